Context: an optimization exercise on an open-source flow, tuned for a short achievable clock period and few clock cycles. The choices shown serve that exercise and are no tape-out recipe. Where RTL was checked, it was by simulation tests only, not by an equivalence proof against the original. Order is by start time. A run may have started before the one above it ended, and the first run may already hold edits. The series may have gaps, and a smaller design here may also do less where the tests do not look. For runs 2 to 4, only the layout was checked, not whether the RTL still works.

$ cat flow/run.sh
#!/bin/bash
# synth_recipe.tcl (not shown) runs the flow's synth.tcl, then flattens the netlist and writes it again
# the make line also repeats each setting of config.mk as NAME=value (left out here)
make -C /OpenROAD-flow-scripts/flow DESIGN_CONFIG=/design/flow/config.mk WORK_HOME=/design/flow/orfs CLKGATE_MAP_FILE= SYNTH_SCRIPT=/design/flow/synth_recipe.tcl finish
$ cat flow/config.mk
export PLATFORM = sky130hd
export DESIGN_NAME = risc
export DESIGN_NICKNAME = risc
export VERILOG_FILES = /design/flow/design.v
export SDC_FILE = /design/flow/constraint.sdc
export NUM_CORES = 4
export LEC_CHECK = 0
export CAP_MARGIN = 20
export CORE_MARGIN = 2
export CORE_UTILIZATION = 40
export SLEW_MARGIN = 20
$ cat flow/constraint.sdc
create_clock -name core_clock -period 10.0 [get_ports {clk}]
set_input_delay 2.0000 -clock core_clock [delete_from_list [all_inputs] [get_ports {clk}]]
set_output_delay 2.0000 -clock core_clock [all_outputs]
set_load 0.01 [all_outputs]
$ cat flow/design.v
module risc(clk, reset, mem_addr, mem_wdata, mem_rdata, mem_read, mem_write,
            rg0, rg1, rg2, rg3, rg4, rg5, rg6, rg7);
input clk, reset;
output [15:0] mem_addr, mem_wdata;
input  [15:0] mem_rdata;
output mem_read, mem_write;
output [15:0] rg0, rg1, rg2, rg3, rg4, rg5, rg6, rg7;
localparam CB = 4;               
localparam CN = 1 << CB;         
localparam TW = 16 - CB;         
localparam M_NONE = 2'd0, M_LOAD = 2'd1, M_LM = 2'd2, M_SM = 2'd3;
reg [15:0] r0, r1, r2, r3, r4, r5, r6, pc1;    
reg fz, fc;                                    
reg [15:0] ir, ir_pc, ir_npc;
reg ir_v, ir_pred, fill_v;
reg [15:0] fa;                                 
reg [15:0] maddr, mwdata;
reg mwrite, pfetch;                            
reg [1:0] mode;
reg [2:0] ld_dst;
reg [6:0] mmask;                               
reg [CN-1:0] c_v, c_j;
wire [CN*16-1:0] c_d;
wire [CN*TW-1:0] c_t;
wire [CN*16-1:0] c_g;
assign mem_addr = maddr;
assign mem_wdata = mwdata;
assign mem_write = mwrite;
assign mem_read = 1'b1;
assign rg0 = r0; assign rg1 = r1; assign rg2 = r2; assign rg3 = r3;
assign rg4 = r4; assign rg5 = r5; assign rg6 = r6; assign rg7 = pc1;
wire [127:0] rflat = {ir_npc, r6, r5, r4, r3, r2, r1, r0};
wire [3:0] op = ir[15:12];
wire [2:0] fra = ir[11:9], frb = ir[8:6], frc = ir[5:3];
wire [1:0] cz = ir[1:0];
wire [15:0] imm6 = {{10{ir[5]}}, ir[5:0]};
wire [15:0] imm9 = {{7{ir[8]}}, ir[8:0]};
wire [6:0] imask = ir[6:0];
wire [15:0] va = rflat[fra*16 +: 16];
wire [15:0] vb = rflat[frb*16 +: 16];
wire x_stall = (mode == M_LOAD) || (mode == M_LM) || (mode == M_SM && mmask != 7'd0);
wire xv = ir_v && !x_stall;
wire is_add = op == 4'b0000, is_nd = op == 4'b0010, is_adi = op == 4'b0001,
     is_lhi = op == 4'b0011, is_lw = op == 4'b0100, is_sw = op == 4'b0101,
     is_lm = op == 4'b0110, is_sm = op == 4'b0111, is_beq = op == 4'b1100,
     is_jal = op == 4'b1000, is_jlr = op == 4'b1001;
wire cond = (cz == 2'b00) || (cz == 2'b01 && fz) || (cz == 2'b10 && fc);
wire [15:0] s_ab = va + vb;
wire [15:0] s_bi = vb + imm6;
wire [15:0] nd_ab = ~(va & vb);
wire [15:0] d_ba = vb - va;
wire eq_ab = va == vb;
wire [15:0] btgt = ir_npc + imm6;
reg x_we; reg [2:0] x_wd; reg [15:0] x_wv;
reg x_fe; reg x_z, x_c;
reg x_rd; reg [15:0] x_tgt;
always @(*) begin
  x_we = 1'b0; x_wd = fra; x_wv = s_bi;
  x_fe = 1'b0; x_z = 1'b0; x_c = 1'b0;
  x_rd = 1'b0; x_tgt = btgt;
  if (is_add && cond) begin
    x_we = 1'b1; x_wd = frc; x_wv = s_ab;
    x_fe = 1'b1; x_z = vb[14:0] == 15'd0; x_c = vb[15];
  end
  if (is_nd && cond) begin
    x_we = 1'b1; x_wd = frc; x_wv = nd_ab;
  end
  if (is_adi) begin
    x_we = 1'b1; x_wv = s_bi;
    x_fe = 1'b1; x_z = s_bi == 16'd0; x_c = (vb[15] == imm6[15]) ? vb[15] : ~s_bi[15];
  end
  if (is_lhi) begin
    x_we = 1'b1; x_wv = imm9;
  end
  if (is_lw) begin
    x_fe = 1'b1; x_z = vb == 16'd0; x_c = 1'b0;
  end
  if (is_beq) begin
    x_fe = 1'b1; x_z = eq_ab; x_c = (vb[15] == va[15]) ? vb[15] : ~d_ba[15];
    x_rd = eq_ab;
  end
  if (is_jal) begin
    x_we = 1'b1; x_wv = ir_npc;
    x_rd = !ir_pred;
  end
  if (is_jlr) begin
    x_we = 1'b1; x_wv = ir_npc;
    x_rd = 1'b1; x_tgt = (fra == frb) ? ir_npc : vb;
  end
end
wire redirect = xv && x_rd;
wire [CB-1:0] cidx = fa[CB-1:0];
wire hit = c_v[cidx] && (c_t[cidx*TW +: TW] == fa[15:CB]);
wire cjmp = c_j[cidx];
wire [15:0] fa1 = fa + 16'd1;
wire ir_free = !ir_v || xv;
wire deliver = ir_free && (hit || pfetch) && !redirect;
wire [15:0] fa_next = redirect ? x_tgt :
                      deliver ? ((hit && cjmp) ? c_g[cidx*16 +: 16] : fa1) : fa;
wire jal_mark = xv && is_jal && !ir_pred;
wire cwe = fill_v || jal_mark;
wire [CB-1:0] widx = ir_pc[CB-1:0];
wire [2:0] mlow = mmask[0] ? 3'd0 : mmask[1] ? 3'd1 : mmask[2] ? 3'd2 : mmask[3] ? 3'd3 :
                  mmask[4] ? 3'd4 : mmask[5] ? 3'd5 : 3'd6;
wire [2:0] ilow = imask[0] ? 3'd0 : imask[1] ? 3'd1 : imask[2] ? 3'd2 : imask[3] ? 3'd3 :
                  imask[4] ? 3'd4 : imask[5] ? 3'd5 : 3'd6;
wire [6:0] mrest = mmask & (mmask - 7'd1);
wire [6:0] irest = imask & (imask - 7'd1);
wire [15:0] mlow_v = rflat[mlow*16 +: 16];
wire [15:0] ilow_v = rflat[ilow*16 +: 16];
always @(posedge clk) begin
  if (!reset) begin
    r0 <= 16'd0; r1 <= 16'd0; r2 <= 16'd0; r3 <= 16'd0;
    r4 <= 16'd0; r5 <= 16'd0; r6 <= 16'd0; pc1 <= 16'd0;
    fz <= 1'b0; fc <= 1'b0;
    ir_v <= 1'b0; ir_pred <= 1'b0; fill_v <= 1'b0;
    fa <= 16'd0; maddr <= 16'd0; mwdata <= 16'd0; mwrite <= 1'b0; pfetch <= 1'b1;
    mode <= M_NONE; ld_dst <= 3'd0; mmask <= 7'd0;
    c_v <= {CN{1'b0}}; c_j <= {CN{1'b0}};
  end else begin
    if (mode == M_LOAD || mode == M_LM) begin
      case (mode == M_LM ? mlow : ld_dst)
        3'd0: r0 <= mem_rdata; 3'd1: r1 <= mem_rdata; 3'd2: r2 <= mem_rdata;
        3'd3: r3 <= mem_rdata; 3'd4: r4 <= mem_rdata; 3'd5: r5 <= mem_rdata;
        3'd6: r6 <= mem_rdata; default: ;
      endcase
    end else if (xv && x_we) begin
      case (x_wd)
        3'd0: r0 <= x_wv; 3'd1: r1 <= x_wv; 3'd2: r2 <= x_wv; 3'd3: r3 <= x_wv;
        3'd4: r4 <= x_wv; 3'd5: r5 <= x_wv; 3'd6: r6 <= x_wv; default: ;
      endcase
    end
    if (xv) pc1 <= ir_npc;
    if (xv && x_fe) begin fz <= x_z; fc <= x_c; end
    if (deliver) begin
      ir <= hit ? c_d[cidx*16 +: 16] : mem_rdata;
      ir_pc <= fa; ir_npc <= fa1;
      ir_pred <= hit && cjmp;
      ir_v <= 1'b1;
    end else if (xv) begin
      ir_v <= 1'b0;
    end
    fill_v <= deliver && !hit;
    fa <= fa_next;
    if (cwe) begin
      c_v[widx] <= 1'b1;
      c_j[widx] <= jal_mark;
    end
    if (mode == M_LM && mrest != 7'd0) begin
      maddr <= maddr + 16'd1; mwrite <= 1'b0; pfetch <= 1'b0;
      mmask <= mrest;
    end else if (mode == M_SM && mmask != 7'd0) begin
      maddr <= maddr + 16'd1; mwrite <= 1'b1; pfetch <= 1'b0;
      mwdata <= mlow_v; mmask <= mrest;
    end else if (xv && is_lw) begin
      maddr <= s_bi; mwrite <= 1'b0; pfetch <= 1'b0;
      mode <= M_LOAD; ld_dst <= fra;
    end else if (xv && is_sw) begin
      maddr <= s_bi; mwrite <= 1'b1; pfetch <= 1'b0; mwdata <= va;
      mode <= M_SM; mmask <= 7'd0;
    end else if (xv && is_lm && imask != 7'd0) begin
      maddr <= va; mwrite <= 1'b0; pfetch <= 1'b0;
      mode <= M_LM; mmask <= imask;
    end else if (xv && is_sm && imask != 7'd0) begin
      maddr <= va; mwrite <= 1'b1; pfetch <= 1'b0; mwdata <= ilow_v;
      mode <= M_SM; mmask <= irest;
    end else begin
      maddr <= fa_next; mwrite <= 1'b0; pfetch <= 1'b1;
      mode <= M_NONE;
    end
  end
end
genvar gi;
generate
  for (gi = 0; gi < CN; gi = gi + 1) begin : ce
    reg [15:0] d, g;
    reg [TW-1:0] t;
    always @(posedge clk) begin
      if (cwe && widx == gi) begin
        d <= ir;
        t <= ir_pc[15:CB];
        if (jal_mark) g <= x_tgt;
      end
    end
    assign c_d[gi*16 +: 16] = d;
    assign c_t[gi*TW +: TW] = t;
    assign c_g[gi*16 +: 16] = g;
  end
endgenerate
endmodule
==> results of run 1 <==
## cell families (layout without fill, tap and decap cells)
group           Yosys count  in the layout  share of synthesized area
xor+xnor                 80             80                     0.0151
compound gates          622            622                     0.0853
other cells               1              3                  0.0000809
fa+ha+maj                76             76                     0.0211
buf+inv                 296            544                     0.0261
simple gates            804            804                     0.0778
mux                     475            475                      0.189
flops                   979            979                      0.585
## cell usage in the layout (no fill, tap or decap), types with 20 or more instances in the layout
cell	instances
inv_1	76
clkbuf_16	99
a22oi_1	31
buf_4	100
a21oi_1	187
ha_1	70
o211ai_1	30
o21ai_0	131
nor2b_1	30
clkdlybuf4s50_1	177
mux2_2	26
a211oi_1	36
nand2b_1	20
xor2_1	25
xnor2_1	55
mux2i_1	131
mux4_2	318
nor2_1	201
nand2_1	333
a311oi_1	22
and2_1	29
a31oi_1	31
dfxtp_1	224
edfxtp_1	752
nand3_1	53
nor3_1	35
## stage by stage
| stage | setup slack (ns) | utilization | hold slack [ns] | instance area, µm² |
|---|---|---|---|---|
| finish | 3.90 | 0.468 | 0.453 | 53600 |
| global route | 3.54 | 0.468 | 0.470 | 53600 |
| CTS | 3.96 | 0.467 | 0.458 | 53600 |
| detailed placement | 4.04 | 0.437 | 0.450 | 50100 |
| global placement | 4.09 | 0.437 | 0.445 | 50100 |
| floorplan | 3.49 | - | 0.406 | 46300 |
## worst register-to-register path: stages, from the launching register on
cell and delay (ns):
edfxtp_1 0.48, buf_4 0.63, mux4_2 0.65, mux2i_1 0.57, inv_1 0.24, ha_1 0.45, inv_1 0.10, nor3_1 0.28
nand2_1 0.10, or4_1 0.55, a21oi_2 0.19, buf_4 0.33, a221o_1 0.57, nor2_1 0.12, a221oi_1 0.32, a21oi_1 0.13
o221a_1 0.24
## routing by layer
| metal | wire (µm) | GRT usage | vias to the layer above |
|---|---|---|---|
| met3 | 12100 | 0.0429 | 246 |
| met1 | 58900 | 0.330 | 15700 |
| li1 | - | - | 13300 |
| met2 | 67100 | 0.386 | 1458 |
| met4 | 4770 | 0.0786 | 2 |
| met5 | 13 | 0 | - |
## final cells by class
class | instances | area [µm²]
antenna | 2 | 5.00
clock buffer | 121 | 2590
clock inverter | 64 | 898
fill | 9939 | 61000
inverter | 79 | 302
multi-input combinational | 2058 | 18200
sequential | 979 | 27100
tap | 1512 | 1890
timing repair buffer | 280 | 2550
## final timing paths
check | end | cells past startpoint
max | maddr[6] | 16
min | pc1[14] | 2
max reg2reg | maddr[6] | 16
min reg2reg | pc1[14] | 2
==> metrics.yaml, run 1 <==
h-tree-depth: 3
dp_cells: 4907
cts_tree: "yes"
cts_buffers: 98
cp-end-kind: "flop"
syn_nets: 3425
clock-sinks: 979
critPathArrivalTime_ns: 6.66
slew_violations: 0
period_share: 0.610
synth-seq-area-share: 0.585
startpoint: "ir[6]"
r2r_start: "ir[6]"
hold_violations: 0
routed_via_density: 6.02
synth_warnings: 1
run_status: "complete, no violations"
top_regs: "ce.d: 256 flops, ce.g: 256 flops, ce.t: 192 flops"
die_h_um: 344
cpPeakStageDelay_ns: 0.63
drive_above_1_share: 0.186
ioPinCount: 180
netlist_instances: 3333
synth_area_leaders: "edfxtp_1 49%, mux4_2 15%, dfxtp_1 9.8%, mux2i_1 2.8%, nand2_1 2.7%"
synth_cell_types: 80
cts_resized: 0
detail-route-antenna-nets: 0
nets: 3588
async_flop_share: 0
overflow: 0
crit_fanout: 44
fin_cells: 5095
cts_root_buf: "clkbuf_16"
dp_hpwl_um: 93700
synth-main-ff-cell: "edfxtp_1"
start_kind: "flop"
drc_errors: 0
synth_edf_count: 752
syn2layout_area_growth_pct: 15.7
die_area_mm2: 0.119
syn_area_per_cell_um2: 13.9
holdCritPathClass: "flop to flop"
grt_pass1_vias: 29700
fin_skew_ns: 0.0453
grt_max_degree: 92
max_slew_margin: 0.233
cp_cell_sequence: "buf_4 -> mux4_2 -> mux2i_1 -> inv_1 -> ha_1 -> inv_1 -> nor3_1 -> nand2_1 -> or4_1 -> a21oi_2 -> buf_4 -> a221o_1 -> nor2_1 -> a221oi_1 -> a21oi_1 -> o221a_1"
slowest_stage: "buf_4"
vias: 30700
synth_seq_cells: 979
post_cts_buffers: 0
routed_wl_um: 143000
drt_iter0_drc: 2999
rsz0062_at_grt: "no"
antenna_found_initial: 5
io_buffer_count: 178
die_w_um: 344
finalSetupViolCount: 0
fin_crit_ns: 6.10
grtUsageTotal: 0.240
ctsLongestPathBuffers: 3
cp_top_family: "compound AO/OA/AOI/OAI gates"
cts_hold_buf: 0
synth_largest_area_cell: "edfxtp_1"
synthMostInstantiatedCell: "edfxtp_1"
hold_start: "pc1[14]"
reg2reg_slack_ns: 3.90
cp_data_required_time_ns: 10.56
wl_per_cell_um: 28.0
maxCapViolCount: 0
clk_pin_slew_worst_paths_ns: 0.06
num_rows: 124
path_class: "flop to flop"
tns_ns: 0
coreArea_mm2: 0.115
netlist.area_leader.share: 0.487
grt_pass1_wl_um: 209000
syn-cell-area_mm2: 0.0463
synth_top_cells_by_count: "752 x edfxtp_1, 333 x nand2_1, 318 x mux4_2"
worst_pin_slew_ns: 1.15
clk_latency_ns: 0.70
crit_buf_inv: 4
gp_congestion: 0.961
fmax_ghz: 0.164
initial_utilization: 0.404
firstDrtPassIters: 5
Testbench counts, summed over its fixed seeds: cycles 35,801.
Power of run 1 is not shown: the default activity estimate is doubtful for this run.
==> inputs of run 2 (changes only) <==
--- a/flow/design.v
+++ b/flow/design.v
@@ -38,12 +38,26 @@
 wire [6:0] imask = ir[6:0];
 wire [15:0] va = rflat[fra*16 +: 16];
 wire [15:0] vb = rflat[frb*16 +: 16];
-wire x_stall = (mode == M_LOAD) || (mode == M_LM) || (mode == M_SM && mmask != 7'd0);
-wire xv = ir_v && !x_stall;
 wire is_add = op == 4'b0000, is_nd = op == 4'b0010, is_adi = op == 4'b0001,
      is_lhi = op == 4'b0011, is_lw = op == 4'b0100, is_sw = op == 4'b0101,
      is_lm = op == 4'b0110, is_sm = op == 4'b0111, is_beq = op == 4'b1100,
      is_jal = op == 4'b1000, is_jlr = op == 4'b1001;
+wire [7:0] oh_a8 = 8'd1 << fra, oh_b8 = 8'd1 << frb, oh_c8 = 8'd1 << frc, oh_l8 = 8'd1 << ld_dst;
+wire [6:0] oh_a = oh_a8[6:0], oh_b = oh_b8[6:0], oh_c = oh_c8[6:0];
+wire [6:0] rset = ((is_add | is_nd | is_sw | is_lm | is_sm | is_beq) ? oh_a : 7'd0) |
+                  ((is_add | is_nd | is_adi | is_lw | is_sw | is_beq | is_jlr) ? oh_b : 7'd0) |
+                  (is_sm ? imask : 7'd0);
+wire [6:0] wset = ((is_add | is_nd) ? oh_c : 7'd0) |
+                  ((is_adi | is_lhi | is_lw | is_jal | is_jlr) ? oh_a : 7'd0) |
+                  (is_lm ? imask : 7'd0);
+wire is_mem = is_lw | is_sw | ((is_lm | is_sm) && imask != 7'd0);
+wire [6:0] mrest = mmask & (mmask - 7'd1);
+wire [6:0] pend_w = (mode == M_LOAD) ? oh_l8[6:0] : (mode == M_LM) ? mmask : 7'd0;
+wire [6:0] pend_r = (mode == M_SM) ? mrest : 7'd0;
+wire port_busy = (mode == M_LM && mrest != 7'd0) || (mode == M_SM && mmask != 7'd0);
+wire x_stall = (((rset | wset) & pend_w) != 7'd0) || ((wset & pend_r) != 7'd0) ||
+               (is_mem && port_busy);
+wire xv = ir_v && !x_stall;
 wire cond = (cz == 2'b00) || (cz == 2'b01 && fz) || (cz == 2'b10 && fc);
 wire [15:0] s_ab = va + vb;
 wire [15:0] s_bi = vb + imm6;
@@ -104,7 +118,6 @@
                   mmask[4] ? 3'd4 : mmask[5] ? 3'd5 : 3'd6;
 wire [2:0] ilow = imask[0] ? 3'd0 : imask[1] ? 3'd1 : imask[2] ? 3'd2 : imask[3] ? 3'd3 :
                   imask[4] ? 3'd4 : imask[5] ? 3'd5 : 3'd6;
-wire [6:0] mrest = mmask & (mmask - 7'd1);
 wire [6:0] irest = imask & (imask - 7'd1);
 wire [15:0] mlow_v = rflat[mlow*16 +: 16];
 wire [15:0] ilow_v = rflat[ilow*16 +: 16];
@@ -118,16 +131,17 @@
     mode <= M_NONE; ld_dst <= 3'd0; mmask <= 7'd0;
     c_v <= {CN{1'b0}}; c_j <= {CN{1'b0}};
   end else begin
+    if (xv && x_we) begin
+      case (x_wd)
+        3'd0: r0 <= x_wv; 3'd1: r1 <= x_wv; 3'd2: r2 <= x_wv; 3'd3: r3 <= x_wv;
+        3'd4: r4 <= x_wv; 3'd5: r5 <= x_wv; 3'd6: r6 <= x_wv; default: ;
+      endcase
+    end
     if (mode == M_LOAD || mode == M_LM) begin
       case (mode == M_LM ? mlow : ld_dst)
         3'd0: r0 <= mem_rdata; 3'd1: r1 <= mem_rdata; 3'd2: r2 <= mem_rdata;
         3'd3: r3 <= mem_rdata; 3'd4: r4 <= mem_rdata; 3'd5: r5 <= mem_rdata;
         3'd6: r6 <= mem_rdata; default: ;
-      endcase
-    end else if (xv && x_we) begin
-      case (x_wd)
-        3'd0: r0 <= x_wv; 3'd1: r1 <= x_wv; 3'd2: r2 <= x_wv; 3'd3: r3 <= x_wv;
-        3'd4: r4 <= x_wv; 3'd5: r5 <= x_wv; 3'd6: r6 <= x_wv; default: ;
       endcase
     end
     if (xv) pc1 <= ir_npc;
--- a/flow/config.mk
+++ b/flow/config.mk
@@ -5,7 +5,9 @@
 export SDC_FILE = /design/flow/constraint.sdc
 export NUM_CORES = 4
 export LEC_CHECK = 0
+export ABC_CLOCK_PERIOD_IN_PS = 3000
 export CAP_MARGIN = 20
 export CORE_MARGIN = 2
 export CORE_UTILIZATION = 40
+export SETUP_SLACK_MARGIN = 5
 export SLEW_MARGIN = 20
==> run 2 against run 1 <==
- worst setup slack gained 1.3 ns
- still clean
- routed wire length grew 9.9%
- utilization is essentially flat
- clock skew grew 0.0023 ns
- critical path type unchanged
- register-to-register slack gained 1.3 ns
- clock-buffer cell count grew 20
==> metrics.yaml, run 2 <==
grtUsageTotal: 0.252  # +0.0126
final_cell_mix: "752 x edfxtp_1, 336 x mux4_2, 315 x nand2_1"
grt_pass1_wl_um: 228000  # +9.4%
coreArea_mm2: 0.120  # +4.5%
fin_skew_ns: 0.0476  # +0.00228 ns
final_common_cell: "edfxtp_1"
start_kind: "flop"
io_buffer_count: 178  # unchanged
grt_max_degree: 67  # -27%
dpl_cell_area_mm2: 0.0520  # +3.8%
dp_hpwl_um: 99700  # +6.4%
num_rows: 127  # +2.4%
antenna_found_initial: 3  # -2
syn_area_per_cell_um2: 13.6  # -2.0%
maxCapViolCount: 0  # unchanged
vias: 33700  # +9.7%
syn2layout_area_growth_pct: 16.2
synth_cell_types: 97  # +21%
rsz0062_at_grt: "no"
finalSetupViolCount: 0  # unchanged
cp_data_required_time_ns: 10.53  # -0.03 ns
cts_hold_buf: 0  # unchanged
synth_edf_count: 752  # unchanged
hold_start: "mwdata[7]"
slew_violations: 0  # unchanged
path_class: "flop to flop"
ioPinCount: 180  # unchanged
crit_fanout: 20  # -55%
fin_crit_ns: 4.81  # -1.28 ns
overflow: 0  # unchanged
holdCritPathClass: "flop to flop"
synth_top_cells_by_count: "752 x edfxtp_1, 336 x mux4_2, 318 x nand2_1"
min_to: "mwdata[7]"
reg2reg_slack_ns: 5.19  # +1.28 ns
grt_pass1_vias: 32200  # +8.2%
cts_root_buf: "clkbuf_16"
die_area_mm2: 0.123  # +4.1%
cts_tree: "yes"
synth_area_leaders: "edfxtp_1 47%, mux4_2 16%, dfxtp_1 9.4%, mux2i_1 2.6%, nand2_1 2.5%"
synth_largest_area_cell: "edfxtp_1"
clk_latency_ns: 0.71  # about the same
clock-sinks: 979  # unchanged
cts_buffers: 102  # +4.1%
netlist_instances: 3543  # +6.3%
hold_depth: 2  # unchanged
period_share: 0.481  # -0.128
syn_nets: 3636  # +6.2%
worst_hold_slack_ns: 0.456  # +0.00236 ns
nets: 3795  # +5.8%
critPathArrivalTime_ns: 5.34  # -1.32 ns
h-tree-depth: 3  # unchanged
r2r-end: "r5[15]"
initial_utilization: 0.403  # -0.00145
top_regs: "ce.d: 256 flops, ce.g: 256 flops, ce.t: 192 flops"
wl_per_cell_um: 29.1  # +3.7%
clk_pin_slew_worst_paths_ns: 0.06  # about the same
die_w_um: 351  # +2.0%
cp-end-kind: "flop"
synth_seq_cells: 979  # unchanged
max_slew_margin: 0.171  # -0.0619
routed_via_density: 6.24  # +3.5%
synth-seq-area-share: 0.562  # -0.0232
drive_above_1_share: 0.202  # +0.0166
r2r_cells: 13  # -3
worst_pin_slew_ns: 1.24  # +0.0870 ns
tns_ns: 0  # unchanged
r2r_start: "ir[9]"
netlist.area_leader.share: 0.468  # -0.0193
synth_warnings: 1  # unchanged
firstDrtPassIters: 5  # unchanged
hold_violations: 0  # unchanged
die_h_um: 351  # +2.0%
fmax_ghz: 0.208  # +27%
run_status: "complete, no violations"
async_flop_share: 0  # unchanged
gp_congestion: 0.987  # +2.7%
fin_area_mm2: 0.0561  # +4.6%
detail-route-antenna-nets: 0  # unchanged
routed_wl_um: 157000  # +9.9%
ctsLongestPathBuffers: 3  # unchanged
drc_errors: 0  # unchanged
drt_iter0_drc: 4446  # +48%
synth-main-ff-cell: "edfxtp_1"
syn-cell-area_mm2: 0.0483  # +4.1%
synthMostInstantiatedCell: "edfxtp_1"
==> run 2: what timing repair did <==
item | CTS | global route
endpoints found under the setup margin | 604 | 565
pin swaps | 9 | 6
resized for setup | 39 | 37
setup buffers | 16 | 18
cloned | 2 | 1
==> run 2: metal layers <==
metal / GRT usage / vias up / share of wire
met5: 0 / - / 0.000083
met4: 0.0878 / 2 / 0.037
met3: 0.0476 / 299 / 0.091
met2: 0.378 / 1865 / 0.45
met1: 0.367 / 17300 / 0.43
li1: - / 14200 / -
==> run 2: layout make-up <==
cell class / instances / area [µm²]
Inverter: 83 / 314
Tap cell: 1612 / 2020
Antenna cell: 1 / 2.50
Clock inverter: 48 / 462
Clock buffer: 141 / 2840
Timing Repair Buffer: 308 / 2990
Fill cell: 10600 / 63800
Sequential cell: 979 / 27100
Multi-Input combinational cell: 2228 / 20300
==> run 2: critical path: stages, from the launching register on <==
cell and delay, ns:
edfxtp_1 0.43, buf_8 0.23, buf_16 0.22, mux4_2 0.51, mux2i_1 0.75, inv_1 0.26, ha_1 0.31, a22o_1 0.26
or3_1 0.40, a311o_1 0.35, and3_1 0.19, o32a_1 0.43, mux2i_1 0.20, a21oi_1 0.08
==> run 2: cell families after synthesis <==
family	synth area share
flip-flops	0.562
other	0.0000777
multiplexers	0.189
AO/OA/AOI/OAI	0.102
buffers and inverters	0.0278
XOR/XNOR	0.0147
adder cells (fa/ha/maj)	0.0203
AND/OR/NAND/NOR	0.0832
==> run 2: metrics by stage <==
| step | std cells | util | worst slack (ns) |
|---|---|---|---|
| 4_1_cts | 5380 | 0.465 | 5.01 |
| 2_1_floorplan | 3543 | - | 5.04 |
| 3_3_place_gp | 5173 | 0.434 | 4.21 |
| 5_1_grt | 5399 | 0.468 | 4.97 |
| 6_report | 5400 | 0.468 | 5.19 |
| 3_5_place_dp | 5173 | 0.434 | 4.06 |
==> run 2: worst max path at each step <==
stage / to / start / cells past startpoint
CTS: r4[8] / ir[7] / 17
detailed placement: r0[10] / ir[7] / 17
finish: r5[15] / ir[9] / 13
floorplan: ir[0] / ir[7] / 14
global placement: r2[10] / ir[7] / 17
global route: r2[12] / ir[7] / 17
Power of run 2 is not shown: the default activity estimate is doubtful for this run.
==> inputs of run 3 (changes only) <==
==> flow/design.v (replaced) <==
module risc(clk, reset, mem_addr, mem_wdata, mem_rdata, mem_read, mem_write,
            rg0, rg1, rg2, rg3, rg4, rg5, rg6, rg7);
input clk, reset;
output [15:0] mem_addr, mem_wdata;
input  [15:0] mem_rdata;
output mem_read, mem_write;
output [15:0] rg0, rg1, rg2, rg3, rg4, rg5, rg6, rg7;
localparam CB = 5;               
localparam CN = 1 << CB;         
localparam TW = 16 - CB;         
localparam M_NONE = 2'd0, M_LOAD = 2'd1, M_LM = 2'd2, M_SM = 2'd3;
reg [15:0] r0, r1, r2, r3, r4, r5, r6, pc1;    
reg fz, fc;                                    
reg [15:0] ir, ir_pc, ir_npc;
reg ir_v, ir_pred;
reg [7:0] sa, sb, sc;                          
reg [10:0] cls;                                
reg [6:0] ir_rset, ir_wset;                    
reg ir_mem;                                    
reg [15:0] fa;                                 
reg [15:0] pfa;                                
reg [15:0] maddr, mwdata;
reg mwrite;
reg pdem;                                      
reg pfill;                                     
reg [1:0] mode;
reg [6:0] ld_oh;                               
reg [6:0] mmask;                               
reg fb_v;
reg [15:0] fb_w, fb_a;
reg [CN-1:0] c_v;
wire [CN-1:0] c_j;
wire [CN*16-1:0] c_d;
wire [CN*TW-1:0] c_t;
wire [CN*16-1:0] c_g;
assign mem_addr = maddr;
assign mem_wdata = mwdata;
assign mem_write = mwrite;
assign mem_read = 1'b1;
assign rg0 = r0; assign rg1 = r1; assign rg2 = r2; assign rg3 = r3;
assign rg4 = r4; assign rg5 = r5; assign rg6 = r6; assign rg7 = pc1;
wire c_add = cls[0], c_nd = cls[1], c_adi = cls[2], c_lhi = cls[3], c_lw = cls[4],
     c_sw = cls[5], c_lm = cls[6], c_sm = cls[7], c_beq = cls[8], c_jal = cls[9],
     c_jlr = cls[10];
wire [1:0] cz = ir[1:0];
wire [15:0] imm6 = {{10{ir[5]}}, ir[5:0]};
wire [15:0] imm9 = {{7{ir[8]}}, ir[8:0]};
wire [6:0] imask = ir[6:0];
wire [15:0] va = ({16{sa[0]}} & r0) | ({16{sa[1]}} & r1) | ({16{sa[2]}} & r2) |
                 ({16{sa[3]}} & r3) | ({16{sa[4]}} & r4) | ({16{sa[5]}} & r5) |
                 ({16{sa[6]}} & r6) | ({16{sa[7]}} & ir_npc);
wire [15:0] vb = ({16{sb[0]}} & r0) | ({16{sb[1]}} & r1) | ({16{sb[2]}} & r2) |
                 ({16{sb[3]}} & r3) | ({16{sb[4]}} & r4) | ({16{sb[5]}} & r5) |
                 ({16{sb[6]}} & r6) | ({16{sb[7]}} & ir_npc);
wire [6:0] mrest = mmask & (mmask - 7'd1);
wire [6:0] pend_w = (mode == M_LOAD) ? ld_oh : (mode == M_LM) ? mmask : 7'd0;
wire [6:0] pend_r = (mode == M_SM) ? mrest : 7'd0;
wire cont_lm = (mode == M_LM) && (mrest != 7'd0);
wire cont_sm = (mode == M_SM) && (mmask != 7'd0);
wire x_stall = (((ir_rset | ir_wset) & pend_w) != 7'd0) || ((ir_wset & pend_r) != 7'd0) ||
               (ir_mem && (cont_lm || cont_sm));
wire xv = ir_v && !x_stall;
wire cond = (cz == 2'b00) || (cz == 2'b01 && fz) || (cz == 2'b10 && fc);
wire [15:0] s_ab = va + vb;
wire [15:0] s_bi = vb + imm6;
wire [15:0] nd_ab = ~(va & vb);
wire [15:0] d_ba = vb - va;
wire eq_ab = va == vb;
wire [15:0] btgt = ir_npc + imm6;
wire [2:0] ilow = imask[0] ? 3'd0 : imask[1] ? 3'd1 : imask[2] ? 3'd2 : imask[3] ? 3'd3 :
                  imask[4] ? 3'd4 : imask[5] ? 3'd5 : 3'd6;
wire [6:0] irest = imask & (imask - 7'd1);
wire [2:0] mlow = mmask[0] ? 3'd0 : mmask[1] ? 3'd1 : mmask[2] ? 3'd2 : mmask[3] ? 3'd3 :
                  mmask[4] ? 3'd4 : mmask[5] ? 3'd5 : 3'd6;
wire [127:0] rflat = {ir_npc, r6, r5, r4, r3, r2, r1, r0};
wire [15:0] ilow_v = rflat[ilow*16 +: 16];
wire [15:0] mlow_v = rflat[mlow*16 +: 16];
reg x_we; reg [6:0] x_wd; reg [15:0] x_wv;
reg x_fe; reg x_z, x_c;
reg x_rd; reg [15:0] x_tgt;
always @(*) begin
  x_we = 1'b0; x_wd = sa[6:0]; x_wv = s_bi;
  x_fe = 1'b0; x_z = 1'b0; x_c = 1'b0;
  x_rd = 1'b0; x_tgt = btgt;
  if (c_add && cond) begin
    x_we = 1'b1; x_wd = sc[6:0]; x_wv = s_ab;
    x_fe = 1'b1; x_z = vb[14:0] == 15'd0; x_c = vb[15];
  end
  if (c_nd && cond) begin
    x_we = 1'b1; x_wd = sc[6:0]; x_wv = nd_ab;
  end
  if (c_adi) begin
    x_we = 1'b1; x_wv = s_bi;
    x_fe = 1'b1; x_z = s_bi == 16'd0; x_c = (vb[15] == imm6[15]) ? vb[15] : ~s_bi[15];
  end
  if (c_lhi) begin
    x_we = 1'b1; x_wv = imm9;
  end
  if (c_lw) begin
    x_fe = 1'b1; x_z = vb == 16'd0; x_c = 1'b0;
  end
  if (c_beq) begin
    x_fe = 1'b1; x_z = eq_ab; x_c = (vb[15] == va[15]) ? vb[15] : ~d_ba[15];
    x_rd = eq_ab;
  end
  if (c_jal) begin
    x_we = 1'b1; x_wv = ir_npc;
    x_rd = !ir_pred;
  end
  if (c_jlr) begin
    x_we = 1'b1; x_wv = ir_npc;
    x_rd = 1'b1; x_tgt = (sa == sb) ? ir_npc : vb;
  end
end
wire redirect = xv && x_rd;
wire [CB-1:0] cidx = fa[CB-1:0];
wire hit = c_v[cidx] && (c_t[cidx*TW +: TW] == fa[15:CB]);
wire pj = hit && c_j[cidx];                    
wire [15:0] cword = c_d[cidx*16 +: 16];
wire [15:0] fa1 = fa + 16'd1;
wire [CB-1:0] cidx1 = fa1[CB-1:0];
wire hit1 = c_v[cidx1] && (c_t[cidx1*TW +: TW] == fa1[15:CB]);
wire ir_free = !ir_v || xv;
wire deliver = ir_free && (hit || pdem) && !redirect;
wire [15:0] fa_next = redirect ? x_tgt :
                      deliver ? (pj ? c_g[cidx*16 +: 16] : fa1) : fa;
wire need_dem = redirect || (deliver ? (pj || !hit1) : !hit);
wire [15:0] prel = pfa - fa;
wire pf_keep = (prel != 16'd0) && (prel[15:5] == 11'd0);
wire pf_ok = (prel != 16'd0) && (prel[15:4] == 12'd0);
wire [7:0] dsa_c, dsb_c, dsc_c, dsa_m, dsb_m, dsc_m;
wire [10:0] dcls_c, dcls_m;
wire [6:0] drs_c, dws_c, drs_m, dws_m;
wire dmem_c, dmem_m;
predec pd_c(.w(cword), .sa(dsa_c), .sb(dsb_c), .sc(dsc_c), .cls(dcls_c),
            .rset(drs_c), .wset(dws_c), .mem(dmem_c));
predec pd_m(.w(mem_rdata), .sa(dsa_m), .sb(dsb_m), .sc(dsc_m), .cls(dcls_m),
            .rset(drs_m), .wset(dws_m), .mem(dmem_m));
wire [CB-1:0] widx = fb_a[CB-1:0];
wire fb_jal = fb_w[15:12] == 4'b1000;
wire [15:0] fb_tgt = fb_a + 16'd1 + {{10{fb_w[5]}}, fb_w[5:0]};
always @(posedge clk) begin
  if (!reset) begin
    r0 <= 16'd0; r1 <= 16'd0; r2 <= 16'd0; r3 <= 16'd0;
    r4 <= 16'd0; r5 <= 16'd0; r6 <= 16'd0; pc1 <= 16'd0;
    fz <= 1'b0; fc <= 1'b0;
    ir_v <= 1'b0;
    fa <= 16'd0; pfa <= 16'd1;
    maddr <= 16'd0; mwdata <= 16'd0; mwrite <= 1'b0; pdem <= 1'b1; pfill <= 1'b1;
    mode <= M_NONE; ld_oh <= 7'd0; mmask <= 7'd0;
    fb_v <= 1'b0;
    c_v <= {CN{1'b0}};
  end else begin
    if (xv && x_we) begin
      if (x_wd[0]) r0 <= x_wv;
      if (x_wd[1]) r1 <= x_wv;
      if (x_wd[2]) r2 <= x_wv;
      if (x_wd[3]) r3 <= x_wv;
      if (x_wd[4]) r4 <= x_wv;
      if (x_wd[5]) r5 <= x_wv;
      if (x_wd[6]) r6 <= x_wv;
    end
    if (mode == M_LOAD || mode == M_LM) begin
      case (mode == M_LM ? mlow : (ld_oh[0] ? 3'd0 : ld_oh[1] ? 3'd1 : ld_oh[2] ? 3'd2 :
                                   ld_oh[3] ? 3'd3 : ld_oh[4] ? 3'd4 : ld_oh[5] ? 3'd5 : 3'd6))
        3'd0: r0 <= mem_rdata; 3'd1: r1 <= mem_rdata; 3'd2: r2 <= mem_rdata;
        3'd3: r3 <= mem_rdata; 3'd4: r4 <= mem_rdata; 3'd5: r5 <= mem_rdata;
        3'd6: r6 <= mem_rdata; default: ;
      endcase
    end
    if (xv) pc1 <= ir_npc;
    if (xv && x_fe) begin fz <= x_z; fc <= x_c; end
    if (deliver) begin
      ir <= hit ? cword : mem_rdata;
      sa <= hit ? dsa_c : dsa_m;
      sb <= hit ? dsb_c : dsb_m;
      sc <= hit ? dsc_c : dsc_m;
      cls <= hit ? dcls_c : dcls_m;
      ir_rset <= hit ? drs_c : drs_m;
      ir_wset <= hit ? dws_c : dws_m;
      ir_mem <= hit ? dmem_c : dmem_m;
      ir_pc <= fa; ir_npc <= fa1;
      ir_pred <= pj;
      ir_v <= 1'b1;
    end else if (xv) begin
      ir_v <= 1'b0;
    end
    fa <= fa_next;
    fb_v <= pfill;
    fb_a <= maddr;
    fb_w <= mem_rdata;
    if (fb_v) c_v[widx] <= 1'b1;
    if (cont_lm) begin
      maddr <= maddr + 16'd1; mwrite <= 1'b0; pdem <= 1'b0; pfill <= 1'b0;
      mmask <= mrest;
    end else if (cont_sm) begin
      maddr <= maddr + 16'd1; mwrite <= 1'b1; pdem <= 1'b0; pfill <= 1'b0;
      mwdata <= mlow_v; mmask <= mrest;
    end else if (xv && c_lw) begin
      maddr <= s_bi; mwrite <= 1'b0; pdem <= 1'b0; pfill <= 1'b0;
      mode <= M_LOAD; ld_oh <= sa[6:0];
    end else if (xv && c_sw) begin
      maddr <= s_bi; mwrite <= 1'b1; pdem <= 1'b0; pfill <= 1'b0; mwdata <= va;
      mode <= M_SM; mmask <= 7'd0;
    end else if (xv && c_lm && imask != 7'd0) begin
      maddr <= va; mwrite <= 1'b0; pdem <= 1'b0; pfill <= 1'b0;
      mode <= M_LM; mmask <= imask;
    end else if (xv && c_sm && imask != 7'd0) begin
      maddr <= va; mwrite <= 1'b1; pdem <= 1'b0; pfill <= 1'b0; mwdata <= ilow_v;
      mode <= M_SM; mmask <= irest;
    end else if (need_dem || !pf_ok) begin
      maddr <= fa_next; mwrite <= 1'b0; pdem <= 1'b1; pfill <= 1'b1;
      mode <= M_NONE;
    end else begin
      maddr <= pfa; mwrite <= 1'b0; pdem <= 1'b0; pfill <= 1'b1;
      mode <= M_NONE;
    end
    if (!(cont_lm || cont_sm || (xv && ir_mem)) && !need_dem && pf_ok)
      pfa <= pfa + 16'd1;
    else if (!pf_keep)
      pfa <= fa1;
  end
end
genvar gi;
generate
  for (gi = 0; gi < CN; gi = gi + 1) begin : ce
    reg [15:0] d, g;
    reg [TW-1:0] t;
    reg j;
    always @(posedge clk) begin
      if (fb_v && widx == gi) begin
        d <= fb_w;
        t <= fb_a[15:CB];
        j <= fb_jal;
        g <= fb_tgt;
      end
    end
    assign c_d[gi*16 +: 16] = d;
    assign c_t[gi*TW +: TW] = t;
    assign c_j[gi] = j;
    assign c_g[gi*16 +: 16] = g;
  end
endgenerate
endmodule
module predec(w, sa, sb, sc, cls, rset, wset, mem);
input [15:0] w;
output [7:0] sa, sb, sc;
output [10:0] cls;
output [6:0] rset, wset;
output mem;
wire [3:0] op = w[15:12];
assign sa = 8'd1 << w[11:9];
assign sb = 8'd1 << w[8:6];
assign sc = 8'd1 << w[5:3];
wire add = op == 4'b0000, nd = op == 4'b0010, adi = op == 4'b0001, lhi = op == 4'b0011,
     lw = op == 4'b0100, sw = op == 4'b0101, lm = op == 4'b0110, sm = op == 4'b0111,
     beq = op == 4'b1100, jal = op == 4'b1000, jlr = op == 4'b1001;
assign cls = {jlr, jal, beq, sm, lm, sw, lw, lhi, adi, nd, add};
assign rset = ((add | nd | sw | lm | sm | beq) ? sa[6:0] : 7'd0) |
              ((add | nd | adi | lw | sw | beq | jlr) ? sb[6:0] : 7'd0) |
              (sm ? w[6:0] : 7'd0);
assign wset = ((add | nd) ? sc[6:0] : 7'd0) |
              ((adi | lhi | lw | jal | jlr) ? sa[6:0] : 7'd0) |
              (lm ? w[6:0] : 7'd0);
assign mem = lw | sw | ((lm | sm) && w[6:0] != 7'd0);
endmodule
==> run 3 against run 2 <==
- now fails the layout checks on capacitance limit, slew limit
- die area grew 70%
- utilization fell by 0.41 points
- worst hold slack better by 0.0056 ns
- worst setup slack lost 0.13 ns
- flip-flop and latch count increased by 783
- critical endpoint is now maddr[8]
- highest routed layer is now met4
==> metrics.yaml, run 3 <==
nets: 5892  # +55%
tns_ns: 0  # unchanged
cts_hold_buf: 0  # unchanged
synth_xor_area_frac: 0.0104  # -0.00432
grt_pass1_wl_um: 402000  # +76%
critPathArrivalTime_ns: 5.73  # +0.39 ns
synth_cell_types: 90  # -7.2%
grt_max_degree: 88  # +31%
crit_path_end: "maddr[8]"
firstDrtPassIters: 7  # +2
async_flop_share: 0  # unchanged
run_status: "failed layout checks"
period_share: 0.494  # +0.0131
so.violations: "capacitance limit, slew limit"
hold_violations: 0  # unchanged
synth_fa_ha_area_frac: 0.0171  # -0.00321
synth_top_cells_by_count: "1515 x edfxtp_1, 560 x mux4_2, 385 x nand2_1"
rsz0062_at_grt: "yes"
syn_area_per_cell_um2: 14.9  # +9.7%
final_cell_mix: "1515 x edfxtp_1, 560 x mux4_2, 382 x nand2_1"
dp_hpwl_um: 174000  # +75%
path_class: "flop to flop"
drc_errors: 0  # unchanged
detail-route-antenna-nets: 0  # unchanged
synth-main-ff-cell: "edfxtp_1"
grt_pass1_vias: 53500  # +66%
start_kind: "flop"
synth_seq_cells: 1762  # +80%
synth_compound_area_frac: 0.0875  # -0.0149
wl_per_cell_um: 33.1  # +14%
startpoint: "ir_npc[15]"
clk_latency_ns: 0.87  # +0.16 ns
r2r_start: "ir_npc[15]"
netlist.area_leader.share: 0.551  # +0.0830
syn-cell-area_mm2: 0.0826  # +71%
grtUsageTotal: 0.266  # +0.0135
synth_warnings: 1  # unchanged
drt_iter0_drc: 8488  # +91%
synth_top_family_by_area: "multiplexers"
top_regs: "ce.d: 512 flops, ce.g: 512 flops, ce.t: 352 flops"
clock-sinks: 1762  # +80%
num_rows: 166  # +31%
synthMostInstantiatedCell: "edfxtp_1"
ioPinCount: 180  # unchanged
maxCapViolCount: 1  # +1
fin_skew_ns: 0.0808  # +0.0332 ns
synth_largest_area_cell: "edfxtp_1"
cts_root_buf: "clkbuf_16"
ctsLongestPathBuffers: 3  # unchanged
fin_crit_ns: 4.94  # +0.131 ns
clk_pin_slew_worst_paths_ns: 0.06  # about the same
fmax_ghz: 0.202  # -2.6%
slew_violations: 4  # +4
synth_edf_count: 1515  # +100%
routed_via_density: 6.52  # +4.5%
overflow: 0  # unchanged
antenna_found_initial: 12  # +9
max_slew_margin: -0.523  # -0.694
reg2reg_slack_ns: 5.06  # -0.13 ns
muxShareOfSynthArea: 0.173  # -0.0167
cts_buffers: 182  # +78%
routed_wl_um: 285000  # +82%
die_area_mm2: 0.210  # +70%
coreArea_mm2: 0.205  # +71%
r2r-end: "maddr[8]"
crit_fanout: 13  # -35%
initial_utilization: 0.403  # about the same
drive_above_1_share: 0.213  # +0.0104
cts_tree: "yes"
syn2layout_area_growth_pct: 15.1
syn_nets: 5653  # +55%
synth_area_leaders: "edfxtp_1 55%, mux4_2 15%, dfxtp_1 6.0%, nand2_1 1.8%, mux2i_1 1.7%"
die_w_um: 458  # +30%
h-tree-depth: 4  # +1
die_h_um: 458  # +30%
vias: 56100  # +67%
gp_congestion: 0.988  # about the same
cp_data_required_time_ns: 10.78  # +0.25 ns
final_common_cell: "edfxtp_1"
cp-end-kind: "flop"
holdCritPathClass: "flop to flop"
finalSetupViolCount: 0  # unchanged
yosys.area_share.simple: 0.0736  # -0.00956
r2r_cells: 12  # -1
synth-seq-area-share: 0.611  # +0.0487
worst_pin_slew_ns: 2.23  # +0.989 ns
io_buffer_count: 178  # unchanged
netlist_instances: 5527  # +56%
nFillCells: 17500  # +66%
[run 3: repair_timing]
action                                  4_1_cts  5_1_grt
buffers inserted                             28       23
pin swaps                                     6       13
endpoints found under the setup margin      241      172
cloned                                        6        6
resized for setup                            47       32
[run 3: worst max-delay path, cell delays in order, from the launching register on]
cell      delay (ns)
edfxtp_1        0.72
a22oi_1         0.29
nand4_1         0.56
ha_1            0.60
nor4_1          0.08
and4_1          0.28
a211oi_1        0.37
a21boi_1        0.21
a211o_4         0.42
and2_0          0.30
o2111a_1        0.42
or4_1           0.44
a31oi_1         0.18
[run 3: area by class of cell]
cell class | instances | area [µm²] | area share
sequential | 1762 | 50500 | 0.531
multi-input combinational | 3264 | 30600 | 0.322
clock buffer | 220 | 4790 | 0.0504
timing repair buffer | 434 | 4250 | 0.0447
tap | 2688 | 3360 | 0.0354
clock inverter | 117 | 1150 | 0.0121
inverter | 122 | 470 | 0.00495
antenna | 7 | 17.5 | 0.000184
[run 3: stage by stage]
stage	instances	area [µm²]	utilization	hold WS, ns	setup WS [ns]
after floorplan	5527	82600	-	0.412	5.04
after global placement	8198	87800	0.428	0.424	3.61
after detailed placement	8205	88000	0.429	0.431	3.67
after CTS	8576	94500	0.461	0.464	5.01
after global routing	8609	95100	0.464	0.478	4.90
final	8614	95100	0.464	0.461	5.06
[run 3: how the worst min path moves through the flow]
stage	end	slack, ns	depth (start not counted)	from
final	fb_v	0.46	1	pfill
after floorplan	fb_v	0.41	1	pfill
after CTS	fb_v	0.46	1	pfill
after global placement	fb_v	0.42	1	pfill
after detailed placement	fb_v	0.43	1	pfill
after global routing	fb_v	0.48	1	pfill
[run 3: logic make-up (layout without fill, tap and decap cells)]
logic type / count (synthesis) / count (layout)
compound gates: 1056 / 1060
mux: 722 / 722
buf+inv: 507 / 893
other cells: 1 / 8
simple gates: 1272 / 1274
fa+ha+maj: 110 / 110
flops: 1762 / 1762
xor+xnor: 97 / 97
[run 3: per-layer routing]
layer,vias up,global-route usage,wire length [µm]
met3,699,0.0524,29100
met4,0,0.118,14500
met5,-,0,0
met1,28900,0.369,113000
met2,3617,0.407,129000
li1,22900,-,-
Power of run 3 is not shown: the default activity estimate is doubtful for this run.
==> inputs of run 4 (changes only) <==
==> flow/flow/run.sh (new file) <==
#!/bin/bash
set -euo pipefail
bash standard.sh SETUP_SLACK_MARGIN=6.5 finish > make_finish.log 2>&1
==> flow/standard.sh (new file) <==
#!/bin/bash
# synth_recipe.tcl (not shown) runs the flow's synth.tcl, then flattens the netlist and writes it again
# the make line also repeats each setting of config.mk as NAME=value (left out here)
make -C /OpenROAD-flow-scripts/flow DESIGN_CONFIG=/design/flow/config.mk WORK_HOME=/design/flow/orfs CLKGATE_MAP_FILE= SYNTH_SCRIPT=/design/flow/synth_recipe.tcl "${@:-finish}"
--- a/flow/config.mk
+++ b/flow/config.mk
@@ -9,5 +9,4 @@
 export CAP_MARGIN = 20
 export CORE_MARGIN = 2
 export CORE_UTILIZATION = 40
-export SETUP_SLACK_MARGIN = 5
 export SLEW_MARGIN = 20
removed: flow/run.sh
==> run 4 against run 3 <==
- the run now finishes clean
- clock skew fell by 0.0072 ns
- sequential share of layout area fell by 4.3 points
- worst setup slack improved by 0.34 ns
- largest cell class unchanged
- utilization rose by 4.6 points
- critical endpoint is now maddr[11]
==> metrics.yaml, run 4 <==
run_status: "complete, no violations"
synth_top_family_by_area: "multiplexers"
drive_above_1_share: 0.378  # +0.165
routed_wl_um: 308000  # +7.9%
r2r-end: "maddr[11]"
synth_top_cells_by_count: "1515 x edfxtp_1, 560 x mux4_2, 385 x nand2_1"
startpoint: "fa[1]"
die_w_um: 458  # unchanged
hold_violations: 0  # unchanged
netlist_instances: 5527  # unchanged
nets: 6352  # +7.8%
drt_iter0_drc: 9060  # +6.7%
synth_largest_area_cell: "edfxtp_1"
max_slew_margin: 0.167  # +0.690
synthMostInstantiatedCell: "edfxtp_1"
cp-end-kind: "flop"
start_kind: "flop"
ctsLongestPathBuffers: 3  # unchanged
detail-route-antenna-nets: 0  # unchanged
crit_fanout: 35  # +22
grt_pass1_vias: 56500  # +5.8%
r2r_start: "fa[1]"
overflow: 0  # unchanged
die_area_mm2: 0.210  # unchanged
vias: 59400  # +5.8%
final_cell_mix: "1515 x edfxtp_1, 560 x mux4_2, 396 x buf_4"
syn2layout_area_growth_pct: 26.5
ioPinCount: 180  # unchanged
holdCritPathClass: "flop to flop"
syn_area_per_cell_um2: 14.9  # unchanged
worst_pin_slew_ns: 1.25  # -0.981 ns
finish.utilization: 0.509  # +0.0456
drc_errors: 0  # unchanged
firstDrtPassIters: 8  # +1
top_regs: "ce.d: 512 flops, ce.g: 512 flops, ce.t: 352 flops"
yosys.area_share.simple: 0.0736  # unchanged
dp_hpwl_um: 172000  # -1.5%
fin_crit_ns: 4.60  # -0.344 ns
r2r_cells: 13  # +1
period_share: 0.460  # -0.0344
synth-main-ff-cell: "edfxtp_1"
final_common_cell: "edfxtp_1"
worst_hold_slack_ns: 0.457  # -0.00455 ns
pre_cts_ws_ns: 3.33  # -0.343 ns
tns_ns: 0  # unchanged
postLayoutSetupSlackWorst_ns: 5.40  # +0.344 ns
fin_skew_ns: 0.0736  # -0.00723 ns
fmax_ghz: 0.217  # +7.5%
reg2reg_slack_ns: 5.40  # +0.34 ns
grt_pass1_wl_um: 427000  # +6.2%
coreArea_mm2: 0.205  # unchanged
maxCapViolCount: 0  # -1
finalSetupViolCount: 0  # unchanged
io_buffer_count: 178  # unchanged
num_rows: 166  # unchanged
gp_congestion: 0.953  # -3.5%
cts_tree: "yes"
grtUsageTotal: 0.284  # +0.0180
muxShareOfSynthArea: 0.173  # unchanged
syn_nets: 5653  # unchanged
synth_warnings: 1  # unchanged
clk_latency_ns: 0.87  # about the same
synth_area_leaders: "edfxtp_1 55%, mux4_2 15%, dfxtp_1 6.0%, nand2_1 1.8%, mux2i_1 1.7%"
clk_pin_slew_worst_paths_ns: 0.06  # about the same
syn-cell-area_mm2: 0.0826  # unchanged
synth_xor_area_frac: 0.0104  # unchanged
cts_buffers: 182  # unchanged
async_flop_share: 0  # unchanged
synth_edf_count: 1515  # unchanged
antenna_found_initial: 18  # +6
h-tree-depth: 4  # unchanged
rsz0062_at_grt: "yes"
critPathArrivalTime_ns: 5.37  # -0.36 ns
hold_depth: 1  # unchanged
slew_violations: 0  # -4
die_h_um: 458  # unchanged
grt_max_degree: 77  # -13%
netlist.area_leader.share: 0.551  # unchanged
synth_cell_types: 90  # unchanged
synth_seq_cells: 1762  # unchanged
synth_fa_ha_area_frac: 0.0171  # unchanged
cp_data_required_time_ns: 10.77  # about the same
initial_utilization: 0.403  # unchanged
clock-sinks: 1762  # unchanged
min_to: "fb_v"
synth-seq-area-share: 0.611  # unchanged
synth_compound_area_frac: 0.0875  # unchanged
wl_per_cell_um: 34.0  # +2.6%
hold_start: "pfill"
path_class: "flop to flop"
routed_via_density: 6.55  # +0.53%
cts_root_buf: "clkbuf_16"
==> run 4: cell counts after synthesis <==
Identical to the previous run, type by type.
==> run 4: layer usage <==
metal,GRT usage,vias to the layer above,share of wire
met5,0,-,0.00019
met4,0.144,10,0.065
met3,0.0750,1009,0.12
met2,0.428,4251,0.44
met1,0.379,30300,0.37
li1,-,23800,-
==> run 4: area by class of cell <==
class                           count  area [µm²]
Antenna cell                        7        17.5
Sequential cell                  1762       50900
Inverter                          122         539
Tap cell                         2688        3360
Timing Repair Buffer              888        9960
Clock buffer                      245        4900
Clock inverter                     84         893
Fill cell                       16600      101000
Multi-Input combinational cell   3270       33800
==> run 4: worst max-delay path, stage by stage, from the launching register on <==
cell,delay [ns]
dfxtp_4,0.43
buf_16,0.28
nand2_1,0.13
a31o_2,0.25
a32o_2,0.33
a222oi_1,0.79
a21oi_1,0.21
or4bb_1,0.53
or4_4,0.44
nor4b_4,0.35
o2111a_2,0.29
buf_6,0.16
nand3_2,0.07
a31oi_1,0.19
==> run 4: per-stage QoR <==
step / area, µm² / instances
finish: 104000 / 9066
global route: 104000 / 9062
CTS: 101000 / 8898
detailed placement: 88200 / 8193
global placement: 88100 / 8190
floorplan: 83700 / 5527
==> run 4: what timing repair did <==
item	in CTS	in global routing
pin swaps	191	222
setup endpoints to repair	904	620
gates resized for setup	1391	409
hold buffers	0	0
buffers inserted	336	136
cloned	40	25
==> run 4: worst max path at each step <==
stage | endpoint | slack (ns)
3_5_place_dp | pfa[14] | 3.33
3_3_place_gp | pfa[7] | 3.28
5_1_grt | maddr[5] | 5.31
6_report | maddr[11] | 5.40
4_1_cts | maddr[14] | 5.65
2_1_floorplan | ce[21].d[0] | 5.26
==> run 4: kinds of logic (layout without fill, tap and decap cells) <==
| logic type | after synthesis | after routing |
|---|---|---|
| fa+ha+maj | 110 | 110 |
| mux | 722 | 722 |
| compound gates | 1056 | 1059 |
| buf+inv | 507 | 1339 |
| simple gates | 1272 | 1278 |
| other cells | 1 | 8 |
| flops | 1762 | 1762 |
| xor+xnor | 97 | 100 |
Power of run 4 is not shown: the default activity estimate is doubtful for this run.
==> inputs of run 5 (changes only) <==
--- a/flow/design.v
+++ b/flow/design.v
@@ -13,12 +13,16 @@
 reg fz, fc;                                    
 reg [15:0] ir, ir_pc, ir_npc;
 reg ir_v, ir_pred;
+reg [15:0] opa, opb;                           
 reg [7:0] sa, sb, sc;                          
 reg [10:0] cls;                                
 reg [6:0] ir_rset, ir_wset;                    
 reg ir_mem;                                    
 reg [15:0] fa;                                 
 reg [15:0] pfa;                                
+wire [15:0] prel = pfa - fa;
+reg [CN-1:0] foh;                              
+reg hit_r;                                     
 reg [15:0] maddr, mwdata;
 reg mwrite;
 reg pdem;                                      
@@ -46,12 +50,7 @@
 wire [15:0] imm6 = {{10{ir[5]}}, ir[5:0]};
 wire [15:0] imm9 = {{7{ir[8]}}, ir[8:0]};
 wire [6:0] imask = ir[6:0];
-wire [15:0] va = ({16{sa[0]}} & r0) | ({16{sa[1]}} & r1) | ({16{sa[2]}} & r2) |
-                 ({16{sa[3]}} & r3) | ({16{sa[4]}} & r4) | ({16{sa[5]}} & r5) |
-                 ({16{sa[6]}} & r6) | ({16{sa[7]}} & ir_npc);
-wire [15:0] vb = ({16{sb[0]}} & r0) | ({16{sb[1]}} & r1) | ({16{sb[2]}} & r2) |
-                 ({16{sb[3]}} & r3) | ({16{sb[4]}} & r4) | ({16{sb[5]}} & r5) |
-                 ({16{sb[6]}} & r6) | ({16{sb[7]}} & ir_npc);
+wire [15:0] va = opa, vb = opb;
 wire [6:0] mrest = mmask & (mmask - 7'd1);
 wire [6:0] pend_w = (mode == M_LOAD) ? ld_oh : (mode == M_LM) ? mmask : 7'd0;
 wire [6:0] pend_r = (mode == M_SM) ? mrest : 7'd0;
@@ -61,12 +60,15 @@
                (ir_mem && (cont_lm || cont_sm));
 wire xv = ir_v && !x_stall;
 wire cond = (cz == 2'b00) || (cz == 2'b01 && fz) || (cz == 2'b10 && fc);
-wire [15:0] s_ab = va + vb;
-wire [15:0] s_bi = vb + imm6;
+wire [15:0] s_ab, s_bi, d_ba;
+ksadd add_ab(.a(va), .b(vb), .ci(1'b0), .s(s_ab));
+ksadd add_bi(.a(vb), .b(imm6), .ci(1'b0), .s(s_bi));
+ksadd sub_ba(.a(vb), .b(~va), .ci(1'b1), .s(d_ba));
 wire [15:0] nd_ab = ~(va & vb);
-wire [15:0] d_ba = vb - va;
 wire eq_ab = va == vb;
 wire [15:0] btgt = ir_npc + imm6;
+wire [15:0] nimm6 = 16'd0 - imm6;
+wire z_bi = vb == nimm6;
 wire [2:0] ilow = imask[0] ? 3'd0 : imask[1] ? 3'd1 : imask[2] ? 3'd2 : imask[3] ? 3'd3 :
                   imask[4] ? 3'd4 : imask[5] ? 3'd5 : 3'd6;
 wire [6:0] irest = imask & (imask - 7'd1);
@@ -91,7 +93,7 @@
   end
   if (c_adi) begin
     x_we = 1'b1; x_wv = s_bi;
-    x_fe = 1'b1; x_z = s_bi == 16'd0; x_c = (vb[15] == imm6[15]) ? vb[15] : ~s_bi[15];
+    x_fe = 1'b1; x_z = z_bi; x_c = (vb[15] == imm6[15]) ? vb[15] : ~s_bi[15];
   end
   if (c_lhi) begin
     x_we = 1'b1; x_wv = imm9;
@@ -113,19 +115,44 @@
   end
 end
 wire redirect = xv && x_rd;
-wire [CB-1:0] cidx = fa[CB-1:0];
-wire hit = c_v[cidx] && (c_t[cidx*TW +: TW] == fa[15:CB]);
-wire pj = hit && c_j[cidx];                    
-wire [15:0] cword = c_d[cidx*16 +: 16];
-wire [15:0] fa1 = fa + 16'd1;
-wire [CB-1:0] cidx1 = fa1[CB-1:0];
-wire hit1 = c_v[cidx1] && (c_t[cidx1*TW +: TW] == fa1[15:CB]);
+wire [CN-1:0] foh1 = {foh[CN-2:0], foh[CN-1]};
+reg [15:0] cword, ctgt;
+reg [TW-1:0] ctag1, ctag0;
+always @(*) begin : cread
+  integer k;
+  cword = 16'd0; ctgt = 16'd0; ctag1 = {TW{1'b0}}; ctag0 = {TW{1'b0}};
+  for (k = 0; k < CN; k = k + 1) begin
+    cword = cword | ({16{foh[k]}} & c_d[k*16 +: 16]);
+    ctgt = ctgt | ({16{foh[k]}} & c_g[k*16 +: 16]);
+    ctag1 = ctag1 | ({TW{foh1[k]}} & c_t[k*TW +: TW]);
+    ctag0 = ctag0 | ({TW{foh[k]}} & c_t[k*TW +: TW]);
+  end
+end
+wire hit = hit_r;
+wire pj = hit && ((foh & c_j) != {CN{1'b0}});   
+wire [15:0] fa1;
+wire pjm = !hit && mem_rdata[15:12] == 4'b1000;
+wire [6:0] jt_lo = {1'b0, fa1[5:0]} + {1'b0, mem_rdata[5:0]};
+wire [9:0] fa1_hp = fa1[15:6] + 10'd1, fa1_hm = fa1[15:6] - 10'd1;
+wire [15:0] jt_m = {(jt_lo[6] && !mem_rdata[5]) ? fa1_hp :
+                    (!jt_lo[6] && mem_rdata[5]) ? fa1_hm : fa1[15:6], jt_lo[5:0]};
+wire [CN-1:0] toh = {{CN-1{1'b0}}, 1'b1} << ctgt[CB-1:0];
+reg [TW-1:0] ctagt;
+always @(*) begin : treadt
+  integer k;
+  ctagt = {TW{1'b0}};
+  for (k = 0; k < CN; k = k + 1) ctagt = ctagt | ({TW{toh[k]}} & c_t[k*TW +: TW]);
+end
+wire hitt = ((toh & c_v) != {CN{1'b0}}) && (ctagt == ctgt[15:CB]);
+assign fa1 = fa + 16'd1;
+wire hit1 = ((foh1 & c_v) != {CN{1'b0}}) && (ctag1 == fa1[15:CB]);
+wire hit0 = ((foh & c_v) != {CN{1'b0}}) && (ctag0 == fa[15:CB]);
 wire ir_free = !ir_v || xv;
-wire deliver = ir_free && (hit || pdem) && !redirect;
+wire fetch_ok = ir_free && (hit || pdem);
+wire deliver = fetch_ok && !redirect;
 wire [15:0] fa_next = redirect ? x_tgt :
-                      deliver ? (pj ? c_g[cidx*16 +: 16] : fa1) : fa;
-wire need_dem = redirect || (deliver ? (pj || !hit1) : !hit);
-wire [15:0] prel = pfa - fa;
+                      deliver ? (pj ? ctgt : pjm ? jt_m : fa1) : fa;
+wire need_dem = redirect || (deliver ? (pj || pjm || !hit1) : !hit);
 wire pf_keep = (prel != 16'd0) && (prel[15:5] == 11'd0);
 wire pf_ok = (prel != 16'd0) && (prel[15:4] == 12'd0);
 wire [7:0] dsa_c, dsb_c, dsc_c, dsa_m, dsb_m, dsc_m;
@@ -136,7 +163,34 @@
             .rset(drs_c), .wset(dws_c), .mem(dmem_c));
 predec pd_m(.w(mem_rdata), .sa(dsa_m), .sb(dsb_m), .sc(dsc_m), .cls(dcls_m),
             .rset(drs_m), .wset(dws_m), .mem(dmem_m));
+wire [6:0] ldw = (mode == M_LOAD) ? ld_oh : (mode == M_LM) ? (7'd1 << mlow) : 7'd0;
+wire [6:0] xw = (xv && x_we) ? x_wd : 7'd0;
+wire [15:0] ra_c;
+rsel8 u_ra_c(.s(dsa_c), .q0(r0), .q1(r1), .q2(r2), .q3(r3), .q4(r4), .q5(r5), .q6(r6), .q7(fa1), .y(ra_c));
+wire [15:0] ra_m;
+rsel8 u_ra_m(.s(dsa_m), .q0(r0), .q1(r1), .q2(r2), .q3(r3), .q4(r4), .q5(r5), .q6(r6), .q7(fa1), .y(ra_m));
+wire [15:0] ra_o;
+rsel8 u_ra_o(.s(sa), .q0(r0), .q1(r1), .q2(r2), .q3(r3), .q4(r4), .q5(r5), .q6(r6), .q7(ir_npc), .y(ra_o));
+wire [15:0] rb_c;
+rsel8 u_rb_c(.s(dsb_c), .q0(r0), .q1(r1), .q2(r2), .q3(r3), .q4(r4), .q5(r5), .q6(r6), .q7(fa1), .y(rb_c));
+wire [15:0] rb_m;
+rsel8 u_rb_m(.s(dsb_m), .q0(r0), .q1(r1), .q2(r2), .q3(r3), .q4(r4), .q5(r5), .q6(r6), .q7(fa1), .y(rb_m));
+wire [15:0] rb_o;
+rsel8 u_rb_o(.s(sb), .q0(r0), .q1(r1), .q2(r2), .q3(r3), .q4(r4), .q5(r5), .q6(r6), .q7(ir_npc), .y(rb_o));
+wire [15:0] la_c = ((ldw & dsa_c[6:0]) != 7'd0) ? mem_rdata : ra_c;
+wire [15:0] la_m = ((ldw & dsa_m[6:0]) != 7'd0) ? mem_rdata : ra_m;
+wire [15:0] la_o = ((ldw & sa[6:0]) != 7'd0) ? mem_rdata : ra_o;
+wire [15:0] lb_c = ((ldw & dsb_c[6:0]) != 7'd0) ? mem_rdata : rb_c;
+wire [15:0] lb_m = ((ldw & dsb_m[6:0]) != 7'd0) ? mem_rdata : rb_m;
+wire [15:0] lb_o = ((ldw & sb[6:0]) != 7'd0) ? mem_rdata : rb_o;
+wire fa_x = fetch_ok ? (hit ? ((xw & dsa_c[6:0]) != 7'd0) : ((xw & dsa_m[6:0]) != 7'd0))
+                     : ((xw & sa[6:0]) != 7'd0);
+wire fb_x = fetch_ok ? (hit ? ((xw & dsb_c[6:0]) != 7'd0) : ((xw & dsb_m[6:0]) != 7'd0))
+                     : ((xw & sb[6:0]) != 7'd0);
+wire [15:0] opa_n = fa_x ? x_wv : fetch_ok ? (hit ? la_c : la_m) : la_o;
+wire [15:0] opb_n = fb_x ? x_wv : fetch_ok ? (hit ? lb_c : lb_m) : lb_o;
 wire [CB-1:0] widx = fb_a[CB-1:0];
+wire [CN-1:0] woh = {{CN-1{1'b0}}, fb_v} << widx;
 wire fb_jal = fb_w[15:12] == 4'b1000;
 wire [15:0] fb_tgt = fb_a + 16'd1 + {{10{fb_w[5]}}, fb_w[5:0]};
 always @(posedge clk) begin
@@ -145,7 +199,7 @@
     r4 <= 16'd0; r5 <= 16'd0; r6 <= 16'd0; pc1 <= 16'd0;
     fz <= 1'b0; fc <= 1'b0;
     ir_v <= 1'b0;
-    fa <= 16'd0; pfa <= 16'd1;
+    fa <= 16'd0; pfa <= 16'd1; foh <= {{CN-1{1'b0}}, 1'b1}; hit_r <= 1'b0;
     maddr <= 16'd0; mwdata <= 16'd0; mwrite <= 1'b0; pdem <= 1'b1; pfill <= 1'b1;
     mode <= M_NONE; ld_oh <= 7'd0; mmask <= 7'd0;
     fb_v <= 1'b0;
@@ -170,25 +224,14 @@
     end
     if (xv) pc1 <= ir_npc;
     if (xv && x_fe) begin fz <= x_z; fc <= x_c; end
-    if (deliver) begin
-      ir <= hit ? cword : mem_rdata;
-      sa <= hit ? dsa_c : dsa_m;
-      sb <= hit ? dsb_c : dsb_m;
-      sc <= hit ? dsc_c : dsc_m;
-      cls <= hit ? dcls_c : dcls_m;
-      ir_rset <= hit ? drs_c : drs_m;
-      ir_wset <= hit ? dws_c : dws_m;
-      ir_mem <= hit ? dmem_c : dmem_m;
-      ir_pc <= fa; ir_npc <= fa1;
-      ir_pred <= pj;
-      ir_v <= 1'b1;
-    end else if (xv) begin
-      ir_v <= 1'b0;
-    end
+    ir_v <= deliver || (ir_v && !xv);
     fa <= fa_next;
+    foh <= {{CN-1{1'b0}}, 1'b1} << fa_next[CB-1:0];
+    hit_r <= redirect ? 1'b0 :
+             deliver ? (pj ? (hitt && (woh & toh) == {CN{1'b0}}) :
+                        (!pjm && hit1 && (woh & foh1) == {CN{1'b0}})) :
+                       (hit0 && (woh & foh) == {CN{1'b0}});
     fb_v <= pfill;
-    fb_a <= maddr;
-    fb_w <= mem_rdata;
     if (fb_v) c_v[widx] <= 1'b1;
     if (cont_lm) begin
       maddr <= maddr + 16'd1; mwrite <= 1'b0; pdem <= 1'b0; pfill <= 1'b0;
@@ -221,6 +264,24 @@
       pfa <= fa1;
   end
 end
+always @(posedge clk) begin
+    if (fetch_ok) begin
+      ir <= hit ? cword : mem_rdata;
+      sa <= hit ? dsa_c : dsa_m;
+      sb <= hit ? dsb_c : dsb_m;
+      sc <= hit ? dsc_c : dsc_m;
+      cls <= hit ? dcls_c : dcls_m;
+      ir_rset <= hit ? drs_c : drs_m;
+      ir_wset <= hit ? dws_c : dws_m;
+      ir_mem <= hit ? dmem_c : dmem_m;
+      ir_pc <= fa; ir_npc <= fa1;
+      ir_pred <= pj || pjm;
+    end
+    opa <= opa_n;
+    opb <= opb_n;
+    fb_a <= maddr;
+    fb_w <= mem_rdata;
+end
 genvar gi;
 generate
   for (gi = 0; gi < CN; gi = gi + 1) begin : ce
@@ -264,3 +325,51 @@
               (lm ? w[6:0] : 7'd0);
 assign mem = lw | sw | ((lm | sm) && w[6:0] != 7'd0);
 endmodule
+module ksadd(a, b, ci, s);
+input [15:0] a, b;
+input ci;
+output [15:0] s;
+wire [15:0] p = a ^ b;
+wire [16:0] g0 = {a & b, ci};
+wire [16:0] p0 = {p, 1'b0};
+wire [16:0] g1, p1, g2, p2, g3, p3, g4, p4;
+genvar i;
+generate
+  for (i = 0; i < 17; i = i + 1) begin : l1
+    if (i < 1) begin
+      assign g1[i] = g0[i]; assign p1[i] = p0[i];
+    end else begin
+      assign g1[i] = g0[i] | (p0[i] & g0[i-1]); assign p1[i] = p0[i] & p0[i-1];
+    end
+  end
+  for (i = 0; i < 17; i = i + 1) begin : l2
+    if (i < 2) begin
+      assign g2[i] = g1[i]; assign p2[i] = p1[i];
+    end else begin
+      assign g2[i] = g1[i] | (p1[i] & g1[i-2]); assign p2[i] = p1[i] & p1[i-2];
+    end
+  end
+  for (i = 0; i < 17; i = i + 1) begin : l3
+    if (i < 4) begin
+      assign g3[i] = g2[i]; assign p3[i] = p2[i];
+    end else begin
+      assign g3[i] = g2[i] | (p2[i] & g2[i-4]); assign p3[i] = p2[i] & p2[i-4];
+    end
+  end
+  for (i = 0; i < 17; i = i + 1) begin : l4
+    if (i < 8) begin
+      assign g4[i] = g3[i]; assign p4[i] = p3[i];
+    end else begin
+      assign g4[i] = g3[i] | (p3[i] & g3[i-8]); assign p4[i] = p3[i] & p3[i-8];
+    end
+  end
+endgenerate
+assign s = p ^ g4[15:0];
+endmodule
+module rsel8(s, q0, q1, q2, q3, q4, q5, q6, q7, y);
+input [7:0] s;
+input [15:0] q0, q1, q2, q3, q4, q5, q6, q7;
+output [15:0] y;
+assign y = ({16{s[0]}} & q0) | ({16{s[1]}} & q1) | ({16{s[2]}} & q2) | ({16{s[3]}} & q3) |
+           ({16{s[4]}} & q4) | ({16{s[5]}} & q5) | ({16{s[6]}} & q6) | ({16{s[7]}} & q7);
+endmodule
==> flow/flow/run.sh (replaced) <==
#!/bin/bash
set -euo pipefail
bash standard.sh SETUP_SLACK_MARGIN=7 finish > make_finish.log 2>&1
--- a/flow/config.mk
+++ b/flow/config.mk
@@ -6,7 +6,7 @@
 export NUM_CORES = 4
 export LEC_CHECK = 0
 export ABC_CLOCK_PERIOD_IN_PS = 3000
-export CAP_MARGIN = 20
+export CAP_MARGIN = 40
 export CORE_MARGIN = 2
 export CORE_UTILIZATION = 40
-export SLEW_MARGIN = 20
+export SLEW_MARGIN = 40
==> run 5 against run 4 <==
- still clean on timing, DRC and antenna
- register-to-register slack worse by 0.23 ns
- first-iteration DRC count grew 110%
- flip-flop and latch count is 65 higher
- highest routed layer unchanged
==> metrics.yaml, run 5 <==
maxCapViolCount: 0  # unchanged
period_share: 0.483  # +0.0228
hold_violations: 0  # unchanged
clock-sinks: 1827  # +3.7%
syn2layout_area_growth_pct: 32.2
clk_latency_ns: 0.90  # +0.03 ns
dpl_cell_area_mm2: 0.0979  # +11%
synth_top_cells_by_count: "1483 x edfxtp_1, 805 x a22oi_1, 563 x nor2_1"
ctsLongestPathBuffers: 3  # unchanged
drc_errors: 0  # unchanged
crit_top_cell: "buf_4"
reg2reg_slack_ns: 5.17  # -0.23 ns
startpoint: "foh[5]"
top_regs: "ce.d: 512 flops, ce.g: 512 flops, ce.t: 352 flops"
ioPinCount: 180  # unchanged
die_w_um: 481  # +5.0%
coreArea_mm2: 0.227  # +11%
crit_fanout: 31  # -11%
netlist.area_leader.share: 0.489  # -0.0618
antenna_found_initial: 44  # +26
final_cell_mix: "1483 x edfxtp_1, 755 x a22oi_1, 656 x buf_4"
cp_cell_sequence: "buf_4 -> a22oi_1 -> nand4_1 -> nor4_4 -> buf_4 -> and2_4 -> buf_4 -> and2_2 -> a2111oi_0 -> nand3_1 -> nor4_2 -> xnor2_1 -> nor4bb_1 -> a41o_1"
grtUsageMet3: 0.214  # +0.139
synth_area_leaders: "edfxtp_1 49%, dfxtp_1 7.6%, a22oi_1 6.6%, nor2_1 2.3%, a22o_1 2.2%"
num_rows: 175  # +5.4%
wl_per_cell_um: 44.6  # +31%
start_kind: "flop"
tns_ns: 0  # unchanged
grt-busiest-layer: "met2"
r2r_cells: 14  # +1
cpPeakStageDelay_ns: 0.56  # -0.23 ns
fin_crit_ns: 4.83  # +0.228 ns
critPathArrivalTime_ns: 5.64  # +0.27 ns
drt_iter0_drc: 18800  # +110%
routed_wl_um: 533000  # +73%
max_slew_margin: 0.347  # +0.180
synth_xor_area_frac: 0.0131  # +0.00269
async_flop_share: 0  # unchanged
initial_utilization: 0.401  # -0.00150
io_buffer_count: 178  # unchanged
synth_compound_area_frac: 0.200  # +0.113
synth-main-ff-cell: "edfxtp_1"
syn-cell-area_mm2: 0.0910  # +10%
rsz0062_at_grt: "yes"
cp-end-kind: "flop"
die_h_um: 481  # +5.0%
cp_data_required_time_ns: 10.82  # +0.05 ns
worst_pin_slew_ns: 0.969  # -0.277 ns
crit_path_end: "hit_r"
slowest_stage: "and2_2"
cts_hold_buf: 0  # unchanged
netlist_instances: 7939  # +44%
synth_fa_ha_area_frac: 0.0176  # +0.000532
die_area_mm2: 0.231  # +10%
slew_violations: 0  # unchanged
h-tree-depth: 4  # unchanged
finalSetupViolCount: 0  # unchanged
synth_edf_count: 1483  # -2.1%
gp_congestion: 1.04  # +9.1%
dp_hpwl_um: 288000  # +68%
synthMostInstantiatedCell: "edfxtp_1"
firstDrtPassIters: 14  # +6
grt_pass1_wl_um: 695000  # +63%
synth-seq-area-share: 0.565  # -0.0460
use_met2: 0.588  # +0.161
vias: 89900  # +51%
syn_nets: 8079  # +43%
nets: 8893  # +40%
fmax_ghz: 0.207  # -4.7%
grt_pass1_vias: 81000  # +43%
finish.utilization: 0.530  # +0.0210
cts_tree: "yes"
routed_via_density: 7.52  # +15%
synth_cell_types: 113  # +26%
grt_max_degree: 66  # -14%
yosys.area_share.simple: 0.117  # +0.0437
cts_root_buf: "clkbuf_16"
run_status: "complete, no violations"
grtUsageTotal: 0.435  # +0.151
cts_buffers: 194  # +6.6%
drive_above_1_share: 0.317  # -0.0612
overflow: 0  # unchanged
holdCritPathClass: "flop to flop"
synth_largest_area_cell: "edfxtp_1"
path_class: "flop to flop"
detail-route-antenna-nets: 0  # unchanged
r2r_start: "foh[5]"
r2r-end: "hit_r"
final_common_cell: "edfxtp_1"
use_met1: 0.537  # +0.157
synth_warnings: 1  # unchanged
muxShareOfSynthArea: 0.0487  # -0.124
fin_skew_ns: 0.0822  # +0.00866 ns
synth_top_family_by_area: "compound AO/OA/AOI/OAI gates"
synth_seq_cells: 1827  # +3.7%
fin_area_mm2: 0.120  # +15%
syn_area_per_cell_um2: 11.5  # -23%
clk_pin_slew_worst_paths_ns: 0.07  # about the same
==> run 5: kinds of logic (layout without fill, tap and decap cells) <==
group	after synthesis	in the layout
buffers and inverters	865	1817
XOR/XNOR	135	140
adder cells (fa/ha/maj)	125	125
AO/OA/AOI/OAI	2479	2486
multiplexers	333	333
flip-flops	1827	1827
other	1	32
AND/OR/NAND/NOR	2174	2189
==> run 5: what timing repair did <==
item                                     CTS  global route
resized for setup                       2029           609
buffers inserted                         555           226
pin swaps                                210           299
endpoints found under the hold margin      0             0
cloned                                    46            34
endpoints found under the setup margin  1667          1189
==> run 5: how the worst min path moves through the flow <==
stage	cells past startpoint	start	to	slack, ns
after global placement	0	maddr[15]	fb_a[15]	0.39
after floorplan	0	maddr[15]	fb_a[15]	0.40
after detailed placement	0	maddr[15]	fb_a[15]	0.39
after global routing	0	maddr[14]	fb_a[14]	0.44
final	1	pfill	fb_v	0.44
after CTS	1	pfill	fb_v	0.43
==> run 5: critical path, delay by kind of cell, from the launching register on <==
| family | cells | cell delay, ns |
|---|---|---|
| buffers and inverters | 3 | 1.19 |
| flip-flops | 1 | 0.42 |
| AO/OA/AOI/OAI | 3 | 0.69 |
| XOR/XNOR | 1 | 0.13 |
| AND/OR/NAND/NOR | 7 | 2.26 |
==> run 5: final cells by class <==
cell class	instances	area [µm²]
Timing Repair Buffer	1328	15400
Fill cell	19000	107000
Clock inverter	115	1530
Sequential cell	1827	52200
Multi-Input combinational cell	5274	41500
Tap cell	3009	3760
Inverter	128	581
Antenna cell	31	77.6
Clock buffer	246	5230
==> run 5: metrics by stage <==
| step | hold WS (ns) | worst slack [ns] | std cells |
|---|---|---|---|
| floorplan | 0.404 | 5.16 | 7939 |
| global placement | 0.390 | 3.80 | 10700 |
| detailed placement | 0.389 | 3.85 | 10700 |
| CTS | 0.435 | 5.47 | 11700 |
| global route | 0.443 | 5.26 | 11900 |
| finish | 0.440 | 5.17 | 12000 |
==> run 5: metal layers <==
metal / vias to the layer above / share of wire
met1: 44200 / 0.34
met2: 9316 / 0.39
met3: 2918 / 0.17
met5: - / 0.0026
met4: 59 / 0.095
li1: 33400 / -
Testbench counts for the RTL of run 5, summed over its fixed seeds: cycles 30,592.
Power of run 5 is not shown: the default activity estimate is doubtful for this run.
==> inputs of run 6 (changes only) <==
--- a/flow/design.v
+++ b/flow/design.v
@@ -130,29 +130,15 @@
 end
 wire hit = hit_r;
 wire pj = hit && ((foh & c_j) != {CN{1'b0}});   
-wire [15:0] fa1;
-wire pjm = !hit && mem_rdata[15:12] == 4'b1000;
-wire [6:0] jt_lo = {1'b0, fa1[5:0]} + {1'b0, mem_rdata[5:0]};
-wire [9:0] fa1_hp = fa1[15:6] + 10'd1, fa1_hm = fa1[15:6] - 10'd1;
-wire [15:0] jt_m = {(jt_lo[6] && !mem_rdata[5]) ? fa1_hp :
-                    (!jt_lo[6] && mem_rdata[5]) ? fa1_hm : fa1[15:6], jt_lo[5:0]};
-wire [CN-1:0] toh = {{CN-1{1'b0}}, 1'b1} << ctgt[CB-1:0];
-reg [TW-1:0] ctagt;
-always @(*) begin : treadt
-  integer k;
-  ctagt = {TW{1'b0}};
-  for (k = 0; k < CN; k = k + 1) ctagt = ctagt | ({TW{toh[k]}} & c_t[k*TW +: TW]);
-end
-wire hitt = ((toh & c_v) != {CN{1'b0}}) && (ctagt == ctgt[15:CB]);
-assign fa1 = fa + 16'd1;
+wire [15:0] fa1 = fa + 16'd1;
 wire hit1 = ((foh1 & c_v) != {CN{1'b0}}) && (ctag1 == fa1[15:CB]);
 wire hit0 = ((foh & c_v) != {CN{1'b0}}) && (ctag0 == fa[15:CB]);
 wire ir_free = !ir_v || xv;
 wire fetch_ok = ir_free && (hit || pdem);
 wire deliver = fetch_ok && !redirect;
 wire [15:0] fa_next = redirect ? x_tgt :
-                      deliver ? (pj ? ctgt : pjm ? jt_m : fa1) : fa;
-wire need_dem = redirect || (deliver ? (pj || pjm || !hit1) : !hit);
+                      deliver ? (pj ? ctgt : fa1) : fa;
+wire need_dem = redirect || (deliver ? (pj || !hit1) : !hit);
 wire pf_keep = (prel != 16'd0) && (prel[15:5] == 11'd0);
 wire pf_ok = (prel != 16'd0) && (prel[15:4] == 12'd0);
 wire [7:0] dsa_c, dsb_c, dsc_c, dsa_m, dsb_m, dsc_m;
@@ -228,8 +214,7 @@
     fa <= fa_next;
     foh <= {{CN-1{1'b0}}, 1'b1} << fa_next[CB-1:0];
     hit_r <= redirect ? 1'b0 :
-             deliver ? (pj ? (hitt && (woh & toh) == {CN{1'b0}}) :
-                        (!pjm && hit1 && (woh & foh1) == {CN{1'b0}})) :
+             deliver ? (!pj && hit1 && (woh & foh1) == {CN{1'b0}}) :
                        (hit0 && (woh & foh) == {CN{1'b0}});
     fb_v <= pfill;
     if (fb_v) c_v[widx] <= 1'b1;
@@ -275,7 +260,7 @@
       ir_wset <= hit ? dws_c : dws_m;
       ir_mem <= hit ? dmem_c : dmem_m;
       ir_pc <= fa; ir_npc <= fa1;
-      ir_pred <= pj || pjm;
+      ir_pred <= pj;
     end
     opa <= opa_n;
     opb <= opb_n;
==> run 6 against run 5 <==
- cell count decreased by 6.9%
- synthesized cell count decreased by 8.5%
- non-clock buffer count decreased by 56
- still clean on timing, DRC and antenna
- first-iteration DRC count decreased by 16%
- via count decreased by 8.9%
- critical path depth decreased by 1
- critical endpoint is now maddr[3]
- clock-buffer cell count decreased by 2
==> metrics.yaml, run 6 <==
crit_buf_inv: 3  # unchanged
cp_data_required_time_ns: 10.77  # -0.05 ns
io_buffer_count: 178  # unchanged
firstDrtPassIters: 10  # -4
cp-end-kind: "flop"
final_cell_mix: "1483 x edfxtp_1, 829 x a22oi_1, 652 x buf_4"
critPathArrivalTime_ns: 4.70  # -0.94 ns
ioPinCount: 180  # unchanged
clk_latency_ns: 0.91  # about the same
nets: 8223  # -7.5%
wl_per_cell_um: 44.3  # -0.63%
synth_area_leaders: "edfxtp_1 52%, dfxtp_1 8.0%, a22oi_1 7.5%, mux2i_1 2.2%, a221oi_1 2.2%"
cp_top_family: "simple AND/OR/NAND/NOR gates"
path_class: "flop to flop"
overflow: 0  # unchanged
dp_hpwl_um: 272000  # -5.6%
fin_crit_ns: 3.93  # -0.896 ns
worst_pin_slew_ns: 0.990  # +0.0213 ns
grt_max_degree: 90  # +36%
final_common_cell: "edfxtp_1"
maxCapViolCount: 0  # unchanged
die_area_mm2: 0.220  # -5.1%
dp_cells: 9976  # -6.8%
start_kind: "flop"
fin_area_mm2: 0.114  # -4.9%
cts_tree: "yes"
slowest_stage: "nor4_4"
detail-route-antenna-nets: 0  # unchanged
synth_largest_area_cell: "edfxtp_1"
finish.utilization: 0.533  # +0.00283
grtUsageTotal: 0.433  # -0.00138
syn-cell-area_mm2: 0.0863  # -5.2%
top_regs: "ce.d: 512 flops, ce.g: 512 flops, ce.t: 352 flops"
fin_cells: 11100  # -6.9%
drt_iter0_drc: 15800  # -16%
cpPeakStageDelay_ns: 0.53  # -0.03 ns
synth-seq-area-share: 0.596  # +0.0307
fin_skew_ns: 0.0644  # -0.0178 ns
cts_hold_buf: 0  # unchanged
grt_pass1_wl_um: 651000  # -6.4%
routed_via_density: 7.35  # -2.2%
cts_buffers: 192  # -1.0%
synth_edf_count: 1483  # unchanged
tns_ns: 0  # unchanged
die_h_um: 469  # -2.6%
syn_nets: 7399  # -8.4%
clk_pin_slew_worst_paths_ns: 0.07  # about the same
drive_above_1_share: 0.322  # +0.00461
gp_congestion: 1.07  # +3.1%
syn2layout_area_growth_pct: 32.6
coreArea_mm2: 0.215  # -5.4%
num_rows: 170  # -2.9%
die_w_um: 469  # -2.6%
drc_errors: 0  # unchanged
hold_violations: 0  # unchanged
clock-sinks: 1827  # unchanged
netlist_instances: 7268  # -8.5%
cp_cell_sequence: "buf_12 -> a22oi_1 -> nand4_1 -> nor4_4 -> xnor2_1 -> or4_4 -> nor4_4 -> a2bb2o_4 -> buf_12 -> buf_12 -> and4_4 -> o21ai_1 -> a221oi_1"
synth_top_cells_by_count: "1483 x edfxtp_1, 857 x a22oi_1, 482 x clkbuf_1"
cts_root_buf: "clkbuf_16"
period_share: 0.393  # -0.0896
finalSetupViolCount: 0  # unchanged
run_status: "complete, no violations"
grt_pass1_vias: 73800  # -8.9%
vias: 81900  # -8.9%
crit_top_cell: "buf_12"
netlist.area_leader.share: 0.516  # +0.0266
fmax_ghz: 0.254  # +23%
slew_violations: 0  # unchanged
synth_seq_cells: 1827  # unchanged
syn_area_per_cell_um2: 11.9  # +3.6%
synth_warnings: 1  # unchanged
rsz0062_at_grt: "yes"
holdCritPathClass: "flop to flop"
dpl_cell_area_mm2: 0.0934  # -4.6%
synth_cell_types: 105  # -7.1%
ctsLongestPathBuffers: 3  # unchanged
antenna_found_initial: 48  # +9.1%
synth-main-ff-cell: "edfxtp_1"
initial_utilization: 0.402  # +0.000975
h-tree-depth: 4  # unchanged
max_slew_margin: 0.323  # -0.0245
synthMostInstantiatedCell: "edfxtp_1"
async_flop_share: 0  # unchanged
routed_wl_um: 494000  # -7.4%
crit_fanout: 24  # -23%
-- run 6: cell count changes after synthesis, sizes merged, moves of 26 or more --
| cell | change |
|---|---|
| a22o | -55 |
| buf | -93 |
| a32o | -29 |
| and2 | -34 |
| mux4 | -35 |
| nand4 | -37 |
| nand3 | -202 |
| o211ai | +26 |
| a22oi | +52 |
| and3 | -49 |
| a311oi | -47 |
| nor2 | -118 |
-- run 6: kinds of logic after synthesis --
family          count (synthesis)  synth area share
simple gates                 1741            0.0986
compound gates               2389             0.199
other cells                     1         0.0000434
mux                           296            0.0415
flops                        1827             0.596
buf+inv                       781            0.0357
xor+xnor                      119            0.0123
fa+ha+maj                     114            0.0169
-- run 6: timing repair --
| action | in CTS | in global routing |
|---|---|---|
| buffers inserted | 555 | 116 |
| pin swaps | 265 | 224 |
| resized for setup | 2160 | 321 |
| hold endpoints to repair | 0 | 0 |
| gates cloned | 70 | 14 |
| setup endpoints to repair | 1540 | 855 |
-- run 6: worst reg2reg max path, cell delays in order, from the launching register on --
cell and delay, ns:
dfxtp_4 0.49, buf_12 0.28, a22oi_1 0.28, nand4_1 0.19, nor4_4 0.53, xnor2_1 0.18, or4_4 0.45, nor4_4 0.36
a2bb2o_4 0.22, buf_12 0.15, buf_12 0.15, and4_4 0.25, o21ai_1 0.06, a221oi_1 0.26
-- run 6: final timing paths --
kind,startpoint,to,slack [ns],cells after the start
max reg2reg,foh[14],maddr[3],6.07,13
min reg2reg,maddr[6],fb_a[6],0.41,0
max,foh[14],maddr[3],6.07,13
min,maddr[6],fb_a[6],0.41,0
-- run 6: stage by stage --
step                setup WS, ns  hold slack (ns)
floorplan                   6.03            0.404
global placement            4.57            0.423
detailed placement          4.63            0.422
CTS                         6.31            0.417
global route                6.12            0.411
finish                      6.07            0.406
-- run 6: routing by layer --
layer | up-vias | share of wire | global-route usage | routed length, µm
li1 | 30800 | - | - | -
met5 | - | 0.0013 | 0.00390 | 666
met2 | 8270 | 0.39 | 0.594 | 195000
met3 | 2349 | 0.17 | 0.201 | 82400
met1 | 40500 | 0.35 | 0.541 | 171000
met4 | 42 | 0.091 | 0.292 | 45000
-- run 6: layout make-up --
class,count,area [µm²]
Inverter,115,485
Clock buffer,244,5110
Tap cell,2838,3550
Timing Repair Buffer,1272,14900
Antenna cell,45,113
Fill cell,17700,100000
Clock inverter,113,1170
Sequential cell,1827,52100
Multi-Input combinational cell,4684,37100
Testbench counts for the RTL of run 6, summed over its fixed seeds: cycles 31,201.
Power of run 6 is not shown: the default activity estimate is doubtful for this run.

[static timing again, ports no longer ideal]
No port has a modelled driver above. Below, the same layouts with a new extraction and two added sets of constraints.
Step 1, drivers: a clkbuf_16 drives clk and a buf_2 each remaining input, both assumed.
Step 2 also shifts input and output timing later by t, the mid clock arrival at the registers, as if the neighbouring blocks saw the same clock.
a / b / c = ideal / step 1 / step 2; a / b = the first two.
| run | shift t [ns] | setup WS [ns] | worst hold slack (ns) | clock arrival spread, ns | worst data-port slew with drivers (ns) |
|---|---|---|---|---|---|
| run 1 | 0.751 | 3.905 / 3.905 / 3.905 | 0.453 / 0.453 / 0.453 | 0.045 / 0.046 | 0.05 |
| run 2 | 0.754 | 5.189 / 5.189 / 5.189 | 0.456 / 0.456 / 0.456 | 0.049 / 0.049 | 0.07 |
| run 3 | 0.919 | 5.058 / 5.058 / 5.058 | 0.461 / 0.461 / 0.461 | 0.085 / 0.085 | 0.18 |
| run 4 | 0.924 | 5.402 / 5.402 / 5.206 | 0.457 / 0.457 / 0.457 | 0.073 / 0.074 | 0.14 |
| run 5 | 0.955 | 5.174 / 5.174 / 4.241 | 0.440 / 0.440 / 0.440 | 0.083 / 0.082 | 0.23 |
| run 6 | 0.961 | 6.070 / 6.070 / 5.306 | 0.406 / 0.406 / 0.406 | 0.072 / 0.072 | 0.17 |
The setup slack of run 5, which loses most, moves by 0.000 ns with the drivers and by -0.933 ns with both steps.
